What follows belongs to an exercise in optimizing a design on an open flow for small area; a production flow would make more cautious choices.
Where RTL was checked, it was by simulation tests only, not by an equivalence proof against the original.
The runs stand in the order in which they began. Some may have run side by side, so a run need not build on the results above it, and the first need not be the original design.
Some runs may be left out. An edit can pass the tests and still lose a function that they never use.
Only the layout flow was run in run 9; the RTL was not checked for function there.
Power figures rest on the tool's default switching activity, not on a simulated workload.

<file path="design/flow/config.mk">
export PLATFORM = sky130hd
export DESIGN_NAME = sync_arith_unit_12
export DESIGN_NICKNAME = sync_arith_unit_12
export VERILOG_FILES = /design/flow/design.v
export SDC_FILE = /design/flow/constraint.sdc
export NUM_CORES = 4
export LEC_CHECK = 0
export CAP_MARGIN = 20
export CORE_MARGIN = 2
export CORE_UTILIZATION = 40
export SLEW_MARGIN = 20
</file>
<file path="design/flow/constraint.sdc">
create_clock -name core_clock -period 15.0 [get_ports {i_clk}]
set_input_delay 3.0000 -clock core_clock [delete_from_list [all_inputs] [get_ports {i_clk}]]
set_output_delay 3.0000 -clock core_clock [all_outputs]
set_load 0.01 [all_outputs]
</file>
<file path="design/flow/design.v">
module sync_arith_unit_12 (
    input  logic [31:0] i_arg_A,
    input  logic [31:0] i_arg_B,
    input  logic [1:0]  i_op,
    input  logic        i_clk,
    input  logic        i_reset,
    output logic [31:0] o_result,
    output logic [3:0]  o_status,
    output logic        o_error_konw,
    output logic        o_error_przes,
    output logic        o_error_ust
);
    wire [31:0] A = i_arg_A;
    wire [31:0] B = i_arg_B;
    logic [31:0] a_pre;    
    always_comb begin
        a_pre[0] = 1'b0;
        for (int i = 1; i < 32; i++) a_pre[i] = a_pre[i-1] | A[i-1];
    end
    wire        a_lo_nz = a_pre[31];
    wire [31:0] konw    = {A[31] & a_lo_nz, A[30:0] ^ ({31{A[31]}} & a_pre[30:0])};
    assign o_error_konw = A[31] & ~a_lo_nz;
    logic [31:0] c;        
    always_comb begin
        c[0] = 1'b0;
        for (int i = 1; i < 32; i++)
            c[i] = (A[i-1] & B[i-1]) | (c[i-1] & (A[i-1] | B[i-1]));
    end
    wire poro = (A[31] == B[31]) ? ~A[31] : c[31];
    assign o_error_ust = (|B[30:5]) | (B[31] & (|B[4:0]));
    wire [31:0] onehot = (32'd1 << B[4:0]) & ~32'd1;
    wire [31:0] ustaw  = o_error_ust ? 32'd0 : (~A | onehot);
    wire        a_7f   = ~A[31] & (&A[30:0]);
    wire        sel_sh = (&B[30:5]) & (B[31] | (&B[4:0]));
    wire [31:0] shv    = A >> (~B[4:0]);
    wire        fill   = (B[31] & A[31]) | a_7f;
    wire [31:0] przes  = sel_sh ? shv : {1'b0, {31{fill}}};
    assign o_error_przes = ~B[31] & ~(&B[30:0]) & (|A) & ~a_7f;
    logic [31:0] w;
    always_comb begin
        case (i_op)
            2'b00: w = konw;
            2'b01: w = {31'd0, poro};
            2'b10: w = ustaw;
            default: w = przes;
        endcase
    end
    wire err = o_error_konw | o_error_przes | o_error_ust;
    always_ff @(posedge i_clk, posedge i_reset) begin
        if (i_reset) begin
            o_result <= '0;
            o_status <= '0;
        end else begin
            o_result <= w;
            o_status <= {err, ^w, ~|w, 1'b0};
        end
    end
endmodule
</file>
<file path="design/flow/flow/run.sh">
#!/bin/bash
# Layout flow: the standard ORFS flow, except that synthesis maps the
# combinational logic with an area-oriented ABC script (flow/area.script).
# Registers, their names and cell types are as in the standard synthesis.
set -euo pipefail
work=$(pwd)
export MY_ABC_SCRIPT=$work/flow/area.script
sed "s#$work/synth_recipe.tcl#$work/flow/my_synth.tcl#" standard.sh > own_standard.sh
grep -q "flow/my_synth.tcl" own_standard.sh
bash own_standard.sh finish > orfs_make.log 2>&1
test -f out/final.def
</file>
<file path="design/flow/flow/area.script">
strash
&get -n
&st
&deepsyn -T 30
&dch -f
&nf -R 1000 -p -F 8 -A 4 -a
&put
</file>
<file path="design/flow/flow/my_synth.tcl">
proc synth {args} { yosys synth -nofsm -noshare {*}$args }
# map the combinational logic with our own ABC script
proc abc {args} {
  set i [lsearch -exact $args -script]
  if { $i >= 0 } { lset args [expr { $i + 1 }] $::env(MY_ABC_SCRIPT) }
  yosys abc {*}$args
}
source $::env(SCRIPTS_DIR)/synth.tcl
# left out here: clear keep_hierarchy, flatten, clean up, hide names made inside functions, write 1_2_yosys.v
</file>
<file path="design/flow/standard.sh">
#!/bin/bash
# synth_recipe.tcl (not shown) runs the flow's synth.tcl, then flattens the netlist and writes it again
# the make line also repeats each setting of config.mk as NAME=value (left out here)
make -C /OpenROAD-flow-scripts/flow DESIGN_CONFIG=/design/flow/config.mk WORK_HOME=/design/flow/orfs CLKGATE_MAP_FILE= SYNTH_SCRIPT=/design/flow/synth_recipe.tcl "${@:-finish}"
</file>
==> results of run 1 <==
==> critical path: cells and delay by family <==
family	cells	cell delay (ps)
buf+inv	2	1090
simple gates	16	5810
==> through the flow <==
step	util	hold slack, ps	std cells	instance area [um^2]	setup WS, ps
floorplan	-	3000	649	4520	3610
global placement	0.532	3490	906	5820	2280
detailed placement	0.532	3510	906	5820	2190
CTS	0.550	3220	914	6010	2160
global route	0.550	3240	914	6010	1860
finish	0.550	3140	914	6010	2070
==> final timing paths <==
path                            start           end  slack (ps)  cells past startpoint
min in group core_clock    i_arg_A[8]   o_result[8]        3620                      4
hold / removal                i_reset  o_result[28]        3140                      2
max in group asynchronous     i_reset  o_result[14]       11420                      2
setup / recovery           i_arg_A[1]  o_error_konw        2070                     18
==> cell families (layout without fill, tap and decap cells) <==
family,after synthesis,in the layout,synth area share
AO/OA/AOI/OAI,235,235,0.320
XOR/XNOR,19,19,0.0369
adder cells (fa/ha/maj),16,16,0.0443
buffers and inverters,45,170,0.0382
flip-flops,35,35,0.194
multiplexers,36,36,0.0837
other,1,1,0.000830
AND/OR/NAND/NOR,262,262,0.282
==> power by group <==
group	total, mW	leakage, nW	switching (mW)	internal (mW)
clock network	0.131	0.0900	0.0362	0.0950
logic	0.178	1.67	0.0992	0.0785
registers	0.105	0.449	0.00179	0.103
==> flip-flops by register name, summed over array words and instances (netlist names) <==
name	flops
o_result	32
o_status	3
==> metal layers <==
layer | track usage | routed length, um | vias to the layer above
li1 | - | - | 2728
met4 | 0.139 | 788 | 0
met2 | 0.531 | 8990 | 432
met5 | 0 | 0 | -
met3 | 0.0494 | 2340 | 63
met1 | 0.437 | 7710 | 2666
==> area by class of cell <==
class,instances,area (um^2),share of cell area
Clock buffer,5,125,0.0208
Clock inverter,3,67.6,0.0112
Inverter,44,165,0.0275
Multi-Input combinational cell,569,3470,0.576
Sequential cell,35,876,0.146
Tap cell,140,175,0.0291
Timing Repair Buffer,118,1140,0.189
==> cells in the final DEF (no fill, tap or decap), types with 6 or more instances in the layout <==
master and instances:
mux2i_1 22, o21ai_0 67, buf_4 13, a21oi_1 65, nand3_1 27, o21a_1 7
nor3_1 19, clkinv_1 43, o221ai_1 8, or3_1 10, ha_1 16, clkdlybuf4s50_1 103
mux2_1 14, a22oi_1 8, and3_1 9, o31ai_1 7, nand2_1 74, dfrtp_1 35
nor2_1 57, xnor2_1 11, a21o_1 6, nor4_1 12, or2_0 11, a31oi_1 9
o22ai_1 22, a221oi_1 6, nand4_1 19, xor2_1 8
==> notes.md, run 1 <==
status=timing/DRC/antenna clean; Hold Path Class=primary input to async pin; total CTS buffers=5; crit end category=output pin; Tmin final=12,930 ps; RSZ-0062 raised after global routing=false; Max Cap Violations=0; cell taking the most area after synthesis=dfrtp_1; sequential cell area fraction in the yosys report=0.194; Ports=107; Worst path slowest cell=or4_1; setup violators final=0; die area=12,200 um^2; root buffer selected by CTS=clkbuf_16; first-pass GRT wire length=29.9 mm; setup tns final=0 ps; Worst-path clk slew=50 ps; die height=110 um; drt drc=0; Area contributors post-synth=dfrtp_1, o21ai_0, a21oi_1, nand2_1, mux2i_1; initial antenna violation count=0; Tcrit/Tclk final=0.862; Post-synth EDFFs=0; Slew @ Worst Pin=1170 ps; cell row count=38; buffers added on ports=105; DIE WIDTH=110 um; Max FO, Critical Path=7; Max Buffers Root-to-Sink=2; Mapped Nets=733; mapped cell area=4520 um^2; Initial Util=0.413; yosys warns=1; number of global-route vias before repair=5,344; Syn Area/Cell=6.96 um^2; setup repair bufs after CTS=0; crit-path cells=clkdlybuf4s50_1, or4_1, or2_0, or3_1, or3_1, or4_1, or4_1, or3_1, or4_1, or2_0, or3_1, or4_1, or2_0, or3_1, or2_0, nor2_1, and2_0, clkdlybuf4s50_1; critical path class=primary input to output pin; Crit path required time=12,000 ps; antenna-violating nets left=0; Unique masters post-synth=53; DR pass1 iterations=6; Slew Limit Fails=0; PD cells=68.8 nW/um^2; Layout area overhead=33.2%; Power, Total=414 uW; vias=5,889; largest net degree at the start of global routing=65; core area=10,900 um^2; VDD IR max=109 uV; critical path startpoint category=primary input; ys flop type=dfrtp_1; mean routed wirelength per cell=21.7 um; FMAX=0.0774 GHz; fillers=1,047; count leader, synth=nand2_1; Sinks on Clock Net=35; hpwl dp=15.2 mm; CTS resizes=0; Post-CTS Hold Buffers=0; synth cell count leaders=nand2_1, o21ai_0, a21oi_1, nor2_1, clkinv_1; crit path DAT=9930 ps; max_slew headroom=0.201; share of the synthesized area in the top cell type=0.194; DRT Wirelength=19.8 mm; Final Wtd Congestion=1.04; Via density=6.44; n_diodes=0; Gate Count Post-Synth=649; CTS tree=built; share of cells above drive strength 1=0.0310; Yosys reg bits=35; 1st-iter DRT viols=749; total grt overflow=0; LEAKAGE=2.21 nW; FFs w/ async S/R, synth=1.00; gr usage total=0.329; Max stage delay on crit path=600 ps; Total Nets Final=857; final hold violation count=0; H-tree depth=2
==> run 2, diff against run 1 <==
==> design/flow/design.v (replaced) <==
module sync_arith_unit_12 (
    input  logic [31:0] i_arg_A,
    input  logic [31:0] i_arg_B,
    input  logic [1:0]  i_op,
    input  logic        i_clk,
    input  logic        i_reset,
    output logic [31:0] o_result,
    output logic [3:0]  o_status,
    output logic        o_error_konw,
    output logic        o_error_przes,
    output logic        o_error_ust
);
    wire [31:0] A = i_arg_A;
    wire [31:0] B = i_arg_B;
    wire sel_konw = (i_op == 2'b00);
    wire sel_poro = (i_op == 2'b01);
    wire sel_ust  = (i_op == 2'b10);
    wire sel_prz  = (i_op == 2'b11);
    logic [31:0] c;        
    always_comb begin
        c[0] = 1'b0;
        for (int i = 1; i < 32; i++)
            c[i] = (A[i-1] & B[i-1]) | (c[i-1] & (A[i-1] | B[i-1]));
    end
    wire poro = (A[31] == B[31]) ? ~A[31] : c[31];
    assign o_error_ust = (|B[30:5]) | (B[31] & (|B[4:0]));
    wire        u_ok   = sel_ust & ~o_error_ust;
    wire        u_bit  = u_ok & (|B[4:0]);
    logic [31:0] a_pre;    
    always_comb begin
        a_pre[0] = 1'b0;
        for (int i = 1; i < 32; i++) a_pre[i] = a_pre[i-1] | A[i-1];
    end
    wire        a_lo_nz = a_pre[31];
    assign o_error_konw = A[31] & ~a_lo_nz;
    wire        k_neg   = sel_konw & A[31];
    wire        en_a    = sel_konw | u_ok;
    wire [30:0] x       = ({31{k_neg}} & a_pre[30:0]) | {31{u_ok}};
    wire [31:0] w_ku    = {(k_neg & a_lo_nz) | (u_ok & ~A[31]), ({31{en_a}} & A[30:0]) ^ x};
    wire        a_7f   = ~A[31] & (&A[30:0]);
    wire        sel_sh = (&B[30:5]) & (B[31] | (&B[4:0]));
    wire        fill   = (B[31] & A[31]) | a_7f;
    assign o_error_przes = ~B[31] & ~(&B[30:0]) & (|A) & ~a_7f;
    wire [4:0]  s      = ~B[4:0];
    wire        g_sh   = sel_prz & sel_sh;
    wire        g1     = g_sh & s[0];        
    wire        g0     = g_sh & ~s[0];       
    wire        g_fill = sel_prz & ~sel_sh & fill;
    wire [31:0] t0     = ({32{g1}} & {1'b0, A[31:1]}) | ({32{g0}} & A) | {1'b0, {31{g_fill}}}
                       | {u_bit & ~s[0], u_bit & s[0], 30'd0};
    wire [31:0] w_sh   = t0 >> {s[4:1] & {4{sel_sh | sel_ust}}, 1'b0};
    wire [31:0] w = w_ku | w_sh | {31'd0, sel_poro & poro};
    wire err = o_error_konw | o_error_przes | o_error_ust;
    always_ff @(posedge i_clk, posedge i_reset) begin
        if (i_reset) begin
            o_result <= '0;
            o_status <= '0;
        end else begin
            o_result <= w;
            o_status <= {err, ^w, ~|w, 1'b0};
        end
    end
endmodule
==> design/flow/flow/run.sh (replaced) <==
#!/bin/bash
# Layout flow: the standard ORFS flow, except that synthesis maps the
# combinational logic with an area-oriented ABC script (flow/area.script),
# and the ports get the smallest buffer.
# Registers, their names and cell types are as in the standard synthesis.
set -euo pipefail
work=$(pwd)
export MY_ABC_SCRIPT=$work/flow/area.script
# the smallest buffer on each port
export BUFFER_PORTS_ARGS="-buffer_cell sky130_fd_sc_hd__buf_1"
sed "s#$work/synth_recipe.tcl#$work/flow/my_synth.tcl#" standard.sh > own_standard.sh
grep -q "flow/my_synth.tcl" own_standard.sh
# no half/full adder extraction before ABC: it maps the whole logic itself
sed -i "s#CLKGATE_MAP_FILE= #CLKGATE_MAP_FILE= ADDER_MAP_FILE= #" own_standard.sh
grep -q "ADDER_MAP_FILE= " own_standard.sh
bash own_standard.sh finish > orfs_make.log 2>&1
test -f out/final.def
==> design/flow/flow/area.script (replaced) <==
strash
&get -n
&st
&dch -f
&nf -R 1000 -p -F 8 -A 4 -a
&put
--- a/design/flow/config.mk
+++ b/design/flow/config.mk
@@ -7,5 +7,7 @@
 export LEC_CHECK = 0
-export CAP_MARGIN = 20
+export CAP_MARGIN = 10
 export CORE_MARGIN = 2
-export CORE_UTILIZATION = 40
-export SLEW_MARGIN = 20
+export CORE_UTILIZATION = 45
+export CTS_BUF_LIST = sky130_fd_sc_hd__clkbuf_4
+export GPL_TIMING_DRIVEN = 0
+export SLEW_MARGIN = 10
==> run 2 against run 1 <==
Wire length decreased by 29%. Non-clock buffer count decreased by 3. Synthesized area decreased by 12%. Count of clock-buffer cells in the layout unchanged.
==> notes.md, run 2 <==
status=timing/DRC/antenna clean; Sinks on Clock Net=35 (unchanged); first-pass GRT wire length=22.2 mm (-26%); critical path startpoint category=primary input; Reg with most FFs=o_result; core area=8640 um^2 (-21%); antenna-violating nets left=0 (unchanged); Tcrit/Tclk final=0.561 (-0.301); final core occ=0.548 (-0.00175); fillers=864 (-17%); count leader, synth=nand2_1; root buffer selected by CTS=clkbuf_4; Via density=6.28 (-2.6%); die height=98.0 um (-11%); mapped cell area=3980 um^2 (-12%); Area contributors post-synth=dfrtp_1, o21ai_0, nand2_1, xnor2_1, a21oi_1; Worst-path clk slew=100 ps (+50 ps); drt drc=0 (unchanged); n_diodes=0 (unchanged); initial antenna violation count=0 (unchanged); gr usage total=0.285 (-0.0438); Max FO, Critical Path=8 (+1); Unique masters post-synth=41 (-23%); total CTS buffers=5 (unchanged); FFs w/ async S/R, synth=1.00 (unchanged); Total Nets Final=745 (-13%); Slew Limit Fails=0 (unchanged); RSZ-0062 raised after global routing=false; vias=4,926 (-16%); DRT Wirelength=14.0 mm (-29%); final hold violation count=0 (unchanged); PD cells=70.7 nW/um^2 (+2.9%); mean routed wirelength per cell=17.9 um (-18%); largest net degree at the start of global routing=36 (-45%); hold_ws=2740 ps (-407 ps); 1st-iter DRT viols=340 (-55%); Syn Area/Cell=7.15 um^2 (+2.8%); DIE WIDTH=98.0 um (-11%); max_slew headroom=0.151 (-0.0505); setup violators final=0 (unchanged); hpwl dp=11.4 mm (-25%); Max Buffers Root-to-Sink=2 (unchanged); Mapped Nets=624 (-15%); cell area after layout=4730 um^2 (-21%); CTS tree=built; Gate Count Post-Synth=556 (-14%); setup tns final=0 ps (unchanged); max reg flops=32 (unchanged); Tmin final=8410 ps (-4520 ps); FMAX=0.119 GHz (+54%); H-tree depth=2 (unchanged); critical path class=primary input to output pin; Top Registers=o_result (32), o_status (3); Initial Util=0.460 (+0.0474); Max Cap Violations=0 (unchanged); Crit path required time=12,000 ps (about the same); share of cells above drive strength 1=0.0369 (+0.00592); DR pass1 iterations=5 (-1); sequential cell area fraction in the yosys report=0.220 (+0.0264); cell row count=34 (-11%); CTS resizes=0 (unchanged); Yosys reg bits=35 (unchanged); number of global-route vias before repair=4,481 (-16%); synth cell count leaders=nand2_1, o21ai_0, a21oi_1, nor2_1, xnor2_1; buffers added on ports=105 (unchanged); Post-CTS Hold Buffers=0 (unchanged); Final Wtd Congestion=0.945 (-9.0%); cell taking the most area after synthesis=dfrtp_1; Post-synth EDFFs=0 (unchanged); die area=9600 um^2 (-21%); ys flop type=dfrtp_1; share of the synthesized area in the top cell type=0.220 (+0.0264); setup repair bufs after CTS=0 (unchanged); Placed Area=4690 um^2 (-19%); most frequent cells in the layout=buf_1, nand2_1, o21ai_0, a21oi_1, nor2_1; total grt overflow=0 (unchanged); VDD IR max=29.5 uV (-73%); Slew @ Worst Pin=1270 ps (+106 ps); Layout area overhead=19.1%; Ports=107 (unchanged); yosys warns=1 (unchanged); commonest non-fill, non-tap cell in the layout=buf_1; Power, Total=335 uW (-19%); LEAKAGE=1.68 nW (-24%); crit end category=output pin; crit path DAT=5410 ps (-4520 ps); Hold Path Class=primary input to async pin
run 2: layout make-up:
cell class,instances,area (um^2),share of cell area
Buffer,1,7.51,0.00159
Tap cell,108,135,0.0285
Clock buffer,5,37.5,0.00793
Timing Repair Buffer,114,542,0.114
Multi-Input combinational cell,506,3080,0.650
Sequential cell,35,876,0.185
Inverter,14,52.6,0.0111
Clock inverter,2,8.76,0.00185
run 2: path summary, 6_finish.rpt:
check,from,endpoint,slack (ps),cells past startpoint
max,i_arg_A[0],o_error_konw,6590,12
min,i_reset,o_result[24],2740,2
min in group core_clock,i_arg_A[29],o_result[29],3170,4
max in group asynchronous,i_reset,o_result[0],11820,2
run 2: critical path, cell delays in order:
cell and delay (ps):
buf_1 190, nor3_1 260, nand2b_1 140, nor4_1 300
nand2b_1 180, nor3_1 190, and2_0 220, and3_1 190
nand2_1 100, nor3_1 220, and2_0 230, buf_1 180
run 2: cell families after synthesis:
family,after synthesis,share of synthesized area
flip-flops,35,0.220
AND/OR/NAND/NOR,213,0.246
multiplexers,17,0.0444
other,1,0.000943
XOR/XNOR,61,0.134
buffers and inverters,15,0.0151
AO/OA/AOI/OAI,214,0.338
run 2: power by group:
part	total, mW	switching (mW)	internal [mW]	leakage, nW
combinational	0.180	0.106	0.0739	1.22
clock	0.0449	0.0283	0.0166	0.0285
sequential	0.110	0.00269	0.108	0.429
total	0.335	0.137	0.198	1.68
run 2: through the flow:
step,setup slack [ps],cells
2_1_floorplan,7390,556
3_3_place_gp,5740,769
3_5_place_dp,6600,778
4_1_cts,6580,785
5_1_grt,6310,785
6_report,6590,785
run 2: per-layer routing:
| layer | wire length [um] | GRT usage | vias to the layer above | part of all wire |
|---|---|---|---|---|
| met5 | 0 | 0 | - | 0 |
| met4 | 523 | 0.127 | 0 | 0.037 |
| met3 | 1170 | 0.0480 | 31 | 0.083 |
| met2 | 6340 | 0.454 | 259 | 0.45 |
| met1 | 6000 | 0.380 | 2262 | 0.43 |
| li1 | - | - | 2374 | - |
==> run 3, diff against run 2 <==
==> design/flow/flow/area.script (replaced) <==
strash
&get -n
&st
&deepsyn -T 120
&dch -f
&nf -R 1000 -p -F 8 -A 4 -a
&put
--- a/design/flow/config.mk
+++ b/design/flow/config.mk
@@ -7,7 +7,9 @@
 export LEC_CHECK = 0
-export CAP_MARGIN = 10
+export CAP_MARGIN = 20
 export CORE_MARGIN = 2
-export CORE_UTILIZATION = 45
-export CTS_BUF_LIST = sky130_fd_sc_hd__clkbuf_4
+export CORE_UTILIZATION = 50
+export CTS_BUF_LIST = sky130_fd_sc_hd__clkbuf_4 sky130_fd_sc_hd__clkbuf_8
+export CTS_CLUSTER_DIAMETER = 200
+export CTS_CLUSTER_SIZE = 40
 export GPL_TIMING_DRIVEN = 0
-export SLEW_MARGIN = 10
+export SLEW_MARGIN = 20
==> run 3 against run 2 <==
Core utilization rose by 7.3 points. Synthesized cell count is 6.7% higher. Non-clock buffer count fell by 1. Total power increased by 5.0%. Hold slack got worse by 85 ps. Die area is 7.5% lower. Combinational power decreased by 3%. Clock power grew about 50%. Global-route usage increased by 7.5 points. Largest power group unchanged.
==> notes.md, run 3 <==
Max Buffers Root-to-Sink=2 (unchanged); count leader, synth=nand2_1; final core occ=0.621 (+0.0729); initial antenna violation count=0 (unchanged); largest net degree at the start of global routing=37 (+2.8%); core area=7810 um^2 (-9.6%); crit end category=output pin; Tcrit/Tclk final=0.618 (+0.0575); yosys warns=1 (unchanged); PD cells=72.6 nW/um^2 (+2.6%); Total Nets Final=781 (+4.8%); 1st-iter DRT viols=679 (+100%); first-pass GRT wire length=24.8 mm (+11%); Final Wtd Congestion=0.990 (+4.8%); Worst-path clk slew=70 ps (-30 ps); Unique masters post-synth=49 (+20%); FMAX=0.108 GHz (-9.3%); setup violators final=0 (unchanged); critical path class=primary input to output pin; share of the synthesized area in the top cell type=0.215 (-0.00521); cell taking the most area after synthesis=dfrtp_1; Net Sw Frac=0.396 (-0.0120); Initial Util=0.521 (+0.0612); CTS tree=built; most frequent cells in the layout=nand2_1, buf_1, a21oi_1, nor2_1, o21ai_0; vias=5,329 (+8.2%); Post-CTS Hold Buffers=0 (unchanged); RSZ-0062 raised after global routing=false; VDD IR max=40.2 uV (+37%); share of cells above drive strength 1=0.0322 (-0.00471); mapped cell area=4070 um^2 (+2.4%); cell area after layout=4850 um^2 (+2.4%); Reg with most FFs=o_result; die area=8880 um^2 (-7.5%); root buffer selected by CTS=clkbuf_8; commonest non-fill, non-tap cell in the layout=nand2_1; setup repair bufs after CTS=0 (unchanged); Crit path required time=12,000 ps (about the same); Placed Area=4760 um^2 (+1.5%); status=timing/DRC/antenna clean; Gate Count Post-Synth=593 (+6.7%); Hold Path Class=primary input to async pin; max reg flops=32 (unchanged); Sinks on Clock Net=35 (unchanged); Max Cap Violations=0 (unchanged); H-tree depth=2 (unchanged); Ports=107 (unchanged); gr usage total=0.360 (+0.0747); Net Switching=139 uW (+2.0%); Yosys reg bits=35 (unchanged); Syn Area/Cell=6.87 um^2 (-4.0%); Comb power frac=0.498 (-0.038); mean routed wirelength per cell=19.6 um (+9.6%); Worst path slowest cell=or4_1; total CTS buffers=5 (unchanged); crit path DAT=6270 ps (+860 ps); Cell Int Power=212 uW (+7.2%); Slew @ Worst Pin=906 ps (-368 ps); sequential cell area fraction in the yosys report=0.215 (-0.00521); cell row count=32 (-5.9%); total grt overflow=0 (unchanged); hpwl dp=12.7 mm (+12%); DRT Wirelength=16.0 mm (+14%); drt drc=0 (unchanged); LEAKAGE=1.73 nW (+3.0%); Via density=6.53 (+4.1%); max_slew headroom=0.394 (+0.243); Mapped Nets=661 (+5.9%); Post-synth EDFFs=0 (unchanged); CTS resizes=0 (unchanged); Tmin final=9270 ps (+863 ps); DR pass1 iterations=6 (+1); Max stage delay on crit path=560 ps (+260 ps); DIE WIDTH=94.2 um (-3.8%); number of global-route vias before repair=4,668 (+4.2%); Max FO, Critical Path=10 (+2); antenna-violating nets left=0 (unchanged); die height=94.2 um (-3.8%); Top Registers=o_result (32), o_status (3); buffers added on ports=105 (unchanged); crit-path cells=buf_1, or4_1, or2_0, or4_1, nor2_1, nor4b_1, nand2b_1, nor3_1, nand2_1, nor2_1, and2_0, buf_1; final hold violation count=0 (unchanged); Slew Limit Fails=0 (unchanged); FFs w/ async S/R, synth=1.00 (unchanged); n_diodes=0 (unchanged); Clk network pwr share=0.191 (+0.057); sequential share of power=0.311 (-0.019); critical path startpoint category=primary input; Area contributors post-synth=dfrtp_1, nand2_1, a21oi_1, xnor2_1, mux2i_1; ys flop type=dfrtp_1; synth cell count leaders=nand2_1, a21oi_1, nor2_1, o21ai_0, xnor2_1; Layout area overhead=19.1% (about the same); setup tns final=0 ps (unchanged)
==> run 3: cell count changes in the layout (fill, tap and decap cells not counted), moves of 6 or more <==
cell / delta
mux2i_1: +11
a31oi_1: +7
buf_8: -6
nand2_1: +39
nor4_1: -13
a221o_1: -7
xor2_1: -9
nor2_1: +7
o21ai_0: -33
a21oi_1: +7
a221oi_1: -18
nand3_1: +18
==> run 3: metal layers <==
| metal | up-vias | track usage | routed length [um] |
|---|---|---|---|
| met4 | 0 | 0.134 | 544 |
| met3 | 50 | 0.0417 | 1500 |
| met5 | - | 0 | 0 |
| met1 | 2494 | 0.477 | 6480 |
| li1 | 2458 | - | - |
| met2 | 327 | 0.599 | 7480 |
==> run 3: cells by family (layout without fill, tap and decap cells) <==
logic type	Yosys count	in the layout	synth area share
xor gates and xnor gates	51	51	0.110
buffers and inverters	18	139	0.0175
muxes	26	26	0.0648
and+or+nand+nor	277	277	0.308
other	1	1	0.000921
AOI/OAI and AO/OA	185	185	0.284
DFF	35	35	0.215
==> run 3: final cells by class <==
type                            count  area (um^2)
Multi-Input combinational cell    540         3150
Fill cell                         756         2960
Sequential cell                    35          876
Timing Repair Buffer              113          533
Tap cell                          102          128
Clock buffer                        7         83.8
Inverter                           17         63.8
Buffer                              1         7.51
Clock inverter                      1         5.00
==> run 3: final timing paths <==
kind | slack [ps] | start | end | cells past startpoint
min in group core_clock | 3240 | i_arg_A[25] | o_result[25] | 4
min | 2650 | i_reset | o_result[26] | 2
max | 5730 | i_arg_A[1] | o_error_konw | 12
max in group asynchronous | 11920 | i_reset | o_result[4] | 3
==> run 3: critical path: cells and delay by family <==
| family | cells | cell delay [ps] |
|---|---|---|
| AND/OR/NAND/NOR | 10 | 2880 |
| buffers and inverters | 2 | 380 |
==> run 3: through the flow <==
stage / setup slack [ps] / std cells / power [mW] / hold WS, ps
after detailed placement: 5860 / 808 / 0.283 / 2960
after CTS: 5840 / 816 / 0.352 / 2660
final: 5730 / 816 / 0.352 / 2650
after floorplan: 6550 / 593 / 0.226 / 3000
after global routing: 5420 / 816 / 0.374 / 2670
after global placement: 5350 / 800 / 0.275 / 3150
==> run 3: power groups by stage <==
stage / combinational [mW] / clock (mW) / sequential, mW
2_1_floorplan: 0.108 / 0 / 0.118
3_3_place_gp: 0.165 / 0 / 0.111
3_5_place_dp: 0.171 / 0 / 0.111
4_1_cts: 0.174 / 0.0686 / 0.110
5_1_grt: 0.189 / 0.0740 / 0.110
6_report: 0.175 / 0.0673 / 0.109
==> run 4, diff against run 3 <==
--- a/design/flow/flow/run.sh
+++ b/design/flow/flow/run.sh
@@ -10,2 +10,8 @@
 export BUFFER_PORTS_ARGS="-buffer_cell sky130_fd_sc_hd__buf_1"
+# repair_design buffers high-fanout nets: keep it to the smaller buffers
+export DONT_USE_CELLS="sky130_fd_sc_hd__buf_6 sky130_fd_sc_hd__buf_8 sky130_fd_sc_hd__buf_12 sky130_fd_sc_hd__buf_16"
+# clock tree of small buffers, without dummy loads
+export CTS_ARGS="-sink_clustering_enable -repair_clock_nets -dont_use_dummy_load -buf_list sky130_fd_sc_hd__clkbuf_4"
+# downsize gates off the critical paths after global routing
+export RECOVER_POWER=100
 sed "s#$work/synth_recipe.tcl#$work/flow/my_synth.tcl#" standard.sh > own_standard.sh
==> design/flow/flow/area.script (replaced) <==
strash
&get -n
&st
&dch -f
&nf -R 1000 -p -F 8 -A 4 -a
&put
==> design/flow/config.mk (replaced) <==
export PLATFORM = sky130hd
export DESIGN_NAME = sync_arith_unit_12
export DESIGN_NICKNAME = sync_arith_unit_12
export VERILOG_FILES = /design/flow/design.v
export SDC_FILE = /design/flow/constraint.sdc
export NUM_CORES = 4
export LEC_CHECK = 0
export CAP_MARGIN = 10
export CORE_MARGIN = 2
export CORE_UTILIZATION = 45
export CTS_BUF_LIST = sky130_fd_sc_hd__clkbuf_4
export GPL_TIMING_DRIVEN = 0
export SLEW_MARGIN = 10
==> run 4 against run 3 <==
Total power down 5.8%. First-iteration DRC count down 51%. Synthesized area decreased by 2.4%. Critical path depth rose by 6. Synthesized cell count shrank 6.2%. Cell area down 3.2%. Fmax rose by 9.4%.
==> notes.md, run 4 <==
Worst path slowest cell=nor2_1; H-tree depth=2 (unchanged); total grt overflow=0 (unchanged); Sinks on Clock Net=35 (unchanged); Via density=6.26 (-4.2%); Max stage delay on crit path=1040 ps (+480 ps); Post-synth EDFFs=0 (unchanged); max reg flops=32 (unchanged); Crit path required time=15,260 ps (+3260 ps); most frequent cells in the layout=buf_1, nand2_1, o21ai_0, a21oi_1, nor2_1; DRT Wirelength=14.0 mm (-12%); sequential cell area fraction in the yosys report=0.220 (+0.00521); Post-CTS Hold Buffers=0 (unchanged); status=timing/DRC/antenna clean; VDD IR max=28.1 uV (-30%); max layer used=met4; gr usage total=0.285 (-0.0745); Worst-path clk slew=100 ps (+30 ps); commonest non-fill, non-tap cell in the layout=buf_1; 1st-iter DRT viols=330 (-51%); Max FO, Critical Path=29 (+19); Initial Util=0.460 (-0.0612); ys flop type=dfrtp_1; share of cells above drive strength 1=0.0311 (-0.00110); root buffer selected by CTS=clkbuf_4; Tcrit/Tclk final=0.565 (-0.0533); share of the synthesized area in the top cell type=0.220 (+0.00521); cell mode on critical path=xnor2_1; crit path DAT=8730 ps (+2460 ps); mean routed wirelength per cell=17.9 um (-8.8%); Total Nets Final=745 (-4.6%); Layout area overhead=18.1%; setup repair bufs after CTS=0 (unchanged); Slew Limit Fails=0 (unchanged); Mapped Nets=624 (-5.6%); drt drc=0 (unchanged); Max Cap Violations=0 (unchanged); crit end category=flip-flop; RSZ-0062 raised after global routing=false; number of global-route vias before repair=4,478 (-4.1%); critical path startpoint category=primary input; critical path class=primary input to flip-flop; FMAX=0.118 GHz (+9.4%); Hold Path Class=primary input to async pin; die height=98.0 um (+4.0%); Top Registers=o_result (32), o_status (3); setup violators final=0 (unchanged); hpwl dp=11.4 mm (-10%); first-pass GRT wire length=22.2 mm (-10%); total CTS buffers=5 (unchanged); Area contributors post-synth=dfrtp_1, o21ai_0, nand2_1, xnor2_1, a21oi_1; DR pass1 iterations=6 (unchanged); Slew @ Worst Pin=1290 ps (+382 ps); max_slew headroom=0.138 (-0.256); count leader, synth=nand2_1; CTS tree=built; synth cell count leaders=nand2_1, o21ai_0, a21oi_1, nor2_1, xnor2_1; vias=4,899 (-8.1%); n_diodes=0 (unchanged); Gate Count Post-Synth=556 (-6.2%); cell row count=34 (+6.3%); mapped cell area=3980 um^2 (-2.4%); Metal-1 WL=5.95 mm (-8.2%); Ports=107 (unchanged); initial antenna violation count=0 (unchanged); buffers added on ports=105 (unchanged); antenna-violating nets left=0 (unchanged); final hold violation count=0 (unchanged); met2 wire length=6.27 mm (-16%); CTS resizes=0 (unchanged); yosys warns=1 (unchanged); Unique masters post-synth=41 (-16%); Power, Total=331 uW (-5.8%); Yosys reg bits=35 (unchanged); Syn Area/Cell=7.15 um^2 (+4.1%); routed wl met3=1.21 mm (-19%); CP bufs+invs=2 (unchanged); DIE WIDTH=98.0 um (+4.0%); Tmin final=8470 ps (-799 ps); Max Buffers Root-to-Sink=2 (unchanged); critical path's top delay family=compound AO/OA/AOI/OAI gates; LEAKAGE=1.66 nW (-3.8%); Reg with most FFs=o_result; FFs w/ async S/R, synth=1.00 (unchanged); core area=8640 um^2 (+11%); crit-path cells=buf_1, nand4_1, nor3_1, nand2_1, a21oi_1, a21oi_1, nor2_1, clkbuf_1, o21ai_0, nand2_1, o21ai_0, o311ai_0, xor2_1, xnor2_1, xnor2_1, xnor2_1, xnor2_1, xnor2_1; die area=9600 um^2 (+8.1%); setup tns final=0 ps (unchanged); largest net degree at the start of global routing=36 (-2.7%); PD cells=70.6 nW/um^2 (-2.7%); cell taking the most area after synthesis=dfrtp_1; Final Wtd Congestion=0.945 (-4.6%)
-- run 4: changes by cell type in the layout (fill, tap and decap cells not counted), sizes merged, moves of 9 or more --
| cell | previous run | this run |
|---|---|---|
| nand3 | 25 | 7 |
| mux2i | 23 | 12 |
| nand2 | 133 | 94 |
| nor4 | 10 | 23 |
| o21ai | 38 | 72 |
| a221oi | 7 | 25 |
| xor2 | 15 | 24 |
-- run 4: per-layer routing --
layer	GRT usage	vias up
met4	0.129	0
met1	0.381	2246
met5	0	-
met3	0.0480	35
li1	-	2368
met2	0.453	250
-- run 4: cell families after synthesis --
| kind of cell | share of synthesized area |
|---|---|
| AOI/OAI and AO/OA | 0.338 |
| xor gates and xnor gates | 0.134 |
| buffers and inverters | 0.0151 |
| DFF | 0.220 |
| muxes | 0.0444 |
| other | 0.000943 |
| and+or+nand+nor | 0.246 |
-- run 4: per-stage QoR --
step	area [um^2]	util	setup WS (ps)	instances	hold slack, ps
after detailed placement	4690	0.543	6600	778	3180
after floorplan	3980	-	7390	556	3000
final	4690	0.544	6530	783	2960
after global placement	4500	0.522	5740	769	3160
after global routing	4690	0.544	5960	783	3080
after CTS	4730	0.547	6580	783	2820
-- run 4: worst max-delay path by stage --
stage                      startpoint            to  slack [ps]  depth (start not counted)
after global placement    i_arg_A[14]   o_status[2]        5740                         17
after floorplan            i_arg_A[2]  o_error_konw        7390                         10
after CTS                  i_arg_A[0]  o_error_konw        6580                         12
after detailed placement   i_arg_A[0]  o_error_konw        6600                         12
after global routing      i_arg_B[30]   o_status[2]        5960                         18
final                     i_arg_B[29]   o_status[2]        6530                         18
-- run 4: layout make-up --
class / instances / area [um^2]
well taps: 108 / 135
inverters: 14 / 52.6
multi-input cells: 506 / 3070
repair buffers: 114 / 518
clock buffers: 5 / 37.5
plain buffers: 1 / 7.51
fillers: 870 / 3940
flip-flops and latches: 35 / 876
-- run 4: power breakdown --
| part | leakage, nW | switching (mW) | total (mW) | internal, mW |
|---|---|---|---|---|
| Clock | 0.0230 | 0.0262 | 0.0419 | 0.0157 |
| Combinational | 1.21 | 0.106 | 0.179 | 0.0734 |
| Sequential | 0.429 | 0.00269 | 0.110 | 0.108 |
| Total | 1.66 | 0.135 | 0.331 | 0.197 |
==> run 5, diff against run 4 <==
--- a/design/flow/flow/run.sh
+++ b/design/flow/flow/run.sh
@@ -10,4 +10,2 @@
 export BUFFER_PORTS_ARGS="-buffer_cell sky130_fd_sc_hd__buf_1"
-# repair_design buffers high-fanout nets: keep it to the smaller buffers
-export DONT_USE_CELLS="sky130_fd_sc_hd__buf_6 sky130_fd_sc_hd__buf_8 sky130_fd_sc_hd__buf_12 sky130_fd_sc_hd__buf_16"
 # clock tree of small buffers, without dummy loads
@@ -21,2 +19,8 @@
 grep -q "ADDER_MAP_FILE= " own_standard.sh
+# repair_design buffers high-fanout nets: keep it to the smaller buffers,
+# on top of the platform's own don't-use list
+platform_dont_use=$(make -s -C "$FLOW_HOME" DESIGN_CONFIG="$work/config.mk" WORK_HOME="$work/orfs" print-DONT_USE_CELLS | sed -n 's/^DONT_USE_CELLS: *//p')
+test -n "$platform_dont_use"
+dont_use="$platform_dont_use sky130_fd_sc_hd__buf_6 sky130_fd_sc_hd__buf_8 sky130_fd_sc_hd__buf_12 sky130_fd_sc_hd__buf_16"
+sed -i "s#CLKGATE_MAP_FILE= #CLKGATE_MAP_FILE= 'DONT_USE_CELLS=$dont_use' #" own_standard.sh
 bash own_standard.sh finish > orfs_make.log 2>&1
--- a/design/flow/config.mk
+++ b/design/flow/config.mk
@@ -7,3 +7,3 @@
 export LEC_CHECK = 0
-export CAP_MARGIN = 10
+export CAP_MARGIN = 0
 export CORE_MARGIN = 2
@@ -12,2 +12,2 @@
 export GPL_TIMING_DRIVEN = 0
-export SLEW_MARGIN = 10
+export SLEW_MARGIN = 0
==> run 5 against run 4 <==
Now fails the layout checks on capacitance limit, slew limit. Global-route usage up 0.36 points. Total power about the same. Sequential power about the same. Combinational power about the same. Die area unchanged. Synthesized cell count unchanged. Critical path type unchanged. Largest power group unchanged.
==> notes.md, run 5 <==
Clk network pwr share=0.127 (about the same); gr usage total=0.289 (+0.00355); critical path class=primary input to flip-flop; Sinks on Clock Net=35 (unchanged); Ports=107 (unchanged); Synth Area in Adders=0 (unchanged); die height=98.0 um (unchanged); mapped cell area=3980 um^2 (unchanged); post-synthesis xor/xnor area fraction=0.134 (unchanged); yosys warns=1 (unchanged); Layout area overhead=16.2%; buffers added on ports=105 (unchanged); Final Wtd Congestion=0.945 (unchanged); first-pass GRT wire length=22.6 mm (+1.6%); max_slew headroom=-0.965 (-1.10); CTS tree=built; Unique masters post-synth=41 (unchanged); Initial Util=0.460 (unchanged); Yosys reg bits=35 (unchanged); Syn Area/Cell=7.15 um^2 (unchanged); setup repair bufs after CTS=0 (unchanged); setup tns final=0 ps (unchanged); count leader, synth=nand2_1; DR pass1 iterations=5 (-1); 1st-iter DRT viols=447 (+35%); largest net degree at the start of global routing=49 (+36%); Slew @ Worst Pin=2940 ps (+1650 ps); Crit path required time=15,210 ps (-50 ps); critical path startpoint category=primary input; Post-CTS Hold Buffers=0 (unchanged); Synth Area in Simple Gates=0.246 (unchanged); Cell Int Power=196 uW (-0.43%); DRT Wirelength=14.2 mm (+1.6%); Max Cap Violations=1 (+1); Final WS setup=5740 ps (-789 ps); die area=9600 um^2 (unchanged); status=failed layout checks; root buffer selected by CTS=clkbuf_4; mean routed wirelength per cell=18.2 um (+1.9%); share of the synthesized area in the top cell type=0.220 (unchanged); final hold violation count=0 (unchanged); H-tree depth=2 (unchanged); drt drc=0 (unchanged); sequential share of power=0.333 (about the same); hpwl dp=11.2 mm (-1.5%); PD cells=71.7 nW/um^2 (+1.6%); RSZ-0062 raised after global routing=false; crit path DAT=9470 ps (+740 ps); crit end category=flip-flop; Synth Area in Compound Gates=0.338 (unchanged); mux cell area share after synthesis=0.0444 (unchanged); ys flop type=dfrtp_1; total CTS buffers=5 (unchanged); Worst-path clk slew=100 ps (about the same); sequential cell area fraction in the yosys report=0.220 (unchanged); pre-CTS WS=6550 ps (-49.8 ps); CTS resizes=0 (unchanged); cell taking the most area after synthesis=dfrtp_1; synth cell count leaders=nand2_1, o21ai_0, a21oi_1, nor2_1, xnor2_1; Area contributors post-synth=dfrtp_1, o21ai_0, nand2_1, xnor2_1, a21oi_1; Hold Path Class=primary input to async pin; commonest non-fill, non-tap cell in the layout=buf_1; Net Sw Frac=0.409 (+0.00257); Mapped Nets=624 (unchanged); largest family of logic cells by synthesized area=compound AO/OA/AOI/OAI gates; FFs w/ async S/R, synth=1.00 (unchanged); LEAKAGE=1.63 nW (-1.8%); Top Registers=o_result (32), o_status (3); antenna-violating nets left=0 (unchanged); Post-synth EDFFs=0 (unchanged); total grt overflow=0 (unchanged); Via density=6.36 (+1.6%); setup violators final=0 (unchanged); core area=8640 um^2 (unchanged); most frequent cells in the layout=buf_1, nand2_1, o21ai_0, a21oi_1, nor2_1; Max FO, Critical Path=48 (+66%); Total Nets Final=743 (-0.27%); Reg with most FFs=o_result; FMAX=0.108 GHz (-8.5%); share of cells above drive strength 1=0.0282 (-0.00288); Tcrit/Tclk final=0.618 (+0.0526); DIE WIDTH=98.0 um (unchanged); Comb power frac=0.540 (about the same); SO Viols=capacitance limit, slew limit; number of global-route vias before repair=4,428 (-1.1%); Net Switching=135 uW (+0.63%); Max Buffers Root-to-Sink=2 (unchanged); cell row count=34 (unchanged); initial antenna violation count=0 (unchanged); VDD IR max=29.2 uV (+3.9%); Tmin final=9260 ps (+789 ps); Slew Limit Fails=49 (+49); n_diodes=0 (unchanged); max reg flops=32 (unchanged); vias=4,966 (+1.4%); Gate Count Post-Synth=556 (unchanged)
==> run 5: power groups by stage <==
| stage | combinational [mW] | sequential (mW) | clock (mW) |
|---|---|---|---|
| floorplan | 0.115 | 0.120 | 0 |
| global placement | 0.175 | 0.113 | 0 |
| detailed placement | 0.178 | 0.113 | 0 |
| CTS | 0.178 | 0.111 | 0.0445 |
| global route | 0.197 | 0.112 | 0.0478 |
| finish | 0.179 | 0.110 | 0.0420 |
==> run 5: cell families (layout without fill, tap and decap cells) <==
group / Yosys count / in the layout
xor+xnor: 61 / 61
other cells: 1 / 1
simple gates: 213 / 213
mux: 17 / 17
buf+inv: 15 / 132
flops: 35 / 35
compound gates: 214 / 214
==> run 5: cell type report <==
class,count,area (um^2)
inverters,14,52.6
plain buffers,1,7.51
fillers,896,4020
repair buffers,112,443
well taps,108,135
multi-input cells,506,3070
flip-flops and latches,35,876
clock buffers,5,37.5
==> run 5: worst max path at each step <==
stage                      startpoint      endpoint  cells past startpoint
final                     i_arg_B[29]   o_status[2]                     17
after detailed placement   i_arg_A[0]  o_error_konw                     12
after global routing      i_arg_B[30]   o_status[2]                     17
after floorplan            i_arg_A[2]  o_error_konw                     10
after CTS                  i_arg_A[0]  o_error_konw                     12
after global placement    i_arg_A[14]   o_status[2]                     17
==> run 5: critical path, cell delays in order <==
cell     delay [ps]
buf_1           170
nand4_1         110
nor3_1          360
nand2_1         130
a21oi_1         340
a21oi_1         260
nor2_1         2220
o21ai_0         630
o21ai_0         480
o21ai_0         260
o21ai_0         440
xnor2_1         140
xnor2_1         200
xnor2_1         110
xnor2_1         300
xnor2_1         150
xnor2_1         140
==> run 5: routing by layer <==
metal,track usage,routed length (um)
met1,0.407,6200
met2,0.472,6490
met3,0.0229,1130
met4,0.0929,408
met5,0,0
==> run 5: stage by stage <==
| stage | utilization | power [mW] | hold WS (ps) | area, um^2 | instances |
|---|---|---|---|---|---|
| finish | 0.535 | 0.331 | 2540 | 4620 | 781 |
| global route | 0.535 | 0.356 | 2530 | 4620 | 781 |
| CTS | 0.535 | 0.334 | 2820 | 4620 | 780 |
| detailed placement | 0.531 | 0.291 | 3180 | 4590 | 775 |
| global placement | 0.522 | 0.287 | 3160 | 4500 | 769 |
| floorplan | - | 0.235 | 3000 | 3980 | 556 |
==> run 6, diff against run 5 <==
--- a/design/flow/config.mk
+++ b/design/flow/config.mk
@@ -7,3 +7,3 @@
 export LEC_CHECK = 0
-export CAP_MARGIN = 0
+export CAP_MARGIN = 10
 export CORE_MARGIN = 2
@@ -12,2 +12,2 @@
 export GPL_TIMING_DRIVEN = 0
-export SLEW_MARGIN = 0
+export SLEW_MARGIN = 10
==> run 6 against run 5 <==
The run now finishes clean. Sequential power hardly changed. Fmax is 9.3% higher. Die area stayed put. Wire length is 1.9% lower. Total power is 0.20% lower. Non-clock buffer count is 2 higher. First-iteration DRC count is 3.6% lower. Cell count is 0.26% higher. Core utilization is 0.36 points higher. Sequential share of layout area is 0.13 points lower. Clock power hardly changed. Sequential cell count stayed put.
==> notes.md, run 6 <==
fillers=907 (+1.2%); most frequent cells in the layout=buf_1, nand2_1, o21ai_0, a21oi_1, nor2_1; DIE WIDTH=98.0 um (unchanged); share of cells above drive strength 1=0.0311 (+0.00288); Sinks on Clock Net=35 (unchanged); Total Nets Final=745 (+0.27%); FMAX=0.118 GHz (+9.3%); vias=4,890 (-1.5%); die height=98.0 um (unchanged); Unique masters post-synth=41 (unchanged); count leader, synth=nand2_1; Final WS setup=6530 ps (+790 ps); Ports=107 (unchanged); Worst-path clk slew=100 ps (about the same); Post-CTS Hold Buffers=0 (unchanged); Slew @ Worst Pin=1220 ps (-1710 ps); Yosys reg bits=35 (unchanged); hpwl dp=11.3 mm (+1.0%); largest net degree at the start of global routing=36 (-27%); max reg flops=32 (unchanged); antenna-violating nets left=0 (unchanged); root buffer selected by CTS=clkbuf_4; DRT Wirelength=14.0 mm (-1.9%); Layout area overhead=17.0%; pre-CTS WS=6570 ps (+19.3 ps); RSZ-0062 raised after global routing=false; register area=876 um^2 (unchanged); setup repair bufs after CTS=0 (unchanged); drt drc=0 (unchanged); sequential cell area fraction in the yosys report=0.220 (unchanged); status=timing/DRC/antenna clean; Final Wtd Congestion=0.945 (unchanged); crit-path cells=buf_1, nor3_1, nand2b_1, nor4_1, nand2b_1, nor3_1, and2_0, and3_1, nand2_1, nor3_1, and2_0, buf_1; cell mode on critical path=nor3_1; max_slew headroom=0.183 (+1.15); buffers added on ports=105 (unchanged); Reg with most FFs=o_result; Worst path slowest cell=nor4_1; Post-synth EDFFs=0 (unchanged); DR pass1 iterations=5 (unchanged); Area contributors post-synth=dfrtp_1, o21ai_0, nand2_1, xnor2_1, a21oi_1; commonest non-fill, non-tap cell in the layout=buf_1; Mapped Nets=624 (unchanged); LEAKAGE=1.65 nW (+1.2%); total grt overflow=0 (unchanged); CTS resizes=0 (unchanged); Initial Util=0.460 (unchanged); share of the synthesized area in the top cell type=0.220 (unchanged); Via density=6.25 (-1.8%); multi-input combinational cell area=3070 um^2 (+0.16%); setup violators final=0 (unchanged); mean routed wirelength per cell=17.8 um (-2.1%); cell row count=34 (unchanged); first-pass GRT wire length=22.2 mm (-1.9%); cell taking the most area after synthesis=dfrtp_1; Max Cap Violations=0 (-1); Max Buffers Root-to-Sink=2 (unchanged); total CTS buffers=5 (unchanged); PD cells=71.1 nW/um^2 (-0.87%); Tmin final=8470 ps (-790 ps); CTS tree=built; crit end category=output pin; number of global-route vias before repair=4,403 (-0.56%); 1st-iter DRT viols=431 (-3.6%); ys flop type=dfrtp_1; VDD IR max=25.8 uV (-12%); Syn Area/Cell=7.15 um^2 (unchanged); die area=9600 um^2 (unchanged); setup tns final=0 ps (unchanged); mapped cell area=3980 um^2 (unchanged); core area=8640 um^2 (unchanged); synth cell count leaders=nand2_1, o21ai_0, a21oi_1, nor2_1, xnor2_1; Crit path required time=12,000 ps (-3210 ps); crit path DAT=5470 ps (-4000 ps); critical path startpoint category=primary input; final hold violation count=0 (unchanged); initial antenna violation count=0 (unchanged); Gate Count Post-Synth=556 (unchanged); Critical Path Source=i_arg_A[0]; Slew Limit Fails=0 (-100%); yosys warns=1 (unchanged); Max stage delay on crit path=300 ps (-1920 ps); Max FO, Critical Path=8 (-83%); Tcrit/Tclk final=0.565 (-0.0527); FFs w/ async S/R, synth=1.00 (unchanged); Hold Path Class=primary input to async pin; H-tree depth=2 (unchanged); n_diodes=0 (unchanged); gr usage total=0.284 (-0.00451); Top Registers=o_result (32), o_status (3); critical path class=primary input to output pin
-- run 6: kinds of logic after synthesis --
kind of cell | Yosys count | synth area share
AOI/OAI and AO/OA | 214 | 0.338
xor gates and xnor gates | 61 | 0.134
buffers and inverters | 15 | 0.0151
DFF | 35 | 0.220
muxes | 17 | 0.0444
other | 1 | 0.000943
and+or+nand+nor | 213 | 0.246
-- run 6: stage by stage --
| stage | instance area (um^2) | hold WS, ps | utilization | total power [mW] | std cells |
|---|---|---|---|---|---|
| after floorplan | 3980 | 3000 | - | 0.235 | 556 |
| after global placement | 4500 | 3160 | 0.522 | 0.287 | 769 |
| after detailed placement | 4620 | 3180 | 0.535 | 0.291 | 778 |
| after CTS | 4660 | 2820 | 0.539 | 0.334 | 783 |
| after global routing | 4650 | 3090 | 0.539 | 0.356 | 783 |
| final | 4650 | 2970 | 0.539 | 0.331 | 783 |
-- run 6: final timing paths --
check / to / slack, ps / cells after the start
setup / recovery: o_error_konw / 6530 / 12
hold / removal: o_result[13] / 2970 / 2
max in group asynchronous: o_result[3] / 11280 / 2
min in group core_clock: o_result[29] / 3200 / 4
-- run 6: cell type report --
type | instances | area share
multi-input combinational | 506 | 0.661
buffer | 1 | 0.00161
timing repair buffer | 114 | 0.101
inverter | 14 | 0.0113
sequential | 35 | 0.188
clock buffer | 5 | 0.00807
tap | 108 | 0.0291
-- run 6: routing by layer --
metal	up-vias	part of all wire	GRT usage
met3	28	0.084	0.0172
li1	2370	-	-
met2	267	0.45	0.463
met1	2225	0.43	0.401
met5	-	0	0
met4	0	0.031	0.100
-- run 6: power breakdown --
part	internal, mW	switching (mW)	total, mW	leakage (nW)
registers	0.108	0.00264	0.110	0.429
clock network	0.0157	0.0266	0.0422	0.0230
logic	0.0728	0.105	0.178	1.20
total	0.196	0.134	0.331	1.65
-- run 6: worst max-delay path: cells and delay by family --
family	cells	cell delay, ps
and+or+nand+nor	10	2100
buffers and inverters	2	380
==> run 7, diff against run 6 <==
--- a/design/flow/design.v
+++ b/design/flow/design.v
@@ -28,2 +28,7 @@
     wire        u_bit  = u_ok & (|B[4:0]);
+    wire        a_7f   = ~A[31] & (&A[30:0]);
+    wire        sel_sh = (&B[30:5]) & (B[31] | (&B[4:0]));
+    wire        fill   = (B[31] & A[31]) | a_7f;
+    assign o_error_przes = ~B[31] & ~(&B[30:0]) & (|A) & ~a_7f;
+    wire        g_fill = sel_prz & ~sel_sh & fill;
     logic [31:0] a_pre;    
@@ -37,16 +42,27 @@
     wire        en_a    = sel_konw | u_ok;
-    wire [30:0] x       = ({31{k_neg}} & a_pre[30:0]) | {31{u_ok}};
+    wire [30:0] x       = ({31{k_neg}} & a_pre[30:0]) | {31{u_ok | g_fill}};
     wire [31:0] w_ku    = {(k_neg & a_lo_nz) | (u_ok & ~A[31]), ({31{en_a}} & A[30:0]) ^ x};
-    wire        a_7f   = ~A[31] & (&A[30:0]);
-    wire        sel_sh = (&B[30:5]) & (B[31] | (&B[4:0]));
-    wire        fill   = (B[31] & A[31]) | a_7f;
-    assign o_error_przes = ~B[31] & ~(&B[30:0]) & (|A) & ~a_7f;
     wire [4:0]  s      = ~B[4:0];
     wire        g_sh   = sel_prz & sel_sh;
+    wire        en_sh  = g_sh | u_bit;
     wire        g1     = g_sh & s[0];        
     wire        g0     = g_sh & ~s[0];       
-    wire        g_fill = sel_prz & ~sel_sh & fill;
-    wire [31:0] t0     = ({32{g1}} & {1'b0, A[31:1]}) | ({32{g0}} & A) | {1'b0, {31{g_fill}}}
+    wire [31:0] t1     = ({32{g1}} & {1'b0, A[31:1]}) | ({32{g0}} & A)
                        | {u_bit & ~s[0], u_bit & s[0], 30'd0};
-    wire [31:0] w_sh   = t0 >> {s[4:1] & {4{sel_sh | sel_ust}}, 1'b0};
+    logic [31:0] t2, t3, t4, t5;
+    always_comb begin
+        for (int i = 0; i < 32; i++) begin
+            t2[i] = (en_sh & s[1] & (i + 2  < 32 ? t1[(i + 2) % 32]  : 1'b0)) | (en_sh & ~s[1] & t1[i]);
+        end
+        for (int i = 0; i < 32; i++) begin
+            t3[i] = (en_sh & s[2] & (i + 4  < 32 ? t2[(i + 4) % 32]  : 1'b0)) | (en_sh & ~s[2] & t2[i]);
+        end
+        for (int i = 0; i < 32; i++) begin
+            t4[i] = (en_sh & s[3] & (i + 8  < 32 ? t3[(i + 8) % 32]  : 1'b0)) | (en_sh & ~s[3] & t3[i]);
+        end
+        for (int i = 0; i < 32; i++) begin
+            t5[i] = (en_sh & s[4] & (i + 16 < 32 ? t4[(i + 16) % 32] : 1'b0)) | (en_sh & ~s[4] & t4[i]);
+        end
+    end
+    wire [31:0] w_sh = t5;
     wire [31:0] w = w_ku | w_sh | {31'd0, sel_poro & poro};
--- a/design/flow/flow/run.sh
+++ b/design/flow/flow/run.sh
@@ -23,3 +23,3 @@
 test -n "$platform_dont_use"
-dont_use="$platform_dont_use sky130_fd_sc_hd__buf_6 sky130_fd_sc_hd__buf_8 sky130_fd_sc_hd__buf_12 sky130_fd_sc_hd__buf_16"
+dont_use="$platform_dont_use sky130_fd_sc_hd__buf_6 sky130_fd_sc_hd__buf_8 sky130_fd_sc_hd__buf_12 sky130_fd_sc_hd__buf_16 sky130_fd_sc_hd__bufbuf_8 sky130_fd_sc_hd__bufbuf_16 sky130_fd_sc_hd__clkbuf_8 sky130_fd_sc_hd__clkbuf_16"
 sed -i "s#CLKGATE_MAP_FILE= #CLKGATE_MAP_FILE= 'DONT_USE_CELLS=$dont_use' #" own_standard.sh
--- a/design/flow/config.mk
+++ b/design/flow/config.mk
@@ -9,3 +9,3 @@
 export CORE_MARGIN = 2
-export CORE_UTILIZATION = 45
+export CORE_UTILIZATION = 50
 export CTS_BUF_LIST = sky130_fd_sc_hd__clkbuf_4
==> run 7 against run 6 <==
Cell area fell by 4.4%. Clock power about the same. Synthesized cell count down 6.3%. Critical path type unchanged. Largest cell class unchanged. Highest routed layer unchanged.
==> notes.md, run 7 <==
share of the synthesized area in the top cell type=0.227 (+0.00694); sequential cell area fraction in the yosys report=0.227 (+0.00694); count leader, synth=nand2_1; n_diodes=0 (unchanged); setup violators final=0 (unchanged); crit path to=o_error_konw; Tcrit/Tclk final=0.561 (-0.00337); FMAX=0.119 GHz (+0.60%); setup tns final=0 ps (unchanged); Max FO, Critical Path=7 (-1); total grt overflow=0 (unchanged); FFs w/ async S/R, synth=1.00 (unchanged); fillers=802 (-12%); setup repair bufs after CTS=0 (unchanged); mapped cell area=3850 um^2 (-3.1%); cell taking the most area after synthesis=dfrtp_1; vias=4,869 (-0.43%); max_slew headroom=0.189 (+0.00556); CTS tree=built; Initial Util=0.507 (+0.0463); H-tree depth=2 (unchanged); Max Buffers Root-to-Sink=2 (unchanged); gr usage total=0.316 (+0.0314); Area contributors post-synth=dfrtp_1, a22oi_1, xnor2_1, nand2_1, o22ai_1; Gate Count Post-Synth=521 (-6.3%); Slew @ Worst Pin=1220 ps (-8.34 ps); total CTS buffers=5 (unchanged); crit end category=output pin; pre-CTS WS=6610 ps (+39.7 ps); RSZ-0062 raised after global routing=false; Via density=6.61 (+5.8%); Layout area overhead=15.4%; critical path's top delay family=simple AND/OR/NAND/NOR gates; Hold Path Class=primary input to async pin; Sinks on Clock Net=35 (unchanged); status=timing/DRC/antenna clean; buffers added on ports=105 (unchanged); Tmin final=8420 ps (-50.6 ps); Final Wtd Congestion=0.941 (-0.34%); Crit path required time=12,000 ps (about the same); die area=8430 um^2 (-12%); Syn Area/Cell=7.40 um^2 (+3.5%); ys flop type=dfrtp_1; antenna-violating nets left=0 (unchanged); share of cells above drive strength 1=0.0189 (-0.0122); hpwl dp=10.8 mm (-4.8%); initial antenna violation count=0 (unchanged); final hold violation count=0 (unchanged); Mapped Nets=589 (-5.6%); crit path DAT=5420 ps (-50 ps); die height=91.8 um (-6.3%); DRT Wirelength=13.6 mm (-2.3%); Post-CTS Hold Buffers=0 (unchanged); most frequent cells in the layout=buf_1, nand2_1, a22oi_1, o21ai_0, nor2_1; commonest non-fill, non-tap cell in the layout=buf_1; root buffer selected by CTS=clkbuf_4; VDD IR max=40.1 uV (+56%); largest net degree at the start of global routing=36 (unchanged); Ports=107 (unchanged); drt drc=0 (unchanged); Max stage delay on crit path=270 ps (-30 ps); Levels on crit path=12 (unchanged); Worst-path clk slew=100 ps (about the same); Worst path slowest cell=nor3_1; mean routed wirelength per cell=18.5 um (+3.8%); DR pass1 iterations=6 (+1); CP bufs+invs=2 (unchanged); number of global-route vias before repair=4,247 (-3.5%); Final WS setup=6580 ps (+50.6 ps); first-pass GRT wire length=21.4 mm (-3.4%); 1st-iter DRT viols=522 (+21%); DIE WIDTH=91.8 um (-6.3%); Total Nets Final=705 (-5.4%); critical path startpoint category=primary input; hold_ws=2970 ps (-1.48 ps); critical path class=primary input to output pin; PD cells=65.8 nW/um^2 (-7.4%); synth cell count leaders=nand2_1, a22oi_1, o21ai_0, nor2_1, o22ai_1; crit-path cells=clkbuf_1, nor3_1, nand2b_1, nor4_1, nor2b_1, nor3b_1, and2_0, and3_1, nand2_1, nor3_1, and2_0, buf_1; Post-synth EDFFs=0 (unchanged); Reg with most FFs=o_result; Unique masters post-synth=37 (-9.8%); Slew Limit Fails=0 (unchanged); core area=7610 um^2 (-12%); CTS resizes=0 (unchanged); max reg flops=32 (unchanged); yosys warns=1 (unchanged); cell row count=32 (-5.9%); Yosys reg bits=35 (unchanged); Max Cap Violations=0 (unchanged); LEAKAGE=1.34 nW (-19%); Critical Path Source=i_arg_A[2]; Top Registers=o_result (32), o_status (3)
==> run 7: cell count changes in the layout (fill, tap and decap cells not counted), moves of 12 or more <==
cell	previous run	this run
a22oi_1	7	52
o22ai_1	13	39
a221oi_1	25	6
o21ai_0	71	43
nand2_1	94	81
mux2i_1	12	0
a21oi_1	57	24
o22a_1	0	20
==> run 7: cell type report <==
type | count | area (um^2) | area share
buffer | 1 | 7.51 | 0.00169
clock buffer | 5 | 37.5 | 0.00844
tap | 102 | 128 | 0.0287
sequential | 35 | 876 | 0.197
multi-input combinational | 478 | 2950 | 0.664
timing repair buffer | 109 | 418 | 0.0940
inverter | 7 | 26.3 | 0.00591
==> run 7: power by group <==
part           switching, mW  internal (mW)  leakage, nW
Combinational         0.0833         0.0584        0.877
Clock                 0.0268         0.0156       0.0230
Sequential           0.00234          0.106        0.439
Total                  0.112          0.180         1.34
==> run 7: logic make-up after synthesis <==
family          synth area share
compound gates             0.377
simple gates               0.245
xor+xnor                   0.141
flops                      0.227
buf+inv                  0.00877
other cells             0.000973
==> run 7: per-layer routing <==
metal | vias to the layer above | share of wire | GRT usage
met5 | - | 0 | 0
li1 | 2283 | - | -
met3 | 37 | 0.088 | 0.0181
met2 | 299 | 0.46 | 0.529
met4 | 0 | 0.033 | 0.117
met1 | 2250 | 0.42 | 0.430
==> run 7: worst min path at each step <==
stage	slack, ps	to	from
2_1_floorplan	3000	o_result[0]	i_reset
5_1_grt	3090	o_result[13]	i_reset
3_3_place_gp	3150	o_result[2]	i_reset
3_5_place_dp	3180	o_result[0]	i_reset
4_1_cts	2820	o_result[13]	i_reset
6_report	2970	o_result[13]	i_reset
==> run 7: metrics by stage <==
stage               power, mW  std cells  instance area (um^2)  utilization
floorplan               0.206        521                  3850            -
global placement        0.248        728                  4380        0.575
detailed placement      0.252        732                  4420        0.580
CTS                     0.294        737                  4450        0.585
global route            0.312        737                  4450        0.585
finish                  0.293        737                  4450        0.585
==> run 8, diff against run 7 <==
--- a/design/flow/config.mk
+++ b/design/flow/config.mk
@@ -9,3 +9,3 @@
 export CORE_MARGIN = 2
-export CORE_UTILIZATION = 50
+export CORE_UTILIZATION = 60
 export CTS_BUF_LIST = sky130_fd_sc_hd__clkbuf_4
==> run 8 against run 7 <==
Setup slack worse by 120 ps. Cell count shrank 3.4%. Count of clock-buffer cells in the layout stayed put. Die area is 16% lower. Critical path depth is the same. Core utilization up 12 points. Global-route usage increased by 7.2 points. Total power is 2.1% higher. Via count increased by 3.8%. Clock power grew 4.9%. Wire length is 2.6% higher.
==> notes.md, run 8 <==
Syn Area/Cell=7.40 um^2 (unchanged); critical path startpoint category=primary input; Most Used Layer, Global Route=met2; total grt overflow=0 (unchanged); Ports=107 (unchanged); sequential cell area fraction in the yosys report=0.227 (unchanged); share of the synthesized area in the top cell type=0.227 (unchanged); buffers added on ports=105 (unchanged); Post-synth EDFFs=0 (unchanged); number of global-route vias before repair=4,519 (+6.4%); Via density=7.10 (+7.4%); Max Buffers Root-to-Sink=2 (unchanged); Gate Count Post-Synth=521 (unchanged); Worst-path clk slew=90 ps (about the same); met2 usage=0.645 (+0.116); first-pass GRT wire length=22.4 mm (+4.4%); DRT Wirelength=14.0 mm (+2.6%); Tcrit/Tclk final=0.569 (+0.00780); vias=5,054 (+3.8%); Layout area overhead=14.6%; Hold Path Class=primary input to async pin; Sinks on Clock Net=35 (unchanged); Mapped Nets=589 (unchanged); Reg with most FFs=o_result; FFs w/ async S/R, synth=1.00 (unchanged); Layout Cells excl Fill=712 (-3.4%); M3 GR Usage=0.0354 (+0.0173); fillers=534 (-33%); cell taking the most area after synthesis=dfrtp_1; count leader, synth=nand2_1; Tmin final=8540 ps (+117 ps); antenna-violating nets left=0 (unchanged); crit path DAT=5540 ps (+120 ps); mean routed wirelength per cell=19.7 um (+6.2%); ys flop type=dfrtp_1; initial antenna violation count=0 (unchanged); mapped cell area=3850 um^2 (unchanged); DIE WIDTH=84.1 um (-8.3%); Placed Cells=707 (-3.4%); Max Cap Violations=0 (unchanged); Crit path required time=12,000 ps (about the same); Final Wtd Congestion=1.02 (+8.0%); Slew Limit Fails=0 (unchanged); setup violators final=0 (unchanged); Total Nets Final=705 (unchanged); crit end category=output pin; RSZ-0062 raised after global routing=false; final hold violation count=0 (unchanged); register area=876 um^2 (unchanged); root buffer selected by CTS=clkbuf_4; most frequent cells in the layout=buf_1, nand2_1, a22oi_1, o21ai_0, nor2_1; die area=7080 um^2 (-16%); drt drc=0 (unchanged); largest net degree at the start of global routing=36 (unchanged); FMAX=0.117 GHz (-1.4%); cell row count=29 (-9.4%); synth cell count leaders=nand2_1, a22oi_1, o21ai_0, nor2_1, o22ai_1; hpwl dp=10.9 mm (+1.2%); LEAKAGE=1.34 nW (about the same); max_slew headroom=0.166 (-0.0228); Unique masters post-synth=37 (unchanged); commonest non-fill, non-tap cell in the layout=buf_1; Yosys reg bits=35 (unchanged); multi-input combinational cell area=2950 um^2 (about the same); hold_ws=2980 ps (+9.34 ps); CTS resizes=0 (unchanged); Area contributors post-synth=dfrtp_1, a22oi_1, xnor2_1, nand2_1, o22ai_1; setup tns final=0 ps (unchanged); Initial Util=0.614 (+0.107); core area=6280 um^2 (-17%); VDD IR max=96.8 uV (+140%); final core occ=0.703 (+0.119); critical path class=primary input to output pin; n_diodes=0 (unchanged); Max FO, Critical Path=7 (unchanged); share of cells above drive strength 1=0.0173 (-0.00157); setup repair bufs after CTS=0 (unchanged); Placed Area=4380 um^2 (-0.71%); DR pass1 iterations=6 (unchanged); 1st-iter DRT viols=768 (+47%); Top Registers=o_result (32), o_status (3); die height=84.1 um (-8.3%); cell area after layout=4420 um^2 (-0.70%); status=timing/DRC/antenna clean; yosys warns=1 (unchanged); total CTS buffers=5 (unchanged); PD cells=67.7 nW/um^2 (+2.9%); Slew @ Worst Pin=1250 ps (+34.1 ps); CTS tree=built; Post-CTS Hold Buffers=0 (unchanged); H-tree depth=2 (unchanged); gr usage total=0.388 (+0.0724); GR Layer Usage met1=0.520 (+0.0891); max reg flops=32 (unchanged)
-- run 8: cell count changes in the layout (fill, tap and decap cells not counted) --
cell,previous run,this run
buf_1,102,103
nor2_1,41,42
clkbuf_1,4,3
buf_4,3,4
nor2_2,1,0
buf_2,1,0
-- run 8: cells by family (layout without fill, tap and decap cells) --
family	Yosys count	count (layout)	share of synthesized area
AO/OA/AOI/OAI	215	215	0.377
buffers and inverters	8	122	0.00877
AND/OR/NAND/NOR	200	200	0.245
flip-flops	35	35	0.227
XOR/XNOR	62	62	0.141
other	1	1	0.000973
-- run 8: worst max-delay path, stage by stage --
cell and delay (ps):
clkbuf_1 170, nor3_1 260, nand2b_1 140, nor4_1 260, nor2b_1 280, nor3b_1 290, and2_0 270, and3_1 200
nand2_1 70, nor3_1 220, and2_0 200, buf_1 180
-- run 8: path summary, 6_finish.rpt --
path / startpoint / to / slack, ps / depth (start not counted)
worst min-delay path: i_reset / o_result[2] / 2980 / 2
max in group asynchronous: i_reset / o_result[13] / 11290 / 2
min in group core_clock: i_arg_A[7] / o_result[7] / 3220 / 4
worst max-delay path: i_arg_A[2] / o_error_konw / 6460 / 12
-- run 8: area by class of cell --
type / count / share of cell area
timing repair buffer: 109 / 0.0952
buffer: 1 / 0.00170
clock buffer: 5 / 0.00850
tap: 77 / 0.0218
inverter: 7 / 0.00595
sequential: 35 / 0.198
multi-input combinational: 478 / 0.668
-- run 8: report_power, final --
| part | switching (mW) | leakage (nW) | total (mW) | internal (mW) |
|---|---|---|---|---|
| Sequential | 0.00278 | 0.439 | 0.109 | 0.106 |
| Combinational | 0.0870 | 0.877 | 0.145 | 0.0584 |
| Clock | 0.0289 | 0.0230 | 0.0446 | 0.0156 |
-- run 8: layer usage --
layer | vias to the layer above | wire [um]
met3 | 56 | 1470
met4 | 0 | 520
met1 | 2328 | 5460
li1 | 2285 | -
met2 | 385 | 6550
met5 | - | 0
-- run 8: stage by stage --
stage | power, mW | setup slack, ps
5_1_grt | 0.315 | 6200
3_3_place_gp | 0.247 | 6620
6_report | 0.299 | 6460
2_1_floorplan | 0.206 | 7330
3_5_place_dp | 0.254 | 6570
4_1_cts | 0.296 | 6540
==> run 9, diff against run 8 <==
--- a/design/flow/design.v
+++ b/design/flow/design.v
@@ -69,2 +69,3 @@
     wire err = o_error_konw | o_error_przes | o_error_ust;
+    logic [1:0] st;
     always_ff @(posedge i_clk, posedge i_reset) begin
@@ -72,8 +73,9 @@
             o_result <= '0;
-            o_status <= '0;
+            st <= '0;
         end else begin
             o_result <= w;
-            o_status <= {err, ^w, ~|w, 1'b0};
+            st <= {err, ~|w};
         end
     end
+    assign o_status = {st[1], ^o_result, st[0], 1'b0};
 endmodule
==> design/flow/flow/area.script (replaced) <==
strash
&get -n
&st
&dch -f
&nf -R 1000 -F 16 -A 8 -a -C 32
&put
==> run 9 against run 8 <==
Still clean on timing, DRC and antenna. Sequential power about the same. Clock power decreased by 7.2%. Sequential share of layout area down 0.26 points. Synthesized area is 2.1% lower. Non-clock buffer count grew 1. Setup slack improved by 500 ps. Cell count down 3.4%. Highest routed layer unchanged.
==> notes.md, run 9 <==
status=timing/DRC/antenna clean; Max stage delay on crit path=260 ps (-30 ps); Tcrit/Tclk final=0.536 (-0.0331); vias=4,818 (-4.7%); Max FO, Critical Path=7 (unchanged); synth cell count leaders=nand2_1, a22oi_1, o22ai_1, xnor2_1; LEAKAGE=1.31 nW (-2.1%); max reg flops=32 (unchanged); Sinks on Clock Net=34 (-2.9%); Area contributors post-synth=dfrtp_1, a22oi_1, xnor2_1, nand2_1, o22ai_1; first-pass GRT wire length=21.1 mm (-5.5%); yosys warns=1 (unchanged); count leader, synth=nand2_1; 1st-iter DRT viols=501 (-35%); Worst path slowest cell=nor3_1; share of cells above drive strength 1=0.0261 (+0.00878); cell taking the most area after synthesis=dfrtp_1; VDD IR max=111 uV (+14%); Worst-path clk slew=100 ps (about the same); total CTS buffers=5 (unchanged); n_diodes=0 (unchanged); CTS tree=built; crit-path cells=buf_1, nor3_1, nand2b_1, nor4_1, nand2b_1, nor3_1, nand2_1, or2_0, nor2_1, and2_0, buf_1; hpwl dp=10.4 mm (-4.5%); critical path startpoint category=primary input; Final Wtd Congestion=1.02 (+0.39%); fillers=505 (-5.4%); critical path class=primary input to output pin; Top Registers=o_result (32), st (2); core area=5990 um^2 (-4.6%); setup repair bufs after CTS=0 (unchanged); Layout area overhead=15.2%; Tmin final=8040 ps (-497 ps); Slew Limit Fails=0 (unchanged); Cell Int Power=178 uW (-1.3%); register area=851 um^2 (-2.9%); Total Nets Final=683 (-3.1%); buffers added on ports=105 (unchanged); crit path DAT=5040 ps (-500 ps); Post-CTS Hold Buffers=0 (unchanged); total grt overflow=0 (unchanged); gr usage total=0.370 (-0.0184); Critical Path Source=i_arg_A[2]; number of global-route vias before repair=4,338 (-4.0%); Reg with most FFs=o_result; Max Cap Violations=0 (unchanged); mapped cell area=3770 um^2 (-2.1%); Ports=107 (unchanged); critical path's top delay family=simple AND/OR/NAND/NOR gates; cell row count=28 (-3.4%); most frequent cells in the layout=buf_1, nand2_1, a22oi_1, o22ai_1, xnor2_1; mean routed wirelength per cell=18.9 um (-3.8%); share of the synthesized area in the top cell type=0.226 (-0.00166); RSZ-0062 raised after global routing=false; die height=83.3 um (-1.0%); Power, Total=292 uW (-2.2%); Net Switching=114 uW (-3.6%); Comb power frac=0.487 (about the same); Max Buffers Root-to-Sink=2 (unchanged); Syn Area/Cell=7.57 um^2 (+2.4%); DRT Wirelength=13.0 mm (-7.0%); Post-synth EDFFs=0 (unchanged); CP bufs+invs=2 (unchanged); largest net degree at the start of global routing=35 (-2.8%); final hold violation count=0 (unchanged); drt drc=0 (unchanged); H-tree depth=2 (unchanged); Mapped Nets=566 (-3.9%); Crit path required time=12,000 ps (about the same); Placed Cells=683 (-3.4%); Hold Path Class=primary input to async pin; sequential cell area fraction in the yosys report=0.226 (-0.00166); Unique masters post-synth=40 (+8.1%); antenna-violating nets left=0 (unchanged); root buffer selected by CTS=clkbuf_4; FFs w/ async S/R, synth=1.00 (unchanged); Initial Util=0.629 (+0.0156); Slew @ Worst Pin=1200 ps (-48.0 ps); crit end category=output pin; max_slew headroom=0.198 (+0.0325); setup tns final=0 ps (unchanged); die area=6940 um^2 (-2.0%); sequential share of power=0.372 (+0.007); Layout Cells excl Fill=688 (-3.4%); Via density=7.00 (-1.3%); DIE WIDTH=83.3 um (-1.0%); initial antenna violation count=0 (unchanged); PD cells=67.3 nW/um^2 (-0.65%); CTS resizes=0 (unchanged); Gate Count Post-Synth=498 (-4.4%); FMAX=0.124 GHz (+6.2%); Net Sw Frac=0.391 (-0.00565); ys flop type=dfrtp_1; Clk network pwr share=0.142 (-0.007); DR pass1 iterations=5 (-1); setup violators final=0 (unchanged); Yosys reg bits=34 (-2.9%); commonest non-fill, non-tap cell in the layout=buf_1; multi-input combinational cell area=2910 um^2 (-1.4%)
-- run 9: worst paths after layout --
path	end	slack, ps	cells past startpoint
setup / recovery	o_error_konw	6960	11
hold / removal	o_result[24]	2940	2
max in group asynchronous	o_result[0]	11310	2
min in group core_clock	o_result[25]	3150	4
-- run 9: cell type report --
class                           instances  area share
Inverter                                5     0.00432
Tap cell                               75      0.0216
Clock buffer                            5     0.00864
Sequential cell                        34       0.196
Buffer                                  1     0.00173
Timing Repair Buffer                  110      0.0982
Multi-Input combinational cell        458       0.670
-- run 9: layer usage --
| layer | vias up | share of wire | global-route usage |
|---|---|---|---|
| li1 | 2237 | - | - |
| met1 | 2180 | 0.39 | 0.470 |
| met2 | 339 | 0.46 | 0.610 |
| met3 | 62 | 0.10 | 0.0527 |
| met4 | 0 | 0.051 | 0.189 |
| met5 | - | 0 | 0 |
-- run 9: power by group through the flow --
stage	Combinational, mW	Sequential [mW]	Clock [mW]
after floorplan	0.0878	0.115	0
after detailed placement	0.142	0.111	0
after global routing	0.155	0.110	0.0457
final	0.142	0.109	0.0414
after global placement	0.139	0.109	0
after CTS	0.142	0.109	0.0426
-- run 9: metrics by stage --
step / setup slack (ps) / hold WS, ps / instance area [um^2] / util
after floorplan: 7540 / 3000 / 3770 / -
after global placement: 7050 / 3130 / 4260 / 0.711
after detailed placement: 7030 / 3160 / 4310 / 0.719
after CTS: 7000 / 2800 / 4350 / 0.725
after global routing: 6700 / 3040 / 4350 / 0.725
final: 6960 / 2940 / 4350 / 0.725
-- run 9: logic make-up (layout without fill, tap and decap cells) --
logic type / count (synthesis) / after routing / synth area share
flops: 34 / 34 / 0.226
simple gates: 178 / 178 / 0.222
other cells: 1 / 1 / 0.000994
compound gates: 217 / 217 / 0.401
xor+xnor: 62 / 62 / 0.144
buf+inv: 6 / 121 / 0.00697
==> run 10, diff against run 9 <==
--- a/design/flow/design.v
+++ b/design/flow/design.v
@@ -69,3 +69,2 @@
     wire err = o_error_konw | o_error_przes | o_error_ust;
-    logic [1:0] st;
     always_ff @(posedge i_clk, posedge i_reset) begin
@@ -73,9 +72,8 @@
             o_result <= '0;
-            st <= '0;
+            o_status <= '0;
         end else begin
             o_result <= w;
-            st <= {err, ~|w};
+            o_status <= {err, ^w, ~|w, 1'b0};
         end
     end
-    assign o_status = {st[1], ^o_result, st[0], 1'b0};
 endmodule
--- a/design/flow/config.mk
+++ b/design/flow/config.mk
@@ -9,3 +9,3 @@
 export CORE_MARGIN = 2
-export CORE_UTILIZATION = 60
+export CORE_UTILIZATION = 50
 export CTS_BUF_LIST = sky130_fd_sc_hd__clkbuf_4
==> run 10 against run 9 <==
Still clean. Fmax down 0.81%. Global-route usage shrank 4.8 points. Sequential cell count increased by 1. Core utilization fell by 12 points. Via count is 1.1% lower. Synthesized area is 0.76% higher. Sequential share of layout area is 0.37 points higher. Die area rose by 20%. Cell count up 4.9%. First-iteration DRC count fell by 0.80%. Wire length rose by 2.8%. Setup slack worse by 66 ps.
==> notes.md, run 10 <==
mean routed wirelength per cell=18.5 um (-2.0%); Initial Util=0.521 (-0.108); commonest non-fill, non-tap cell in the layout=buf_1; Hold Path Class=primary input to async pin; core area=7290 um^2 (+22%); FFs w/ async S/R, synth=1.00 (unchanged); cell row count=31 (+11%); mux cell area share after synthesis=0 (unchanged); Top Registers=o_result (32), o_status (3); Worst-path clk slew=90 ps (about the same); FMAX=0.123 GHz (-0.81%); most frequent cells in the layout=buf_1, nand2_1, a22oi_1, o22ai_1; root buffer selected by CTS=clkbuf_4; Slew @ Worst Pin=1210 ps (+7.59 ps); Mapped Nets=577 (+1.9%); Ports=107 (unchanged); ys flop type=dfrtp_1; Post-CTS Hold Buffers=0 (unchanged); critical path startpoint category=primary input; setup repair bufs after CTS=0 (unchanged); setup tns final=0 ps (unchanged); H-tree depth=2 (unchanged); Synth Area in Compound Gates=0.389 (-0.0123); die height=91.2 um (+9.5%); n_diodes=0 (unchanged); critical path class=primary input to output pin; mapped cell area=3800 um^2 (+0.76%); total grt overflow=0 (unchanged); die area=8310 um^2 (+20%); Yosys reg bits=35 (+2.9%); number of global-route vias before repair=4,186 (-3.5%); count leader, synth=nand2_1; largest net degree at the start of global routing=36 (+2.9%); Tcrit/Tclk final=0.541 (+0.00441); Max FO, Critical Path=7 (unchanged); crit-path cells=buf_1, nor3_1, nand2b_1, nor4_1, nand2b_1, nor3_1, nand2_1, or2_0, nor2_1, and2_0, buf_1; CTS resizes=0 (unchanged); max reg flops=32 (unchanged); Final Wtd Congestion=1.00 (-1.8%); RSZ-0062 raised after global routing=false; PD cells=66.9 nW/um^2 (-0.60%); Reg with most FFs=o_result; Sinks on Clock Net=35 (+2.9%); CTS tree=built; Post-synth EDFFs=0 (unchanged); Area contributors post-synth=dfrtp_1, a22oi_1, nand2_1, xnor2_1, xor2_1; status=timing/DRC/antenna clean; Slew Limit Fails=0 (unchanged); Max stage delay on crit path=300 ps (+40 ps); 1st-iter DRT viols=497 (-0.80%); cell taking the most area after synthesis=dfrtp_1; sequential cell area fraction in the yosys report=0.230 (+0.00488); crit end category=output pin; LEAKAGE=1.31 nW (-0.20%); antenna-violating nets left=0 (unchanged); Tmin final=8110 ps (+66.1 ps); buffers added on ports=105 (unchanged); DR pass1 iterations=6 (+1); first-pass GRT wire length=21.6 mm (+2.5%); Synth Area in Simple Gates=0.227 (+0.00557); Crit path required time=12,000 ps (about the same); Gate Count Post-Synth=509 (+2.2%); share of the synthesized area in the top cell type=0.230 (+0.00488); Max Buffers Root-to-Sink=2 (unchanged); hpwl dp=10.4 mm (+0.38%); VDD IR max=54.2 uV (-51%); setup violators final=0 (unchanged); Unique masters post-synth=38 (-5.0%); largest family of logic cells by synthesized area=compound AO/OA/AOI/OAI gates; crit path DAT=5110 ps (+70 ps); Via density=6.60 (-5.7%); Synth Area in Adders=0 (unchanged); vias=4,766 (-1.1%); post-synthesis xor/xnor area fraction=0.143 (-0.00109); Max Cap Violations=0 (unchanged); gr usage total=0.321 (-0.0484); Power, Total=293 uW (+0.40%); Critical Path Source=i_arg_A[0]; synth cell count leaders=nand2_1, a22oi_1, o22ai_1, nor2_1, dfrtp_1; share of cells above drive strength 1=0.0193 (-0.00684); DIE WIDTH=91.2 um (+9.5%); Total Nets Final=693 (+1.5%); initial antenna violation count=0 (unchanged); yosys warns=1 (unchanged); max_slew headroom=0.193 (-0.00507); Layout area overhead=15.5%; hold_ws=2950 ps (+11.2 ps); total CTS buffers=5 (unchanged); drt drc=0 (unchanged); Worst path slowest cell=nor4_1; DRT Wirelength=13.4 mm (+2.8%); Syn Area/Cell=7.47 um^2 (-1.4%); final hold violation count=0 (unchanged)
-- run 10: cell types whose count changed after synthesis, sizes merged, moves of 3 or more --
| cell | before | now |
|---|---|---|
| o22a | 3 | 10 |
| a22oi | 60 | 56 |
| nor2 | 24 | 36 |
| clkinv | 5 | 8 |
| a22o | 24 | 12 |
| xnor2 | 39 | 33 |
| a31oi | 0 | 3 |
| a21oi | 21 | 28 |
| nand2 | 85 | 81 |
| xor2 | 23 | 29 |
-- run 10: worst paths after layout --
path                           endpoint  cells past startpoint
min in group core_clock    o_result[15]                      4
worst max-delay path       o_error_konw                     11
worst min-delay path       o_result[19]                      2
max in group asynchronous   o_result[3]                      2
-- run 10: cell families after synthesis --
kind of cell           Yosys count
AO/OA/AOI/OAI                  216
AND/OR/NAND/NOR                186
XOR/XNOR                        62
flip-flops                      35
buffers and inverters            9
other                            1
-- run 10: through the flow --
stage,util,worst slack (ps),instance area (um^2),instances
2_1_floorplan,-,7540,3800,509
3_3_place_gp,0.592,6650,4320,713
3_5_place_dp,0.597,6940,4360,717
4_1_cts,0.602,6920,4390,722
5_1_grt,0.602,6520,4390,722
6_report,0.602,6890,4390,722
-- run 10: per-layer routing --
metal,wire length [um],share of wire,track usage
met2,6270,0.47,0.525
met4,336,0.025,0.102
met1,5750,0.43,0.451
met5,0,0,0
met3,1030,0.077,0.0241
-- run 10: area by class of cell --
| class | instances | area [um^2] |
|---|---|---|
| inverters | 8 | 30.0 |
| flip-flops and latches | 35 | 876 |
| clock buffers | 5 | 37.5 |
| repair buffers | 109 | 418 |
| well taps | 99 | 124 |
| plain buffers | 1 | 7.51 |
| fillers | 766 | 2900 |
| multi-input cells | 465 | 2900 |
-- run 10: where the power goes --
part | switching [mW] | total [mW] | internal, mW | leakage [nW]
logic | 0.0826 | 0.143 | 0.0605 | 0.850
clock network | 0.0257 | 0.0414 | 0.0156 | 0.0230
registers | 0.00235 | 0.109 | 0.107 | 0.436
total | 0.111 | 0.293 | 0.183 | 1.31
-- run 10: critical path: cells and delay by family --
kind                   cells  cell delay, ps
and+or+nand+nor            9            1770
buffers and inverters      2             340
==> run 11, diff against run 10 <==
--- a/design/flow/config.mk
+++ b/design/flow/config.mk
@@ -9,3 +9,3 @@
 export CORE_MARGIN = 2
-export CORE_UTILIZATION = 50
+export CORE_UTILIZATION = 60
 export CTS_BUF_LIST = sky130_fd_sc_hd__clkbuf_4
==> run 11 against run 10 <==
Still clean on timing, DRC and antenna. Total power rose by 1.3%. Combinational power barely moved. Cell area fell by 0.68%. Clock power rose by 2%. Sequential power barely moved. Fmax rose by 0.34%. Sequential share of layout area rose by 0.14 points. Via count rose by 3.2%. Count of clock-buffer cells in the layout did not move. First-iteration DRC count rose by 38%. Die area fell by 16%. Largest power group unchanged.
==> notes.md, run 11 <==
status=timing/DRC/antenna clean; share of the synthesized area in the top cell type=0.230 (unchanged); Layout area overhead=14.7%; share of cells above drive strength 1=0.0193 (unchanged); die height=83.6 um (-8.3%); 1st-iter DRT viols=686 (+38%); Slew @ Worst Pin=1230 ps (+22.4 ps); Net Switching=115 uW (+3.4%); most frequent cells in the layout=buf_1, nand2_1, a22oi_1, o22ai_1; PD cells=68.2 nW/um^2 (+2.0%); Hold Path Class=primary input to async pin; cell mode on critical path=xnor2_1; Crit path required time=15,260 ps (+3260 ps); vias=4,920 (+3.2%); Reg with most FFs=o_result; n_diodes=0 (unchanged); CTS resizes=0 (unchanged); VDD IR max=116 uV (+110%); crit end category=flip-flop; Final WS setup=6920 ps (+27.8 ps); mean routed wirelength per cell=19.1 um (+2.8%); Gate Count Post-Synth=509 (unchanged); sequential share of power=0.368 (-0.003); buffers added on ports=105 (unchanged); number of global-route vias before repair=4,355 (+4.0%); ys flop type=dfrtp_1; LEAKAGE=1.31 nW (unchanged); final core occ=0.723 (+0.122); Syn Area/Cell=7.47 um^2 (unchanged); Total Nets Final=693 (unchanged); Ports=107 (unchanged); register area=876 um^2 (unchanged); Layout Cells excl Fill=698 (-3.3%); Post-CTS Hold Buffers=0 (unchanged); Worst path slowest cell=nor2_1; first-pass GRT wire length=21.2 mm (-1.9%); Comb power frac=0.491 (+0.003); cell row count=28 (-9.7%); hpwl dp=10.2 mm (-2.2%); FFs w/ async S/R, synth=1.00 (unchanged); Max FO, Critical Path=17 (+10); Max stage delay on crit path=820 ps (+520 ps); total CTS buffers=5 (unchanged); initial antenna violation count=0 (unchanged); Unique masters post-synth=38 (unchanged); Tcrit/Tclk final=0.539 (-0.00185); RSZ-0062 raised after global routing=false; core area=6030 um^2 (-17%); root buffer selected by CTS=clkbuf_4; Mapped Nets=577 (unchanged); Yosys reg bits=35 (unchanged); die area=6990 um^2 (-16%); FMAX=0.124 GHz (+0.34%); critical path startpoint category=primary input; antenna-violating nets left=0 (unchanged); synth cell count leaders=nand2_1, a22oi_1, o22ai_1, nor2_1, dfrtp_1; cell area after layout=4360 um^2 (-0.68%); multi-input combinational cell area=2900 um^2 (unchanged); Post-synth EDFFs=0 (unchanged); critical path class=primary input to flip-flop; yosys warns=1 (unchanged); fillers=535 (-30%); sequential cell area fraction in the yosys report=0.230 (unchanged); Initial Util=0.631 (+0.110); Net Sw Frac=0.385 (+0.00785); H-tree depth=2 (unchanged); Clk network pwr share=0.142 (about the same); drt drc=0 (unchanged); Cell Int Power=183 uW (about the same); Area contributors post-synth=dfrtp_1, a22oi_1, nand2_1, xnor2_1, xor2_1; max reg flops=32 (unchanged); Top Registers=o_result (32), o_status (3); Max Cap Violations=0 (unchanged); setup violators final=0 (unchanged); setup repair bufs after CTS=0 (unchanged); Slew Limit Fails=0 (unchanged); largest net degree at the start of global routing=36 (unchanged); Placed Cells=693 (-3.3%); CTS tree=built; Max Buffers Root-to-Sink=2 (unchanged); commonest non-fill, non-tap cell in the layout=buf_1; Sinks on Clock Net=35 (unchanged); Final Wtd Congestion=1.01 (+0.60%); DRT Wirelength=13.3 mm (-0.59%); setup tns final=0 ps (unchanged); pre-CTS WS=7010 ps (+75.9 ps); total grt overflow=0 (unchanged); max_slew headroom=0.178 (-0.0154); final hold violation count=0 (unchanged); crit-path cells=buf_1, and4_1, nand3_1, or4_1, nor2_1, nand3_1, nor2_1, clkbuf_1, a22oi_1, o22a_1, o22ai_1, a22oi_1, o21ai_0, xor2_1, xnor2_1, xnor2_1, xnor2_1, xnor2_1, xnor2_1; Tmin final=8080 ps (-27.8 ps); cell taking the most area after synthesis=dfrtp_1; Via density=7.05 (+6.8%); gr usage total=0.369 (+0.0471); Worst-path clk slew=90 ps (about the same); Placed Area=4330 um^2 (-0.69%); DR pass1 iterations=6 (unchanged); crit path DAT=8340 ps (+3230 ps); DIE WIDTH=83.6 um (-8.3%); mapped cell area=3800 um^2 (unchanged); count leader, synth=nand2_1
run 11: cell counts after synthesis:
No cell type changed its count.
run 11: worst max-delay path by stage:
stage,startpoint,slack (ps),end,cells after the start
after floorplan,i_arg_A[2],7540,o_error_konw,9
after global placement,i_arg_B[13],6760,o_status[2],19
after detailed placement,i_arg_A[2],7010,o_error_konw,11
after CTS,i_arg_A[2],6990,o_error_konw,11
after global routing,i_arg_A[0],6580,o_error_konw,11
final,i_arg_B[13],6920,o_status[2],19
run 11: critical path: cells and delay by family:
family,cells,cell delay (ps)
AND/OR/NAND/NOR,6,2030
AO/OA/AOI/OAI,5,1480
XOR/XNOR,6,1110
buffers and inverters,2,700
run 11: layer usage:
layer,global-route usage,share of wire
met1,0.478,0.39
met2,0.599,0.45
met3,0.0732,0.11
met4,0.152,0.043
met5,0,0
run 11: kinds of logic after synthesis:
kind of cell / count (synthesis) / share of synthesized area
xor+xnor: 62 / 0.143
simple gates: 186 / 0.227
compound gates: 216 / 0.389
flops: 35 / 0.230
buf+inv: 9 / 0.00988
other cells: 1 / 0.000987
run 11: final cells by class:
type | instances | share of cell area
clock buffer | 5 | 0.00861
tap | 75 | 0.0215
inverter | 8 | 0.00689
multi-input combinational | 465 | 0.664
buffer | 1 | 0.00172
timing repair buffer | 109 | 0.0959
sequential | 35 | 0.201
run 11: stage by stage:
stage	power [mW]	hold WS (ps)
final	0.297	2970
after global placement	0.249	3140
after floorplan	0.209	3000
after CTS	0.296	2820
after detailed placement	0.255	3170
after global routing	0.315	3100
run 11: power groups by stage:
| stage | combinational, mW | clock (mW) | sequential, mW |
|---|---|---|---|
| global route | 0.157 | 0.0476 | 0.110 |
| global placement | 0.139 | 0 | 0.111 |
| finish | 0.146 | 0.0422 | 0.109 |
| floorplan | 0.0915 | 0 | 0.118 |
| CTS | 0.144 | 0.0426 | 0.109 |
| detailed placement | 0.144 | 0 | 0.111 |
==> run 12, diff against run 11 <==
==> design/flow/flow/area.script (replaced) <==
strash
&get -n
&st
&dc2
&dch -f
&nf -R 1000 -F 16 -A 8 -a -C 32
&put
--- a/design/flow/config.mk
+++ b/design/flow/config.mk
@@ -9,3 +9,3 @@
 export CORE_MARGIN = 2
-export CORE_UTILIZATION = 60
+export CORE_UTILIZATION = 50
 export CTS_BUF_LIST = sky130_fd_sc_hd__clkbuf_4
==> run 12 against run 11 <==
Highest routed layer unchanged. Critical endpoint is now o_error_konw. Cell area grew 0.95%. Core utilization shrank 12 points. Total power shrank 1.6%. Synthesized cell count shrank 4.3%. Global-route usage shrank 4.6 points. Combinational power is essentially flat. Count of clock-buffer cells in the layout is the same.
==> notes.md, run 12 <==
status=timing/DRC/antenna clean; most frequent cells in the layout=buf_1, a22oi_1, nand2_1, o22ai_1, xnor2_1; commonest non-fill, non-tap cell in the layout=buf_1; mapped cell area=3770 um^2 (-0.79%); hold_ws=2950 ps (-18.9 ps); Syn Area/Cell=7.74 um^2 (+3.7%); LEAKAGE=1.35 nW (+2.9%); share of the synthesized area in the top cell type=0.232 (+0.00184); Max Buffers Root-to-Sink=2 (unchanged); H-tree depth=2 (unchanged); max reg flops=32 (unchanged); final core occ=0.603 (-0.120); FFs w/ async S/R, synth=1.00 (unchanged); number of global-route vias before repair=4,121 (-5.4%); VDD IR max=38.5 uV (-67%); initial antenna violation count=0 (unchanged); Slew @ Worst Pin=1400 ps (+172 ps); mean routed wirelength per cell=19.4 um (+1.7%); Sinks on Clock Net=35 (unchanged); Placed Area=4360 um^2 (+0.84%); crit end category=output pin; DR pass1 iterations=5 (-1); Reg with most FFs=o_result; Crit path required time=12,000 ps (-3260 ps); setup tns final=0 ps (unchanged); Via density=6.70 (-5.0%); final hold violation count=0 (unchanged); die height=90.8 um (+8.7%); Post-synth EDFFs=0 (unchanged); PD cells=66.5 nW/um^2 (-2.5%); Top Registers=o_result (32), o_status (3); Area contributors post-synth=dfrtp_1, a22oi_1, xnor2_1, o22ai_1, a22o_1; FMAX=0.111 GHz (-10%); cell taking the most area after synthesis=dfrtp_1; Max Cap Violations=0 (unchanged); Worst-path clk slew=90 ps (about the same); Ports=107 (unchanged); hpwl dp=10.7 mm (+4.5%); root buffer selected by CTS=clkbuf_4; crit path DAT=6020 ps (-2320 ps); total CTS buffers=5 (unchanged); core area=7290 um^2 (+21%); sequential cell area fraction in the yosys report=0.232 (+0.00184); Initial Util=0.517 (-0.114); drt drc=0 (unchanged); buffers added on ports=105 (unchanged); DRT Wirelength=13.6 mm (+2.5%); max_slew headroom=0.0644 (-0.114); cell row count=31 (+11%); Yosys reg bits=35 (unchanged); Final Wtd Congestion=0.999 (-0.93%); vias=4,715 (-4.2%); Tmin final=9020 ps (+938 ps); yosys warns=1 (unchanged); Total Nets Final=675 (-2.6%); antenna-violating nets left=0 (unchanged); critical path class=primary input to output pin; Tcrit/Tclk final=0.601 (+0.0625); Slew Limit Fails=0 (unchanged); synth cell count leaders=a22oi_1, nand2_1, o22ai_1, nor2_1, xnor2_1; RSZ-0062 raised after global routing=false; DIE WIDTH=90.8 um (+8.7%); gr usage total=0.322 (-0.0463); Max FO, Critical Path=7 (-10); Layout area overhead=16.7%; CTS tree=built; Hold Path Class=primary input to async pin; die area=8250 um^2 (+18%); Unique masters post-synth=43 (+13%); n_diodes=0 (unchanged); setup repair bufs after CTS=0 (unchanged); setup violators final=0 (unchanged); count leader, synth=a22oi_1; first-pass GRT wire length=21.5 mm (+1.3%); Mapped Nets=555 (-3.8%); Post-CTS Hold Buffers=0 (unchanged); 1st-iter DRT viols=532 (-22%); share of cells above drive strength 1=0.0314 (+0.0121); CTS resizes=0 (unchanged); largest net degree at the start of global routing=36 (unchanged); Power, Total=292 uW (-1.6%); Gate Count Post-Synth=487 (-4.3%); cell area after layout=4400 um^2 (+0.95%); total grt overflow=0 (unchanged); ys flop type=dfrtp_1; critical path startpoint category=primary input
run 12: worst max path at each step:
stage,from,end,slack (ps),depth (start not counted)
after floorplan,i_arg_A[2],o_error_konw,6740,10
after global placement,i_arg_B[4],o_status[2],6000,20
after detailed placement,i_arg_A[2],o_error_konw,6040,12
after CTS,i_arg_A[2],o_error_konw,6020,12
after global routing,i_arg_A[0],o_error_konw,5790,12
final,i_arg_A[2],o_error_konw,5980,12
run 12: per-stage QoR:
stage | cells | worst slack [ps]
floorplan | 487 | 6740
finish | 704 | 5980
CTS | 703 | 6020
global route | 704 | 5790
global placement | 691 | 6000
detailed placement | 698 | 6040
run 12: critical path: stages:
cell     delay [ps]
buf_1           170
or3_1           420
or2_0           260
or3_1           370
or3_1           350
nor3_1          250
nand3_1         200
nor3_1          340
nand3_1         160
nor2_1          150
and2_0          180
buf_1           160
run 12: final cells by class:
type	instances	area, um^2
plain buffers	1	7.51
repair buffers	113	448
inverters	6	22.5
flip-flops and latches	35	876
well taps	99	124
clock buffers	5	37.5
fillers	751	2890
multi-input cells	445	2890
run 12: routing by layer:
layer | vias to the layer above | global-route usage | wire [um]
met5 | - | 0 | 0
met3 | 38 | 0.0351 | 1270
met1 | 2132 | 0.455 | 5760
met2 | 318 | 0.516 | 6200
met4 | 0 | 0.106 | 410
li1 | 2227 | - | -
run 12: cells by family after synthesis:
group	Yosys count	synth area share
multiplexers	1	0.00299
XOR/XNOR	61	0.142
other	1	0.000995
AND/OR/NAND/NOR	160	0.203
buffers and inverters	7	0.00797
flip-flops	35	0.232
AO/OA/AOI/OAI	222	0.411
run 12: report_power, final:
part	switching [mW]	internal [mW]	total [mW]
Clock	0.0245	0.0156	0.0401
Combinational	0.0853	0.0587	0.144
Sequential	0.00234	0.106	0.108
Total	0.112	0.180	0.292

## what the ideal ports hide
No port has a modelled driver above. Below, the same layouts with a new extraction and two added sets of constraints. Step 1: set_driving_cell puts a clkbuf_16 on i_clk and a buf_2 on each other input, an assumption about the parent block. Step 2 also shifts input and output timing later by t, the mid clock arrival at the registers, as if the neighbouring blocks saw the same clock. a / b / c = no drivers / after step 1 / after step 2; a / b = the first two.
run	t, ns	setup slack, ns	worst hold slack (ns)
run 1	0.310	2.074 / 2.043 / 2.043	3.143 / 3.133 / 3.443
run 2	0.348	6.589 / 6.570 / 6.570	2.736 / 2.730 / 3.077
run 3	0.307	5.727 / 5.706 / 5.706	2.651 / 2.644 / 2.951
run 4	0.340	6.526 / 6.529 / 6.189	2.964 / 2.958 / 3.298
run 5	0.334	5.737 / 5.740 / 5.406	2.535 / 2.532 / 2.866
run 6	0.340	6.527 / 6.508 / 6.508	2.968 / 2.963 / 3.303
run 7	0.347	6.578 / 6.557 / 6.557	2.966 / 2.962 / 3.309
run 8	0.359	6.461 / 6.440 / 6.440	2.976 / 2.978 / 3.337
run 9	0.340	6.957 / 6.937 / 6.937	2.940 / 2.938 / 3.278
run 10	0.345	6.891 / 6.870 / 6.702	2.951 / 2.948 / 3.293
run 11	0.344	6.919 / 6.920 / 6.576	2.967 / 2.965 / 3.309
run 12	0.337	5.981 / 5.960 / 5.960	2.948 / 2.949 / 3.286
The setup slack of run 11, which loses most, moves by +0.001 ns with the drivers and by -0.343 ns with both steps.
